From an optimization exercise on the open Yosys and OpenROAD flow, aimed at small area; shortcuts taken in it are not production practice. In this exercise RTL edits were held to simulation tests only and were not proved equivalent to the original. Runs are listed by start time; runs that overlapped did not see each other's results, and the first one shown may already differ from the original design. Not every run is shown, and edits may drop behaviour that the tests do not exercise. The flow treats the clock pin as an ideal source, which a real chip does not have.

===== constraint.sdc =====
create_clock -name core_clock -period 13.0 [get_ports {clk}]
set_input_delay 2.6000 -clock core_clock [delete_from_list [all_inputs] [get_ports {clk}]]
set_output_delay 2.6000 -clock core_clock [all_outputs]
set_load 0.01 [all_outputs]

===== design.v =====
`timescale 1ns / 1ns
module mux2 (
    input  wire d0,   
    input  wire d1,   
    input  wire s,    
    output wire y
);
    wire not_s;
    wire and0_out;
    wire and1_out;
    not g_not (not_s, s);
    and g_and0 (and0_out, d0, not_s);
    and g_and1 (and1_out, d1, s);
    or  g_or   (y, and0_out, and1_out);
endmodule
`timescale 1ns / 1ns
module dff (
    input  wire clk,
    input  wire rst,
    input  wire d,
    output reg  q
);
    always @(posedge clk) begin
        if (rst) q <= 1'b0;
        else     q <= d;
    end
endmodule
`timescale 1ns / 1ns
module full_adder (
    input wire a, b, cin, output wire sum, cout
);
    wire xor_ab, and_ab, and_cin_xor;
    xor g1 (xor_ab, a, b);
    xor g2 (sum, xor_ab, cin);
    and g3 (and_ab, a, b);
    and g4 (and_cin_xor, cin, xor_ab);
    or  g5 (cout, and_ab, and_cin_xor);
endmodule
module adder_20b (
    input  wire [19:0] a,
    input  wire [19:0] b,
    output wire [19:0] sum
);
    wire [20:0] carry;
    assign carry[0] = 1'b0;
    genvar i;
    generate
        for (i = 0; i < 20; i = i + 1) begin : fa_loop
            full_adder fa_inst (.a(a[i]), .b(b[i]), .cin(carry[i]), .sum(sum[i]), .cout(carry[i+1]));
        end
    endgenerate
endmodule
`timescale 1ns / 1ns
module adder_n #(parameter WIDTH = 8)(input [WIDTH-1:0] a, b, input cin, output [WIDTH-1:0] sum, output cout);
    wire [WIDTH:0] carry; assign carry[0] = cin;
    genvar i;
    generate for (i=0; i<WIDTH; i=i+1) begin : fa_loop
        full_adder fa_inst (.a(a[i]), .b(b[i]), .cin(carry[i]), .sum(sum[i]), .cout(carry[i+1]));
    end endgenerate
    assign cout = carry[WIDTH];
endmodule
module twos_complement #(parameter WIDTH = 8)(input [WIDTH-1:0] in, output [WIDTH-1:0] out);
    wire [WIDTH-1:0] not_in; wire [WIDTH-1:0] ground = {WIDTH{1'b0}}; wire unused;
    genvar i; generate for (i=0; i<WIDTH; i=i+1) begin : inv_loop not g_not (not_in[i], in[i]); end endgenerate
    adder_n #(.WIDTH(WIDTH)) add_1_inst (.a(not_in), .b(ground), .cin(1'b1), .sum(out), .cout(unused));
endmodule
module mux2_n #(parameter WIDTH = 8)(input [WIDTH-1:0] d0, d1, input s, output [WIDTH-1:0] y);
    genvar i; generate for (i=0; i<WIDTH; i=i+1) begin : mux_loop
        mux2 m_inst (.d0(d0[i]), .d1(d1[i]), .s(s), .y(y[i]));
    end endgenerate
endmodule
module mult_8x8 (input [7:0] a, b, output [15:0] p);
    wire [15:0] pp [0:7];
    genvar i, j; generate for (i=0; i<8; i=i+1) begin : pp_row
        for (j=0; j<16; j=j+1) begin : pp_col
            if (j>=i && j<i+8) and g_and (pp[i][j], a[j-i], b[i]);
            else assign pp[i][j] = 1'b0;
        end
    end endgenerate
    wire [15:0] s01, s23, s45, s67, s03, s47; wire [6:0] un;
    adder_n #(.WIDTH(16)) a01(.a(pp[0]), .b(pp[1]), .cin(1'b0), .sum(s01), .cout(un[0]));
    adder_n #(.WIDTH(16)) a23(.a(pp[2]), .b(pp[3]), .cin(1'b0), .sum(s23), .cout(un[1]));
    adder_n #(.WIDTH(16)) a45(.a(pp[4]), .b(pp[5]), .cin(1'b0), .sum(s45), .cout(un[2]));
    adder_n #(.WIDTH(16)) a67(.a(pp[6]), .b(pp[7]), .cin(1'b0), .sum(s67), .cout(un[3]));
    adder_n #(.WIDTH(16)) a03(.a(s01), .b(s23), .cin(1'b0), .sum(s03), .cout(un[4]));
    adder_n #(.WIDTH(16)) a47(.a(s45), .b(s67), .cin(1'b0), .sum(s47), .cout(un[5]));
    adder_n #(.WIDTH(16)) aF(.a(s03), .b(s47), .cin(1'b0), .sum(p), .cout(un[6]));
endmodule
module mult_pixel_weight (
    input  wire [7:0]  pixel,      
    input  wire [8:0]  weight,     
    output wire [19:0] result      
);
    wire is_negative = weight[8];
    wire [7:0] neg_weight, weight_mag;
    twos_complement #(.WIDTH(8)) tc_w (.in(weight[7:0]), .out(neg_weight));
    mux2_n #(.WIDTH(8)) mux_w (.d0(weight[7:0]), .d1(neg_weight), .s(is_negative), .y(weight_mag));
    wire [15:0] mult_mag;
    mult_8x8 mult_inst (.a(pixel), .b(weight_mag), .p(mult_mag));
    wire [19:0] padded_mag = {1'b0, 1'b0, 1'b0, 1'b0, mult_mag};
    wire [19:0] negative_result;
    twos_complement #(.WIDTH(20)) tc_res (.in(padded_mag), .out(negative_result));
    mux2_n #(.WIDTH(20)) mux_final (.d0(padded_mag), .d1(negative_result), .s(is_negative), .y(result));
endmodule
`timescale 1ns / 1ns
module dot_product_4 (
    input  wire [7:0]  p0, p1, p2, p3,        
    input  wire [8:0]  w0, w1, w2, w3,        
    output wire [19:0] result                 
);
    wire [19:0] m0, m1, m2, m3;
    mult_pixel_weight mul0 (.pixel(p0), .weight(w0), .result(m0));
    mult_pixel_weight mul1 (.pixel(p1), .weight(w1), .result(m1));
    mult_pixel_weight mul2 (.pixel(p2), .weight(w2), .result(m2));
    mult_pixel_weight mul3 (.pixel(p3), .weight(w3), .result(m3));
    wire [19:0] add0_1, add2_3;
    adder_20b adder_stg1_0 (.a(m0), .b(m1), .sum(add0_1));
    adder_20b adder_stg1_1 (.a(m2), .b(m3), .sum(add2_3));
    adder_20b adder_stg2 (.a(add0_1), .b(add2_3), .sum(result));
endmodule
`timescale 1ns / 1ns
module pixel_clipper (
    input  wire [19:0] in_val,     
    output wire [7:0]  out_pixel   
);
    wire is_negative = in_val[19];
    wire [19:0] add_out;
    wire unused_cout;
    adder_n #(.WIDTH(20)) add_64 (
        .a(in_val), .b(20'd64), .cin(1'b0), .sum(add_out), .cout(unused_cout)
    );
    wire [19:0] shifted;
    assign shifted = {7'b0, add_out[19:7]};
    wire over_255 = |shifted[19:8];
    wire [7:0] mux1_out;
    mux2_n #(.WIDTH(8)) mux_over (
        .d0(shifted[7:0]), .d1(8'd255), .s(over_255), .y(mux1_out)
    );
    mux2_n #(.WIDTH(8)) mux_neg (
        .d0(mux1_out), .d1(8'd0), .s(is_negative), .y(out_pixel)
    );
endmodule
`timescale 1ns / 1ns
module mod3_counter (
    input  wire clk,
    input  wire rst,
    input  wire en,
    output wire [1:0] count
);
    wire q0, q1, not_q0, not_q1, d0_cnt, d1_cnt, d0_next, d1_next;
    not inv_q0 (not_q0, q0);
    not inv_q1 (not_q1, q1);
    and and_d0 (d0_cnt, not_q1, not_q0);
    and and_d1 (d1_cnt, not_q1, q0);
    mux2 mux0 (.d0(q0), .d1(d0_cnt), .s(en), .y(d0_next));
    mux2 mux1 (.d0(q1), .d1(d1_cnt), .s(en), .y(d1_next));
    dff ff0 (.clk(clk), .rst(rst), .d(d0_next), .q(q0));
    dff ff1 (.clk(clk), .rst(rst), .d(d1_next), .q(q1));
    assign count = {q1, q0};
endmodule
`timescale 1ns / 1ns
module reg_en #(parameter WIDTH = 8)(input clk, rst, en, input [WIDTH-1:0] d, output [WIDTH-1:0] q);
    genvar i;
    generate
        for (i = 0; i < WIDTH; i = i + 1) begin : bit_loop
            wire d_next;
            mux2 m (.d0(q[i]), .d1(d[i]), .s(en), .y(d_next));
            dff  f (.clk(clk), .rst(rst), .d(d_next), .q(q[i]));
        end
    endgenerate
endmodule
module row_shift_register #(parameter DATA_WIDTH = 24, parameter IMG_WIDTH = 384)(
    input clk, rst, ce, input [DATA_WIDTH-1:0] din, output [DATA_WIDTH-1:0] dout
);
    wire [DATA_WIDTH-1:0] tap [0:IMG_WIDTH];
    assign tap[0] = din;
    genvar i;
    generate
        for (i = 0; i < IMG_WIDTH; i = i + 1) begin : shift_loop
            reg_en #(.WIDTH(DATA_WIDTH)) r_inst (.clk(clk), .rst(rst), .en(ce), .d(tap[i]), .q(tap[i+1]));
        end
    endgenerate
    assign dout = tap[IMG_WIDTH];
endmodule
module line_buffer #(
    parameter DATA_WIDTH = 8,
    parameter IMG_WIDTH  = 128
)(
    input  wire                   clk, rst, ce,
    input  wire [DATA_WIDTH-1:0]  din,
    output wire [DATA_WIDTH-1:0]  dout_0, dout_1, dout_2, dout_3
);
    assign dout_0 = din;
    row_shift_register #(.DATA_WIDTH(DATA_WIDTH), .IMG_WIDTH(IMG_WIDTH)) row1 (.clk(clk), .rst(rst), .ce(ce), .din(dout_0), .dout(dout_1));
    row_shift_register #(.DATA_WIDTH(DATA_WIDTH), .IMG_WIDTH(IMG_WIDTH)) row2 (.clk(clk), .rst(rst), .ce(ce), .din(dout_1), .dout(dout_2));
    assign dout_3 = {DATA_WIDTH{1'b0}};
endmodule
`timescale 1ns / 1ns
module reg8 (input clk, rst, input [7:0] d, output [7:0] q);
    genvar i; generate for (i=0; i<8; i=i+1) begin : dff_loop
        dff f (.clk(clk), .rst(rst), .d(d[i]), .q(q[i]));
    end endgenerate
endmodule
module reg8_en (input clk, rst, en, input [7:0] d, output [7:0] q);
    genvar i; generate for (i=0; i<8; i=i+1) begin : reg_loop
        wire d_next; mux2 m (.d0(q[i]), .d1(d[i]), .s(en), .y(d_next));
        dff f (.clk(clk), .rst(rst), .d(d_next), .q(q[i]));
    end endgenerate
endmodule
module bicubic_core #(
    parameter DATA_WIDTH = 8
)(
    input  wire                   clk, rst, shift_window, 
    input  wire [DATA_WIDTH-1:0]  row0_in, row1_in, row2_in, row3_in,
    input  wire [8:0]             h_w0, h_w1, h_w2, h_w3, v_w0, v_w1, v_w2, v_w3,
    output wire [DATA_WIDTH-1:0]  pixel_out
);
    wire [7:0] r0_c0, r0_c1, r0_c2, r0_c3;
    wire [7:0] r1_c0, r1_c1, r1_c2, r1_c3;
    wire [7:0] r2_c0, r2_c1, r2_c2, r2_c3;
    wire [7:0] r3_c0, r3_c1, r3_c2, r3_c3;
    reg8_en R20 (.clk(clk), .rst(rst), .en(shift_window), .d(row2_in), .q(r2_c0));
    reg8_en R21 (.clk(clk), .rst(rst), .en(shift_window), .d(r2_c0),   .q(r2_c1));
    reg8_en R22 (.clk(clk), .rst(rst), .en(shift_window), .d(r2_c1),   .q(r2_c2));
    reg8_en R23 (.clk(clk), .rst(rst), .en(shift_window), .d(r2_c2),   .q(r2_c3));
    wire [19:0] h_raw_0, h_raw_1, h_raw_2, h_raw_3;
    wire [7:0]  h_norm_0, h_norm_1, h_norm_2, h_norm_3;
    dot_product_4 dp_h2 (.p0(r2_c3), .p1(r2_c2), .p2(r2_c1), .p3(r2_c0), .w0(h_w0), .w1(h_w1), .w2(h_w2), .w3(h_w3), .result(h_raw_2));
    pixel_clipper clip_h2 (.in_val(h_raw_2), .out_pixel(h_norm_2));
    wire [7:0] v_in_0, v_in_1, v_in_2, v_in_3;
    reg8 V2 (.clk(clk), .rst(rst), .d(h_norm_2), .q(v_in_2));
    wire [19:0] v_raw_final;
    assign pixel_out = v_in_2;
endmodule
`timescale 1ns / 1ns
module top_upscaler #(
    parameter IMG_W = 64,      
    parameter IMG_H = 216        
)(
    input  wire        clk, rst,
    input  wire [23:0] pixel_in,   
    input  wire        input_valid,
    output wire [23:0] pixel_out,  
    output wire        output_valid   
);
    wire [23:0] r0, r1, r2, r3;
    reg signed [8:0] h_w0, h_w1, h_w2, h_w3, v_w0, v_w1, v_w2, v_w3;
    wire [1:0] h_phase;
    wire [1:0] v_phase = 2'b00;
    mod3_counter h_counter (.clk(clk), .rst(rst), .en(input_valid), .count(h_phase));
    wire shift_enable = input_valid && (h_phase == 2'b10);
    wire valid_pipe_0;
    dff ff_vpipe0 (.clk(clk), .rst(rst), .d(input_valid), .q(valid_pipe_0));
    dff ff_vpipe1 (.clk(clk), .rst(rst), .d(valid_pipe_0), .q(output_valid));
    line_buffer #(.DATA_WIDTH(24), .IMG_WIDTH(IMG_W)) lb_inst (
        .clk(clk), .rst(rst), .ce(shift_enable),
        .din(pixel_in), .dout_0(r0), .dout_1(r1), .dout_2(r2), .dout_3(r3)
    );
    always @(*) begin
        case (h_phase)
            2'd0:    begin h_w0 = 9'h000; h_w1 = 9'h080; h_w2 = 9'h000; h_w3 = 9'h000; end
            2'd1:    begin h_w0 = 9'h1FC; h_w1 = 9'h072; h_w2 = 9'h017; h_w3 = 9'h1FB; end
            2'd2:    begin h_w0 = 9'h1FB; h_w1 = 9'h017; h_w2 = 9'h072; h_w3 = 9'h1FC; end
            default: begin h_w0 = 9'h000; h_w1 = 9'h000; h_w2 = 9'h000; h_w3 = 9'h000; end
        endcase
        case (v_phase)
            2'd0:    begin v_w0 = 9'h000; v_w1 = 9'h080; v_w2 = 9'h000; v_w3 = 9'h000; end
            2'd1:    begin v_w0 = 9'h1FC; v_w1 = 9'h072; v_w2 = 9'h017; v_w3 = 9'h1FB; end
            2'd2:    begin v_w0 = 9'h1FB; v_w1 = 9'h017; v_w2 = 9'h072; v_w3 = 9'h1FC; end
            default: begin v_w0 = 9'h000; v_w1 = 9'h000; v_w2 = 9'h000; v_w3 = 9'h000; end
        endcase
    end
    wire [7:0] out_r, out_g, out_b;
    bicubic_core core_R (.clk(clk), .rst(rst), .shift_window(shift_enable), .row0_in(r0[23:16]), .row1_in(r1[23:16]), .row2_in(r2[23:16]), .row3_in(r3[23:16]), .h_w0(h_w0), .h_w1(h_w1), .h_w2(h_w2), .h_w3(h_w3), .v_w0(v_w0), .v_w1(v_w1), .v_w2(v_w2), .v_w3(v_w3), .pixel_out(out_r));
    bicubic_core core_G (.clk(clk), .rst(rst), .shift_window(shift_enable), .row0_in(r0[15:8]), .row1_in(r1[15:8]), .row2_in(r2[15:8]), .row3_in(r3[15:8]), .h_w0(h_w0), .h_w1(h_w1), .h_w2(h_w2), .h_w3(h_w3), .v_w0(v_w0), .v_w1(v_w1), .v_w2(v_w2), .v_w3(v_w3), .pixel_out(out_g));
    bicubic_core core_B (.clk(clk), .rst(rst), .shift_window(shift_enable), .row0_in(r0[7:0]), .row1_in(r1[7:0]), .row2_in(r2[7:0]), .row3_in(r3[7:0]), .h_w0(h_w0), .h_w1(h_w1), .h_w2(h_w2), .h_w3(h_w3), .v_w0(v_w0), .v_w1(v_w1), .v_w2(v_w2), .v_w3(v_w3), .pixel_out(out_b));
    assign pixel_out = {out_r, out_g, out_b};
endmodule

===== config.mk =====
export PLATFORM = sky130hd
export DESIGN_NAME = top_upscaler
export DESIGN_NICKNAME = top_upscaler
export VERILOG_FILES = /design/flow/design.v
export SDC_FILE = /design/flow/constraint.sdc
export NUM_CORES = 4
export LEC_CHECK = 0
export CAP_MARGIN = 20
export CORE_MARGIN = 2
export CORE_UTILIZATION = 40
export SLEW_MARGIN = 20

===== run.sh =====
#!/bin/bash
# synth_recipe.tcl (not shown) runs the flow's synth.tcl, then flattens the netlist and writes it again
# the make line also repeats each setting of config.mk as NAME=value (left out here)
make -C /OpenROAD-flow-scripts/flow DESIGN_CONFIG=/design/flow/config.mk WORK_HOME=/design/flow/orfs CLKGATE_MAP_FILE= SYNTH_SCRIPT=/design/flow/synth_recipe.tcl finish

==> results of run 1 <==
-- metal layers --
layer / global-route usage / vias up / part of all wire / routed length, um
li1: - / 49400 / - / -
met1: 0.190 / 44000 / 0.50 / 119000
met2: 0.231 / 771 / 0.44 / 105000
met3: 0.0233 / 346 / 0.035 / 8250
met4: 0.0326 / 0 / 0.019 / 4570
met5: 0 / - / 0 / 0
-- cell usage after synthesis (all sizes together) --
cell type,count
clkbuf,664
dfxtp,3196
o21ai,41
o21a,24
nand4,3
or2,3
a41oi,3
conb,2
xnor3,3
nand3,3
xnor2,9
and2,124
a21oi,3176
ha,314
fa,627
nand2,6570
nor3,3
buf,466
nor2,16
mux2i,49
inv,727
nor2b,10
-- kinds of logic (layout without fill, tap and decap cells) --
family                   count (synthesis)  after routing
XOR/XNOR                                12             12
AND/OR/NAND/NOR                       6732           6732
adder cells (fa/ha/maj)                941            941
multiplexers                            49             49
AO/OA/AOI/OAI                         3244           3244
other                                    2            236
buffers and inverters                 1857           1483
flip-flops                            3196           3196
-- critical path, delay by kind of cell, from the launching register on --
kind | cells | cell delay, ns
DFF | 1 | 0.33
buffers and inverters | 7 | 0.72
adders and majority gates | 24 | 9.53
and+or+nand+nor | 6 | 0.69
AOI/OAI and AO/OA | 4 | 0.71
-- final cells by class --
class | count | area, sq um | area share
flip-flops and latches | 3196 | 64000 | 0.440
clock buffers | 511 | 10300 | 0.0710
inverters | 727 | 2730 | 0.0188
clock inverters | 103 | 1370 | 0.00942
multi-input cells | 11200 | 60000 | 0.412
well taps | 4346 | 5440 | 0.0374
repair buffers | 142 | 1620 | 0.0112
diodes | 2 | 5.00 | 0.0000344
-- through the flow --
| stage | hold slack (ns) | worst slack [ns] | std cells | cell area [sq um] | util |
|---|---|---|---|---|---|
| after floorplan | 0.414 | 1.81 | 16300 | 133000 | - |
| after global placement | 0.434 | 0.960 | 19600 | 134000 | 0.408 |
| after detailed placement | 0.432 | 0.919 | 19600 | 134000 | 0.408 |
| after CTS | 0.423 | 0.927 | 20200 | 145000 | 0.444 |
| after global routing | 0.445 | 0.162 | 20200 | 145000 | 0.444 |
| final | 0.423 | 0.879 | 20200 | 145000 | 0.444 |
-- worst max path at each step --
| stage | startpoint | end | slack (ns) | cells after the start |
|---|---|---|---|---|
| floorplan | flip-flop | core_B.V2.dff_loop[0].f.q | 1.81 | 40 |
| global placement | flip-flop | core_B.V2.dff_loop[7].f.q | 0.96 | 41 |
| detailed placement | flip-flop | core_B.V2.dff_loop[6].f.q | 0.92 | 41 |
| CTS | flip-flop | core_B.V2.dff_loop[6].f.q | 0.93 | 41 |
| global route | flip-flop | core_B.V2.dff_loop[0].f.q | 0.16 | 41 |
| finish | flip-flop | core_B.V2.dff_loop[6].f.q | 0.88 | 41 |
==> impl_metrics.yaml, run 1 <==
routing:
  wl_per_cell_um: 11.7
  ant_nets: 0
  drt-initial-drc-count: 6354
  drt_first_pass_iters: 7
  drc: 0
  vias: 94500
  wirelength_mm: 237
  post_drt_via_cell_ratio: 4.67
sta:
  setup_viol_count_final: 0
  worst_slew_pin_slew_ns: 1.15
  slew_violations: 0
  hold_viol_final: 0
  layout_worst_path_cycle_share: 0.932
  fmax_ghz: 0.0825
  rsz0062_at_grt: "no"
  finalCriticalPeriod_ns: 12.12
  relSlewSlack: 0.235
  tns_ns: 0
  finalClockSkew_ns: 0.0254
floorplan:
  io_pins: 52
  start_util: 0.402
  dieArea_sq_um: 334000
  die_h_um: 578
  rows: 210
  dieWidth_um: 578
  core_area_sq_um: 328000
setup_path:
  critPathMaxFanout: 30
  r2r_cells: 41
  cpMostUsedCell: "fa_1"
  critPathKind: "reg -> reg"
  worst_path_largest_cell_delay_ns: 0.71
  end_kind: "flip-flop"
  worstPathArrival_ns: 12.90
  worstReg2RegEnd: "core_B.V2.dff_loop[6].f.q"
  critPathLaunchType: "flip-flop"
  crit_slowest_cell: "ha_2"
  rrSetupSlack_ns: 0.88
  required_ns: 13.78
outcome:
  status: "finished clean"
cells_and_area:
  final_cell_mix: "6569 x nand2_1, 3196 x dfxtp_1, 3176 x a21oi_1"
  layout-drive-gt1-share: 0.0403
  fillCellCount: 32800
  area_delta_synth_final_pct: 10.4
  fin_nets: 16600
  final_common_cell: "nand2_1"
logic_synthesis:
  synth-seq-cells: 3196
  synth_top_area_share: 0.486
  seq_area_frac_synth: 0.486
  synthTopCellsByArea: "dfxtp_1 49%, nand2_1 19%, a21oi_1 12%"
  synth_xor_area_frac: 0.00111
  synth_top_family_by_area: "simple AND/OR/NAND/NOR gates"
  synth_top_area_cell: "dfxtp_1"
  avgSynthCellArea_sq_um: 8.22
  synthCells: 16000
  synthAdderAreaFrac: 0.125
  yosys.area_share.simple: 0.195
  synth_compound_area_frac: 0.124
  ys_types: 27
  ys_warn_count: 4
  syn-cell-area_sq_um: 132000
  synthMuxAreaShare: 0.00372
cts:
  cts_tree: "yes"
  cts_made_buffers: 350
  ctsHoldBuffers: 0
  clock-root-buffer: "clkbuf_16"
  path_clk_slew_ns: 0.06
  clock-sinks: 3196
  postCtsResizedCells: 0
  postCtsSetupBuffers: 0
  insertion_delay_ns: 0.89
  cts.path.max_buffers: 4
  h-tree-depth: 5
global_route:
  grt_pass1_vias: 89100
  grtUsageTotal: 0.140
  grt_pass1_wl_mm: 415
  grt_max_degree: 230
  overflow: 0
  antenna_found_initial: 3
worst_hold_path:
  hp-class: "reg -> reg"
  min_path_cells: 2
flow_run:
  drv_cap: 0
place:
  gp_congestion: 0.796
  port_buffers: 51
  dp_hpwl_mm: 132
Power of run 1 is not shown: the default activity estimate is doubtful for this run.
==> run 2, diff against run 1 <==
==> design.v (replaced) <==
`timescale 1ns / 1ns
module top_upscaler #(
    parameter IMG_W = 64,
    parameter IMG_H = 216
)(
    input  wire        clk, rst,
    input  wire [23:0] pixel_in,
    input  wire        input_valid,
    output wire [23:0] pixel_out,
    output wire        output_valid
);
    localparam integer DEPTH = 2 * IMG_W;
    reg [1:0] ph;
    always @(posedge clk) begin
        if (rst) ph <= 2'd0;
        else if (input_valid) ph <= {ph[0], ~(ph[0] | ph[1])};
    end
    wire se = input_valid & ph[1];
    reg [1:0] vpipe;
    always @(posedge clk) begin
        if (rst) vpipe <= 2'b00;
        else     vpipe <= {vpipe[0], input_valid};
    end
    assign output_valid = vpipe[1];
    reg [DEPTH*24-1:0] lb;
    always @(posedge clk) begin
        if (se) lb <= {lb[(DEPTH-1)*24-1:0], pixel_in};
    end
    wire [23:0] lb_out = lb[DEPTH*24-1 -: 24];
    reg [6:0] cnt;   
    reg full;
    always @(posedge clk) begin
        if (rst) begin
            cnt <= 0; full <= 1'b0;
        end else if (se) begin
            cnt <= cnt + 1'b1;
            if (&cnt) full <= 1'b1;
        end
    end
    reg [23:0] c0, c1, c2, c3;
    always @(posedge clk) begin
        if (rst) begin
            c0 <= 24'd0; c1 <= 24'd0; c2 <= 24'd0; c3 <= 24'd0;
        end else if (se) begin
            c0 <= full ? lb_out : 24'd0;
            c1 <= c0; c2 <= c1; c3 <= c2;
        end
    end
    wire sel = ph[0];
    wire [23:0] out;
    genvar k;
    generate
        for (k = 0; k < 3; k = k + 1) begin : ch
            wire [7:0] p0 = c3[8*k +: 8];
            wire [7:0] p1 = c2[8*k +: 8];
            wire [7:0] p2 = c1[8*k +: 8];
            wire [7:0] p3 = c0[8*k +: 8];
            wire [7:0] a = sel ? p0 : p3;
            wire [7:0] b = sel ? p1 : p2;
            wire [7:0] c = sel ? p2 : p1;
            wire [7:0] d = sel ? p3 : p0;
            wire [17:0] t = {10'd0, b} * 18'd114 + {10'd0, c} * 18'd23
                          - {10'd0, a} * 18'd4 - {10'd0, d} * 18'd5 + 18'd64;
            wire [7:0] f = t[17] ? 8'd0 : (|t[16:15]) ? 8'd255 : t[14:7];
            assign out[8*k +: 8] = (ph == 2'd0) ? p1 : f;
        end
    endgenerate
    reg [23:0] v;
    always @(posedge clk) v <= out;
    assign pixel_out = v;
endmodule
==> run 2 against run 1 <==
  * Critical path type unchanged
  * Die area shrank 18%
  * Wire length is 43% lower
  * Worst hold slack worse by 0.056 ns
  * Sequential share of layout area grew 33 points
  * Critical path depth decreased by 11
  * Via count fell by 56%
  * Cell area fell by 15%
  * Register-to-register slack improved by 2.9 ns
==> impl_metrics.yaml, run 2 <==
outcome:
  status: "finished clean"
cells_and_area:
  top_register: "lb"
  largest_reg_flops: 3072
  layout-drive-gt1-share: 0.0971
  final_common_cell: "edfxtp_1"
  area_delta_synth_final_pct: 14.1
  final_cell_mix: "3072 x edfxtp_1, 327 x clkbuf_16, 284 x ha_1"
  fin_nets: 5684
sta:
  layout_worst_path_cycle_share: 0.712
  relSlewSlack: 0.205
  finalClockSkew_ns: 0.0663
  rsz0062_at_grt: "no"
  worst_slew_pin_slew_ns: 1.19
  tns_ns: 0
  fmax_ghz: 0.108
  slew_violations: 0
  finalCriticalPeriod_ns: 9.25
  setup_viol_count_final: 0
  hold_viol_final: 0
cts:
  cts_tree: "yes"
  cts.path.max_buffers: 4
  ctsHoldBuffers: 0
  postCtsSetupBuffers: 0
  path_clk_slew_ns: 0.06
  postCtsResizedCells: 0
  clock-root-buffer: "clkbuf_16"
  cts_made_buffers: 319
  clock-sinks: 3204
  insertion_delay_ns: 0.86
  h-tree-depth: 5
routing:
  ant_nets: 0
  wl_per_cell_um: 15.0
  drt-initial-drc-count: 3432
  drt_first_pass_iters: 7
  drc: 0
  wirelength_mm: 135
  vias: 41200
  post_drt_via_cell_ratio: 4.56
global_route:
  grtUsageTotal: 0.0972
  grt_pass1_wl_mm: 221
  overflow: 0
  antenna_found_initial: 2
  grt_pass1_vias: 41100
  grt_max_degree: 196
setup_path:
  r2r-start: "ph[0]"
  worstPathArrival_ns: 9.90
  crit_slowest_cell: "dfxtp_4"
  r2r_cells: 30
  rrSetupSlack_ns: 3.75
  critPathKind: "reg -> reg"
  worst_path_largest_cell_delay_ns: 0.93
  cpMostUsedCell: "inv_1"
  critPathLaunchType: "flip-flop"
  required_ns: 13.65
  end_kind: "flip-flop"
  worstReg2RegEnd: "v[23]"
  critPathMaxFanout: 61
logic_synthesis:
  synthCells: 4898
  synthArstFlopShare: 0
  synth_edf_count: 3072
  avgSynthCellArea_sq_um: 22.1
  yosysMostFrequentCell: "edfxtp_1"
  ys.flop_type: "edfxtp_1"
  synth_top_area_share: 0.854
  synthTopCellsByArea: "edfxtp_1 85%, ha_1 3.3%, dfxtp_1 2.4%"
  synth-seq-cells: 3204
  ys_warn_count: 1
  synth_top_area_cell: "edfxtp_1"
  synth_commonest_cells: "3072 x edfxtp_1, 284 x ha_1, 280 x inv_1"
  ys_types: 71
  syn-cell-area_sq_um: 108000
  seq_area_frac_synth: 0.878
place:
  gp_congestion: 0.786
  port_buffers: 51
  dp_hpwl_mm: 68.4
worst_hold_path:
  hold_start: "lb[1106]"
  min_path_cells: 0
  holdPathEnd: "lb[1130]"
  hp-class: "reg -> reg"
floorplan:
  start_util: 0.403
  io_pins: 52
  core_area_sq_um: 268000
  dieArea_sq_um: 274000
  die_h_um: 524
  rows: 190
  dieWidth_um: 524
flow_run:
  drv_cap: 0
-- run 2: changes by cell type in the layout (fill, tap and decap cells not counted), sizes merged, moves of 53 or more --
cell,delta
nand2,-6357
edfxtp,+3072
dfxtp,-3064
a21oi,-2999
fa,-504
inv,-442
conb,-234
and2,-119
clkbuf,-107
buf,-56
clkinv,+53
xnor2,+53
-- run 2: stage by stage --
stage	setup slack [ns]	area (sq um)	cells	util	hold WS [ns]
after floorplan	1.88	108000	4898	-	0.400
after global placement	4.20	113000	8480	0.422	0.401
after detailed placement	3.90	113000	8480	0.422	0.405
after CTS	3.84	123000	9049	0.459	0.373
after global routing	3.13	123000	9051	0.459	0.380
final	3.75	123000	9051	0.459	0.368
-- run 2: final cells by class --
| class | instances | area [sq um] |
|---|---|---|
| multi-input cells | 1359 | 11900 |
| clock buffers | 404 | 8520 |
| well taps | 3552 | 4440 |
| flip-flops and latches | 3204 | 94900 |
| repair buffers | 86 | 951 |
| fillers | 22100 | 145000 |
| diodes | 1 | 2.50 |
| clock inverters | 165 | 1540 |
| inverters | 280 | 1060 |
-- run 2: worst max-delay path, delay by kind of cell, from the launching register on --
kind	cells	cell delay [ns]
and+or+nand+nor	7	1.26
DFF	1	0.93
AOI/OAI and AO/OA	6	1.28
adders and majority gates	8	3.24
muxes	1	0.51
buffers and inverters	6	1.19
xor gates and xnor gates	2	0.60
-- run 2: how the worst max path moves through the flow --
stage / from / end / slack, ns
global route: ph[0] / v[23] / 3.13
finish: ph[0] / v[23] / 3.75
global placement: ph[0] / v[16] / 4.20
CTS: ph[0] / v[17] / 3.84
floorplan: input_valid / lb[0] / 1.88
detailed placement: ph[0] / v[23] / 3.90
-- run 2: cells by family after synthesis --
group                      Yosys count  share of synthesized area
and+or+nand+nor                    412                     0.0173
DFF                               3204                      0.878
AOI/OAI and AO/OA                  343                     0.0197
xor gates and xnor gates            93                    0.00754
muxes                              104                    0.00998
adders and majority gates          407                     0.0557
buffers and inverters              335                     0.0118
-- run 2: routing by layer --
layer  GRT usage  vias to the layer above  routed length (um)  share of wire
li1            -                    19500                   -              -
met1       0.150                    20800               69200           0.51
met2       0.134                      583               56300           0.42
met3      0.0202                      328                5260          0.039
met4      0.0392                        2                4570          0.034
met5           0                        -                  12       0.000089
Power of run 2 is not shown: the default activity estimate is doubtful for this run.
==> run 3, diff against run 2 <==
--- a/design.v
+++ b/design.v
@@ -12,9 +12,15 @@
     localparam integer DEPTH = 2 * IMG_W;
     reg [1:0] ph;
+    reg nph1;
     always @(posedge clk) begin
-        if (rst) ph <= 2'd0;
-        else if (input_valid) ph <= {ph[0], ~(ph[0] | ph[1])};
+        if (rst) begin
+            ph <= 2'd0; nph1 <= 1'b1;
+        end else if (input_valid) begin
+            ph <= {ph[0], ~(ph[0] | ph[1])};
+            nph1 <= ~ph[0];
+        end
     end
-    wire se = input_valid & ph[1];
+    wire se   = input_valid & ph[1];
+    wire hold = ~input_valid | nph1;
     reg [1:0] vpipe;
     always @(posedge clk) begin
@@ -24,7 +30,6 @@
     assign output_valid = vpipe[1];
     reg [DEPTH*24-1:0] lb;
-    always @(posedge clk) begin
-        if (se) lb <= {lb[(DEPTH-1)*24-1:0], pixel_in};
-    end
+    always @(posedge clk)
+        lb <= ({DEPTH*24{se}} & {lb[(DEPTH-1)*24-1:0], pixel_in}) | ({DEPTH*24{hold}} & lb);
     wire [23:0] lb_out = lb[DEPTH*24-1 -: 24];
     reg [6:0] cnt;   
@@ -38,12 +43,13 @@
         end
     end
+    wire se_w   = se & ~rst;
+    wire se_c0  = se & full & ~rst;
+    wire hold_w = hold & ~rst;
     reg [23:0] c0, c1, c2, c3;
     always @(posedge clk) begin
-        if (rst) begin
-            c0 <= 24'd0; c1 <= 24'd0; c2 <= 24'd0; c3 <= 24'd0;
-        end else if (se) begin
-            c0 <= full ? lb_out : 24'd0;
-            c1 <= c0; c2 <= c1; c3 <= c2;
-        end
+        c0 <= ({24{se_c0}} & lb_out) | ({24{hold_w}} & c0);
+        c1 <= ({24{se_w}}  & c0)     | ({24{hold_w}} & c1);
+        c2 <= ({24{se_w}}  & c1)     | ({24{hold_w}} & c2);
+        c3 <= ({24{se_w}}  & c2)     | ({24{hold_w}} & c3);
     end
     wire sel = ph[0];
@@ -60,6 +66,6 @@
             wire [7:0] c = sel ? p2 : p1;
             wire [7:0] d = sel ? p3 : p0;
-            wire [17:0] t = {10'd0, b} * 18'd114 + {10'd0, c} * 18'd23
-                          - {10'd0, a} * 18'd4 - {10'd0, d} * 18'd5 + 18'd64;
+            wire [17:0] t = {3'd0, b, 7'd0} + {9'd0, b, 1'd0} + {6'd0, c, 4'd0} + {7'd0, c, 3'd0} + 18'd64
+                          - {6'd0, b, 4'd0} - {10'd0, c} - {8'd0, a, 2'd0} - {8'd0, d, 2'd0} - {10'd0, d};
             wire [7:0] f = t[17] ? 8'd0 : (|t[16:15]) ? 8'd255 : t[14:7];
             assign out[8*k +: 8] = (ph == 2'd0) ? p1 : f;
==> run 3 against run 2 <==
  * Still clean
  * Clock skew decreased by 0.0080 ns
  * Flip-flop and latch count is 1 higher
  * Worst hold slack improved by 0.051 ns
  * Worst setup slack gained 3.2 ns
  * Critical path type unchanged
==> impl_metrics.yaml, run 3 <==
place:
  placed_area_sq_um: 105000
  gp_congestion: 0.778
  dp_hpwl_mm: 83.0
  port_buffers: 51
  preCtsSetupSlack_ns: 6.68
global_route:
  antenna_found_initial: 1
  grt_pass1_vias: 57900
  grt_max_degree: 256
  grt_pass1_wl_mm: 277
  grtUsageTotal: 0.119
  overflow: 0
cells_and_area:
  layout-drive-gt1-share: 0.0785
  area_delta_synth_final_pct: 13.3
  final_cell_mix: "3204 x dfxtp_1, 3168 x a22o_1, 339 x clkbuf_16"
  largest_reg_flops: 3072
  design_area_sq_um: 116000
  fin_nets: 7895
  top_register: "lb"
  final_common_cell: "dfxtp_1"
cts:
  clock-sinks: 3205
  postCtsSetupBuffers: 0
  ctsHoldBuffers: 0
  postCtsResizedCells: 0
  cts.path.max_buffers: 4
  cts_tree: "yes"
  h-tree-depth: 5
  path_clk_slew_ns: 0.06
  insertion_delay_ns: 0.93
  cts_made_buffers: 333
  clock-root-buffer: "clkbuf_16"
logic_synthesis:
  synthCells: 7937
  synthArstFlopShare: 0
  ys.flop_type: "dfxtp_1"
  synthTopCellsByArea: "dfxtp_1 63%, a22o_1 27%, fa_1 2.6%"
  synth_edf_count: 0
  synth_commonest_cells: "3205 x dfxtp_1, 3168 x a22o_1, 677 x clkbuf_1"
  seq_area_frac_synth: 0.629
  ys_types: 60
  synth_top_area_share: 0.629
  avgSynthCellArea_sq_um: 12.9
  syn-cell-area_sq_um: 102000
  ys_warn_count: 1
  synth-seq-cells: 3205
  yosysMostFrequentCell: "dfxtp_1"
  synth_top_area_cell: "dfxtp_1"
sta:
  layout_worst_path_cycle_share: 0.468
  finalWorstSetupSlack_ns: 6.92
  finalCriticalPeriod_ns: 6.08
  rsz0062_at_grt: "no"
  tns_ns: 0
  finalClockSkew_ns: 0.0583
  worst_slew_pin_slew_ns: 1.22
  setup_viol_count_final: 0
  hold_viol_final: 0
  slew_violations: 0
  fmax_ghz: 0.164
  relSlewSlack: 0.189
routing:
  drt_first_pass_iters: 5
  wl_per_cell_um: 14.2
  wirelength_mm: 159
  drt-initial-drc-count: 3912
  drc: 0
  vias: 59600
  post_drt_via_cell_ratio: 5.29
  ant_nets: 0
floorplan:
  rows: 185
  start_util: 0.402
  io_pins: 52
  core_area_sq_um: 254000
  die_h_um: 509
  dieWidth_um: 509
  dieArea_sq_um: 259000
setup_path:
  critPathMaxFanout: 65
  worstPathArrival_ns: 6.84
  end_kind: "flip-flop"
  required_ns: 13.76
  rrSetupSlack_ns: 6.92
  critPathKind: "reg -> reg"
  critPathLaunchType: "flip-flop"
outcome:
  status: "finished clean"
worst_hold_path:
  hp-class: "reg -> reg"
flow_run:
  drv_cap: 0
run 3: cell count changes after synthesis, moves of 28 or more:
cell and delta:
nand2_1 -172, a21oi_1 -146, nand3_1 -29, ha_1 -193, inv_1 -28, a22o_1 +3168, xnor2_1 -48, dfxtp_1 +3073
edfxtp_1 -3072, clkbuf_1 +636
run 3: final cells by class:
cell class                      instances  area, sq um
Clock buffer                          479         9670
Multi-Input combinational cell       3757        34200
Antenna cell                            1         2.50
Timing Repair Buffer                   93         1130
Inverter                              252          946
Fill cell                           22600       138000
Tap cell                             3366         4210
Sequential cell                      3205        64200
Clock inverter                         98         1290
run 3: metal layers:
layer / share of wire / wire [um] / GRT usage / up-vias
met1: 0.51 / 81100 / 0.167 / 29200
met4: 0.025 / 3940 / 0.0419 / 0
met5: 0 / 0 / 0 / -
met2: 0.43 / 69300 / 0.184 / 607
li1: - / - / - / 29500
met3: 0.032 / 5140 / 0.0229 / 306
run 3: logic make-up after synthesis:
logic type                 Yosys count  synth area share
and+or+nand+nor                    134           0.00624
DFF                               3205             0.629
xor gates and xnor gates            25           0.00215
AOI/OAI and AO/OA                 3274             0.279
adders and majority gates          226            0.0376
muxes                               98            0.0102
buffers and inverters              975            0.0363
run 3: through the flow:
step / hold slack [ns] / cells / util
2_1_floorplan: 0.414 / 7937 / -
3_3_place_gp: 0.452 / 10700 / 0.412
3_5_place_dp: 0.452 / 10700 / 0.412
4_1_cts: 0.419 / 11200 / 0.455
5_1_grt: 0.435 / 11300 / 0.455
6_report: 0.419 / 11300 / 0.455
run 3: final timing paths:
check	from	end	cells past startpoint
setup / recovery	ph[0]	v[6]	17
hold / removal	lb[745]	lb[769]	1
setup reg to reg	ph[0]	v[6]	17
hold reg to reg	lb[745]	lb[769]	1
run 3: worst max-delay path, cell delays in order (launching register included):
cell and delay, ns:
dfxtp_4 0.73, buf_4 0.78, mux2i_1 0.42, inv_1 0.15, fa_1 0.49, inv_1 0.05, fa_1 0.49, inv_1 0.05
fa_1 0.55, fa_1 0.41, ha_1 0.33, a21oi_1 0.17, nand2_1 0.08, a32o_1 0.27, a221o_1 0.34, or3_1 0.31
a21oi_1 0.14, o21ai_0 0.10
Power of run 3 is not shown: the default activity estimate is doubtful for this run.
==> run 4, diff against run 3 <==
--- a/config.mk
+++ b/config.mk
@@ -8,4 +8,8 @@
 export CAP_MARGIN = 20
 export CORE_MARGIN = 2
-export CORE_UTILIZATION = 40
+export CORE_UTILIZATION = 70
+export CTS_BUF_LIST = sky130_fd_sc_hd__clkbuf_16
+export CTS_CLUSTER_DIAMETER = 100
+export CTS_CLUSTER_SIZE = 30
+export PLACE_DENSITY = 0.78
 export SLEW_MARGIN = 20
==> run 4 against run 3 <==
  * Worst hold slack improved by 0.041 ns
  * Sequential share of layout area rose by 5.0 points
  * Global-route usage rose by 8.3 points
  * Critical endpoint is now v[10]
==> impl_metrics.yaml, run 4 <==
global_route:
  grt_max_degree: 265
  grt_pass1_vias: 54100
  grt_pass1_wl_mm: 265
  grtUsageTotal: 0.202
  overflow: 0
  antenna_found_initial: 0
setup_path:
  crit_slowest_cell: "buf_4"
  critPathMaxFanout: 70
  worstPathArrival_ns: 7.33
  critPathTopFamily: "adder cells"
  critPathLaunchType: "flip-flop"
  critPathBufInv: 5
  worst_path_largest_cell_delay_ns: 0.83
  crit_chain: "buf_4 -> mux2i_1 -> inv_1 -> fa_1 -> inv_1 -> fa_1 -> fa_1 -> inv_1 -> fa_1 -> inv_1 -> ha_1 -> o2111ai_1 -> a31o_2 -> a21oi_1 -> nor3_1 -> o32ai_1 -> nand2_1 -> o21ai_0"
  end_kind: "flip-flop"
  required_ns: 13.65
  critPathKind: "reg -> reg"
floorplan:
  dieArea_sq_um: 149000
  rows: 140
  die_h_um: 386
  dieWidth_um: 386
  start_util: 0.703
  io_pins: 52
  core_area_sq_um: 145000
routing:
  ant_nets: 0
  post_drt_via_cell_ratio: 6.19
  drt-initial-drc-count: 4222
  wl_per_cell_um: 16.5
  vias: 57900
  wirelength_mm: 155
  drt_first_pass_iters: 5
  drc: 0
logic_synthesis:
  yosys.area_share.simple: 0.00624
  avgSynthCellArea_sq_um: 12.9
  seq_area_frac_synth: 0.629
  synthAdderAreaFrac: 0.0376
  ys_types: 60
  synth_top_area_share: 0.629
  synth_compound_area_frac: 0.279
  synthArstFlopShare: 0
  ys.flop_type: "dfxtp_1"
  synth_xor_area_frac: 0.00215
  synthTopCellsByArea: "dfxtp_1 63%, a22o_1 27%, fa_1 2.6%"
  synth_edf_count: 0
  synth-seq-cells: 3205
  ys_warn_count: 1
  syn-cell-area_sq_um: 102000
  synthCells: 7937
  synth_top_area_cell: "dfxtp_1"
  yosysMostFrequentCell: "dfxtp_1"
  synth_commonest_cells: "3205 x dfxtp_1, 3168 x a22o_1, 677 x clkbuf_1"
  synth_top_family_by_area: "compound AO/OA/AOI/OAI gates"
  synthMuxAreaShare: 0.0102
sta:
  relSlewSlack: 0.174
  hold_viol_final: 0
  tns_ns: 0
  finalClockSkew_ns: 0.0320
  setup_viol_count_final: 0
  worst_slew_pin_slew_ns: 1.24
  finalCriticalPeriod_ns: 6.67
  fmax_ghz: 0.150
  rsz0062_at_grt: "no"
  layout_worst_path_cycle_share: 0.513
  slew_violations: 0
cts:
  h-tree-depth: 3
  clock-root-buffer: "clkbuf_16"
  ctsHoldBuffers: 0
  clock-sinks: 3205
  cts.path.max_buffers: 3
  cts_made_buffers: 118
  cts_tree: "yes"
  insertion_delay_ns: 0.77
  postCtsSetupBuffers: 0
  postCtsResizedCells: 0
  path_clk_slew_ns: 0.10
cells_and_area:
  layout-drive-gt1-share: 0.0329
  final_cell_mix: "3204 x dfxtp_1, 3168 x a22o_1, 252 x inv_1"
  fin_nets: 7682
  n_antenna_cell: 0
  area_delta_synth_final_pct: 3.88
  final_common_cell: "dfxtp_1"
  largest_reg_flops: 3072
  top_register: "lb"
worst_hold_path:
  hp-class: "reg -> reg"
place:
  dp_hpwl_mm: 86.6
  gp_congestion: 0.828
  port_buffers: 51
outcome:
  status: "finished clean"
flow_run:
  drv_cap: 0
run 4: cell counts after synthesis:
No cell type changed its count.
run 4: cell families after synthesis:
family	count (synthesis)
AO/OA/AOI/OAI	3274
flip-flops	3205
buffers and inverters	975
adder cells (fa/ha/maj)	226
AND/OR/NAND/NOR	134
multiplexers	98
XOR/XNOR	25
run 4: per-stage QoR:
| stage | cells | setup slack, ns | utilization | area [sq um] | hold slack [ns] |
|---|---|---|---|---|---|
| global route | 9354 | 5.97 | 0.730 | 106000 | 0.476 |
| floorplan | 7937 | 7.39 | - | 102000 | 0.414 |
| finish | 9354 | 6.33 | 0.730 | 106000 | 0.459 |
| CTS | 9351 | 6.41 | 0.729 | 106000 | 0.465 |
| global placement | 9223 | 6.33 | 0.708 | 103000 | 0.450 |
| detailed placement | 9223 | 6.22 | 0.708 | 103000 | 0.452 |
run 4: worst paths after layout:
kind / slack (ns) / depth (start not counted) / endpoint / start
worst min-delay path: 0.46 / 1 / lb[3056] / lb[3032]
worst max register to register: 6.33 / 18 / v[10] / ph[0]
worst min register to register: 0.46 / 1 / lb[3056] / lb[3032]
worst max-delay path: 6.33 / 18 / v[10] / ph[0]
run 4: final cells by class:
cell class / instances / area [sq um]
multi-input combinational: 3757 / 34200
clock inverter: 7 / 126
sequential: 3205 / 64200
tap: 1917 / 2400
fill: 9830 / 39200
inverter: 252 / 946
timing repair buffer: 95 / 1140
clock buffer: 121 / 3030
run 4: layer usage:
metal	global-route usage	wire [um]	vias up	share of wire
met5	0	0	-	0
met4	0.0439	2450	0	0.016
met3	0.0213	3440	144	0.022
met2	0.317	70800	402	0.46
met1	0.304	77900	28600	0.50
li1	-	-	28800	-
Power of run 4 is not shown: the default activity estimate is doubtful for this run.
==> run 5, diff against run 4 <==
--- a/design.v
+++ b/design.v
@@ -1,2 +1,157 @@
+module filter_tap (
+    input  wire [7:0] p0, p1, p2, p3,
+    input  wire       sel,
+    output wire [7:0] f
+);
+    wire [7:0] a = sel ? p0 : p3;
+    wire [7:0] b = sel ? p1 : p2;
+    wire [7:0] c = sel ? p2 : p1;
+    wire [7:0] d = sel ? p3 : p0;
+    wire n1, n2, n3, n4, n5, n6, n7, n8, n9, n10, n11, n12, n13, n14, n15, n16, n17, n18, n19, n20, n21, n22, n23, n24, n25, n26, n27, n28, n29, n30, n31, n32, n33, n34, n35, n36, n37, n38, n39, n40, n41, n42, n43, n44, n45, n46, n47, n48, n49, n50, n51, n52, n53, n54, n55, n56, n57, n58, n59, n60, n61, n62, n63, n64, n65, n66, n67, n68, n69, n70, n71, n72, n73, n74, n75, n76, n77, n78, n79, n80, n81, n82, n83, n84, n85, n86, n87, n88, n89, n90, n91, n92, n93, n94, n95, n96, n97, n98, n99, n100, n101, n102, n103, n104, n105, n106, n107, n108, n109, n110, n111, n112, n113, n114, n115, n116, n117, n118, n119, n120, n121, n122, n123, n124, n125, n126, n127, n128, n129, n130, n131, n132, n133, n134, n135, n136, n137, n138, n139, n140, n141, n142, n143, n144, n145, n146;
+    assign n1 = ~d[3] ^ ~c[3];
+    assign n2 = ~d[3] & ~c[3];
+    assign n3 = d[4] ^ b[0] ^ c[4];
+    assign n4 = (d[4] & b[0]) | (d[4] & c[4]) | (b[0] & c[4]);
+    assign n5 = b[3] ^ c[0] ^ c[1];
+    assign n6 = (b[3] & c[0]) | (b[3] & c[1]) | (c[0] & c[1]);
+    assign n7 = a[3] ^ b[1] ^ d[5];
+    assign n8 = (a[3] & b[1]) | (a[3] & d[5]) | (b[1] & d[5]);
+    assign n9 = b[4] ^ c[1] ^ c[2];
+    assign n10 = (b[4] & c[1]) | (b[4] & c[2]) | (c[1] & c[2]);
+    assign n11 = d[6] ^ b[2] ^ c[6];
+    assign n12 = (d[6] & b[2]) | (d[6] & c[6]) | (b[2] & c[6]);
+    assign n13 = b[5] ^ c[3] ^ c[2];
+    assign n14 = (b[5] & c[3]) | (b[5] & c[2]) | (c[3] & c[2]);
+    assign n15 = ~d[4] ^ ~a[4];
+    assign n16 = ~d[4] & ~a[4];
+    assign n17 = a[5] ^ b[3] ^ c[7];
+    assign n18 = (a[5] & b[3]) | (a[5] & c[7]) | (b[3] & c[7]);
+    assign n19 = b[6] ^ b[0] ^ c[4];
+    assign n20 = (b[6] & b[0]) | (b[6] & c[4]) | (b[0] & c[4]);
+    assign n21 = d[7] ^ d[5] ^ n17;
+    assign n22 = (d[7] & d[5]) | (d[7] & n17) | (d[5] & n17);
+    assign n23 = b[1] ^ c[5] ^ b[7];
+    assign n24 = (b[1] & c[5]) | (b[1] & b[7]) | (c[5] & b[7]);
+    assign n25 = d[6] ^ a[6] ^ b[4];
+    assign n26 = (d[6] & a[6]) | (d[6] & b[4]) | (a[6] & b[4]);
+    assign n27 = c[5] ^ b[2] ^ c[6];
+    assign n28 = (c[5] & b[2]) | (c[5] & c[6]) | (b[2] & c[6]);
+    assign n29 = ~d[7] ^ ~b[5];
+    assign n30 = ~d[7] & ~b[5];
+    assign n31 = c[6] ^ b[3];
+    assign n32 = c[6] & b[3];
+    assign n33 = ~a[0] ^ ~d[2];
+    assign n34 = ~a[0] & ~d[2];
+    assign n35 = c[0] ^ n1 ^ b[2];
+    assign n36 = (c[0] & n1) | (c[0] & b[2]) | (n1 & b[2]);
+    assign n37 = ~a[1] ^ ~d[1];
+    assign n38 = ~a[1] & ~d[1];
+    assign n39 = d[2] ^ n3 ^ a[2];
+    assign n40 = (d[2] & n3) | (d[2] & a[2]) | (n3 & a[2]);
+    assign n41 = n5 ^ n2 ^ ~n39;
+    assign n42 = (n5 & n2) | (n5 & ~n39) | (n2 & ~n39);
+    assign n43 = n4 ^ n7 ^ c[5];
+    assign n44 = (n4 & n7) | (n4 & c[5]) | (n7 & c[5]);
+    assign n45 = n6 ^ n9 ^ ~d[3];
+    assign n46 = (n6 & n9) | (n6 & ~d[3]) | (n9 & ~d[3]);
+    assign n47 = n10 ^ n15 ^ n13;
+    assign n48 = (n10 & n15) | (n10 & n13) | (n15 & n13);
+    assign n49 = n8 ^ n11 ^ ~n47;
+    assign n50 = (n8 & n11) | (n8 & ~n47) | (n11 & ~n47);
+    assign n51 = n19 ^ n14 ^ n16;
+    assign n52 = (n19 & n14) | (n19 & n16) | (n14 & n16);
+    assign n53 = c[3] ^ n51 ^ ~n12;
+    assign n54 = (c[3] & n51) | (c[3] & ~n12) | (n51 & ~n12);
+    assign n55 = n20 ^ n23 ^ c[4];
+    assign n56 = (n20 & n23) | (n20 & c[4]) | (n23 & c[4]);
+    assign n57 = n18 ^ n22 ^ n25;
+    assign n58 = (n18 & n22) | (n18 & n25) | (n22 & n25);
+    assign n59 = n24 ^ n29 ^ n27;
+    assign n60 = (n24 & n29) | (n24 & n27) | (n29 & n27);
+    assign n61 = a[7] ^ n26 ^ ~n59;
+    assign n62 = (a[7] & n26) | (a[7] & ~n59) | (n26 & ~n59);
+    assign n63 = c[7] ^ n30 ^ n31;
+    assign n64 = (c[7] & n30) | (c[7] & n31) | (n30 & n31);
+    assign n65 = n28 ^ n63 ^ ~b[6];
+    assign n66 = (n28 & n63) | (n28 & ~b[6]) | (n63 & ~b[6]);
+    assign n67 = c[7] ^ n32 ^ b[4];
+    assign n68 = (c[7] & n32) | (c[7] & b[4]) | (n32 & b[4]);
+    assign n69 = ~d[1] ^ ~c[1];
+    assign n70 = ~d[1] & ~c[1];
+    assign n71 = b[1] ^ n33 ^ ~c[2];
+    assign n72 = (b[1] & n33) | (b[1] & ~c[2]) | (n33 & ~c[2]);
+    assign n73 = n35 ^ n34 ^ n37;
+    assign n74 = (n35 & n34) | (n35 & n37) | (n34 & n37);
+    assign n75 = n36 ^ n41 ^ n38;
+    assign n76 = (n36 & n41) | (n36 & n38) | (n41 & n38);
+    assign n77 = n42 ^ n45 ^ ~n40;
+    assign n78 = (n42 & n45) | (n42 & ~n40) | (n45 & ~n40);
+    assign n79 = n49 ^ n44 ^ ~n46;
+    assign n80 = (n49 & n44) | (n49 & ~n46) | (n44 & ~n46);
+    assign n81 = n48 ^ n53 ^ ~n50;
+    assign n82 = (n48 & n53) | (n48 & ~n50) | (n53 & ~n50);
+    assign n83 = n55 ^ n52 ^ n54;
+    assign n84 = (n55 & n52) | (n55 & n54) | (n52 & n54);
+    assign n85 = n61 ^ n58 ^ ~n56;
+    assign n86 = (n61 & n58) | (n61 & ~n56) | (n58 & ~n56);
+    assign n87 = n65 ^ n60 ^ ~n62;
+    assign n88 = (n65 & n60) | (n65 & ~n62) | (n60 & ~n62);
+    assign n89 = n67 ^ n64 ^ n66;
+    assign n90 = (n67 & n64) | (n67 & n66) | (n64 & n66);
+    assign n91 = n69 ^ b[0];
+    assign n92 = n69 & b[0];
+    assign n93 = n70 ^ n71 ^ ~d[0];
+    assign n94 = (n70 & n71) | (n70 & ~d[0]) | (n71 & ~d[0]);
+    assign n95 = ~(n73 ^ n72);
+    assign n96 = n73 | n72;
+    assign n97 = ~(n74 ^ n75);
+    assign n98 = n74 | n75;
+    assign n99 = n77 ^ n76 ^ ~n43;
+    assign n100 = (n77 & n76) | (n77 & ~n43) | (n76 & ~n43);
+    assign n101 = ~(n78 ^ ~n79);
+    assign n102 = n78 | ~n79;
+    assign n103 = n80 ^ n21 ^ ~n81;
+    assign n104 = (n80 & n21) | (n80 & ~n81) | (n21 & ~n81);
+    assign n105 = n83 ^ n82 ^ ~n57;
+    assign n106 = (n83 & n82) | (n83 & ~n57) | (n82 & ~n57);
+    assign n107 = ~(n84 ^ ~n85);
+    assign n108 = n84 | ~n85;
+    assign n109 = ~(n87 ^ ~n86);
+    assign n110 = n87 | ~n86;
+    assign n111 = n88 ^ n89 ^ ~b[7];
+    assign n112 = (n88 & n89) | (n88 & ~b[7]) | (n89 & ~b[7]);
+    assign n113 = n90 ^ b[5] ^ n68;
+    assign n114 = (n90 & b[5]) | (n90 & n68) | (b[5] & n68);
+    assign n115 = ~d[0] ^ ~c[0];
+    assign n116 = ~d[0] & ~c[0];
+    assign n117 = ~(n91 ^ n116);
+    assign n118 = n91 | n116;
+    assign n120 = (n93 & n92) | (n93 & n118) | (n92 & n118);
+    assign n122 = (n95 & n94) | (n95 & n120) | (n94 & n120);
+    assign n124 = (n97 & n96) | (n97 & n122) | (n96 & n122);
+    assign n126 = (n99 & n98) | (n99 & n124) | (n98 & n124);
+    assign n128 = (n101 & n100) | (n101 & n126) | (n100 & n126);
+    assign n129 = ~n103 ^ n102 ^ n128;
+    assign n130 = (~n103 & n102) | (~n103 & n128) | (n102 & n128);
+    assign n131 = n105 ^ ~n104 ^ n130;
+    assign n132 = (n105 & ~n104) | (n105 & n130) | (~n104 & n130);
+    assign n133 = n107 ^ n106 ^ n132;
+    assign n134 = (n107 & n106) | (n107 & n132) | (n106 & n132);
+    assign n135 = n109 ^ n108 ^ n134;
+    assign n136 = (n109 & n108) | (n109 & n134) | (n108 & n134);
+    assign n137 = n111 ^ n110 ^ n136;
+    assign n138 = (n111 & n110) | (n111 & n136) | (n110 & n136);
+    assign n139 = n113 ^ n112 ^ n138;
+    assign n140 = (n113 & n112) | (n113 & n138) | (n112 & n138);
+    assign n141 = ~b[6] ^ n114 ^ n140;
+    assign n142 = (~b[6] & n114) | (~b[6] & n140) | (n114 & n140);
+    assign n143 = ~b[7] ^ b[6] ^ n142;
+    assign n144 = (~b[7] & b[6]) | (~b[7] & n142) | (b[6] & n142);
+    assign n145 = ~(b[7] ^ n144);
+    assign n146 = b[7] | n144;
+    wire [16:0] t = {~n146, n145, n143, n141, n139, n137, n135, n133, n131, n129, n127, n125, n123, n121, n119, n117, n115};
+    wire neg = t[16];
+    assign f = neg ? 8'd0 : t[15] ? 8'd255 : t[14:7];
+endmodule
 `timescale 1ns / 1ns
 module top_upscaler #(
@@ -62,11 +217,6 @@
             wire [7:0] p2 = c1[8*k +: 8];
             wire [7:0] p3 = c0[8*k +: 8];
-            wire [7:0] a = sel ? p0 : p3;
-            wire [7:0] b = sel ? p1 : p2;
-            wire [7:0] c = sel ? p2 : p1;
-            wire [7:0] d = sel ? p3 : p0;
-            wire [17:0] t = {3'd0, b, 7'd0} + {9'd0, b, 1'd0} + {6'd0, c, 4'd0} + {7'd0, c, 3'd0} + 18'd64
-                          - {6'd0, b, 4'd0} - {10'd0, c} - {8'd0, a, 2'd0} - {8'd0, d, 2'd0} - {10'd0, d};
-            wire [7:0] f = t[17] ? 8'd0 : (|t[16:15]) ? 8'd255 : t[14:7];
+            wire [7:0] f;
+            filter_tap ft (.p0(p0), .p1(p1), .p2(p2), .p3(p3), .sel(sel), .f(f));
             assign out[8*k +: 8] = (ph == 2'd0) ? p1 : f;
         end
==> run 5 against run 4 <==
  * Non-clock buffer count grew 7
  * Worst hold slack lost 0.0045 ns
  * Maximum frequency shrank 26%
  * Global-route usage shrank 0.73 points
  * Count of clock-buffer cells in the layout shrank 2
==> impl_metrics.yaml, run 5 <==
floorplan:
  start_util: 0.707
  core_area_sq_um: 144000
  dieArea_sq_um: 149000
  rows: 139
  io_pins: 52
  die_h_um: 385
  dieWidth_um: 385
routing:
  ant_nets: 0
  drt_first_pass_iters: 5
  post_drt_via_cell_ratio: 6.17
  vias: 56400
  drc: 0
  wl_per_cell_um: 16.2
  wirelength_mm: 148
  drt-initial-drc-count: 4129
cells_and_area:
  layout-drive-gt1-share: 0.0311
  layout.cells.non_filler: 9142
  final_cell_mix: "3204 x dfxtp_1, 3168 x a22o_1, 201 x inv_1"
  largest_reg_flops: 3072
  top_register: "lb"
  area_delta_synth_final_pct: 3.10
  fin_nets: 7455
  final_common_cell: "dfxtp_1"
  fillCellCount: 9774
setup_path:
  critPathMaxFanout: 53
  critPathLaunch: "ph[0]"
  crit_slowest_cell: "dfxtp_4"
  critPathBufInv: 7
  critPathKind: "reg -> reg"
  worst_path_largest_cell_delay_ns: 0.92
  required_ns: 13.67
  worstPathArrival_ns: 9.65
  critPathLaunchType: "flip-flop"
  critPathTopFamily: "adder cells"
  end_kind: "flip-flop"
  cpMostUsedCell: "fa_1"
  r2r-start: "ph[0]"
global_route:
  grtUsageTotal: 0.195
  antenna_found_initial: 3
  grt_pass1_vias: 52500
  grt_pass1_wl_mm: 256
  overflow: 0
  grt_max_degree: 282
flow_run:
  drv_cap: 0
logic_synthesis:
  synthTopCellsByArea: "dfxtp_1 63%, a22o_1 27%, buf_2 3.2%"
  ys_types: 41
  synthArstFlopShare: 0
  syn-cell-area_sq_um: 102000
  synthCells: 7726
  synth_top_area_share: 0.630
  synth-seq-cells: 3205
  synth_top_area_cell: "dfxtp_1"
  avgSynthCellArea_sq_um: 13.2
  synth_commonest_cells: "3205 x dfxtp_1, 3168 x a22o_1, 647 x buf_2"
  ys_warn_count: 1
  ys.flop_type: "dfxtp_1"
  yosysMostFrequentCell: "dfxtp_1"
  synth_edf_count: 0
  seq_area_frac_synth: 0.630
cts:
  insertion_delay_ns: 0.78
  path_clk_slew_ns: 0.11
  postCtsResizedCells: 0
  h-tree-depth: 3
  clock-sinks: 3205
  cts_tree: "yes"
  cts.path.max_buffers: 3
  clock-root-buffer: "clkbuf_16"
  ctsHoldBuffers: 0
  cts_made_buffers: 117
  postCtsSetupBuffers: 0
sta:
  finalClockSkew_ns: 0.0481
  relSlewSlack: 0.140
  slew_violations: 0
  rsz0062_at_grt: "no"
  tns_ns: 0
  setup_viol_count_final: 0
  fmax_ghz: 0.111
  hold_viol_final: 0
  layout_worst_path_cycle_share: 0.691
  worst_slew_pin_slew_ns: 1.29
  finalCriticalPeriod_ns: 8.99
worst_hold_path:
  hold_start: "lb[3018]"
  hp-class: "reg -> reg"
place:
  dp_hpwl_mm: 83.2
  port_buffers: 51
  gp_congestion: 0.802
  dp_cells: 9006
outcome:
  status: "finished clean"
## run 5: changes by cell type after synthesis, sizes merged, moves of 13 or more
cell,previous run,this run
clkbuf,677,65
buf,46,656
inv,252,199
ha,91,44
o21ai,31,4
nand2,41,15
nor2,42,16
a21oi,31,7
fa,135,158
mux2i,47,60
## run 5: area by class of cell
class / count / area, sq um / share of cell area
sequential: 3205 / 64200 / 0.611
multi-input combinational: 3601 / 33400 / 0.318
clock buffer: 119 / 2980 / 0.0284
tap: 1903 / 2380 / 0.0227
timing repair buffer: 102 / 1190 / 0.0114
inverter: 199 / 747 / 0.00712
clock inverter: 10 / 135 / 0.00129
antenna: 3 / 7.51 / 0.0000715
## run 5: worst paths after layout
check,depth (start not counted),slack [ns],endpoint
worst min-delay path,1,0.45,lb[3042]
worst max-delay path,26,4.01,v[21]
worst max register to register,26,4.01,v[21]
worst min register to register,1,0.45,lb[3042]
## run 5: stage by stage
stage                     cell area (sq um)   util  worst slack [ns]  hold WS (ns)
after detailed placement             102000  0.706              3.95         0.447
after global routing                 105000  0.729              3.48         0.475
after CTS                            105000  0.728              3.92         0.452
after global placement               102000  0.706              4.07         0.427
final                                105000  0.729              4.01         0.455
after floorplan                      102000      -              5.01         0.414
## run 5: kinds of logic after synthesis
| group | Yosys count | synth area share |
|---|---|---|
| flip-flops | 3205 | 0.630 |
| multiplexers | 99 | 0.0102 |
| adder cells (fa/ha/maj) | 207 | 0.0370 |
| AND/OR/NAND/NOR | 64 | 0.00315 |
| XOR/XNOR | 7 | 0.000602 |
| AO/OA/AOI/OAI | 3224 | 0.276 |
| buffers and inverters | 920 | 0.0424 |
## run 5: per-layer routing
metal  global-route usage  share of wire  vias to the layer above
li1                     -              -                    28100
met1                0.298           0.51                    27800
met2                0.298           0.45                      333
met3               0.0225          0.019                      174
met4               0.0431          0.020                        0
met5                    0              0                        -
## run 5: worst reg2reg max path, stage by stage (launching register included)
cell	delay (ns)
dfxtp_4	0.92
buf_4	0.77
mux2i_1	0.56
inv_1	0.14
fa_1	0.50
fa_1	0.51
inv_1	0.05
fa_1	0.53
inv_1	0.05
fa_1	0.45
ha_1	0.30
inv_1	0.04
maj3_2	0.30
a221oi_2	0.30
fa_1	0.26
fa_1	0.20
fa_1	0.20
fa_1	0.17
inv_1	0.05
fa_1	0.44
fa_1	0.48
fa_1	0.51
fa_1	0.45
inv_1	0.07
ha_1	0.30
nor2b_1	0.17
o31ai_1	0.18
Power of run 5 is not shown: the default activity estimate is doubtful for this run.
==> run 6, diff against run 5 <==
==> design.v (replaced) <==
module filter_tap (
    input  wire [7:0] p0, p1, p2, p3,
    input  wire       sel,
    output wire [7:0] f
);
    wire [7:0] b = sel ? p1 : p2;
    wire [7:0] c = sel ? p2 : p1;
    wire [7:0] d = sel ? p3 : p0;
    wire n1, n2, n3, n4, n5, n6, n7, n8, n9, n10, n11, n12, n13, n14, n15, n16, n17, n18, n19, n20, n21, n22, n23, n24, n25, n26, n27, n28, n29, n30, n31, n32, n33, n34, n35, n36, n37, n38, n39, n40, n41, n42, n43, n44, n45, n46, n47, n48, n49, n50, n51, n52, n53, n54, n55, n56, n57, n58, n59, n60, n61, n62, n63, n64, n65, n66, n67, n68, n69, n70, n71, n72, n73, n74, n75, n76, n77, n78, n79, n80, n81, n82, n83, n84, n85, n86, n87, n88, n89, n90, n91, n92, n93, n94, n95, n96, n97, n98, n99, n100, n101, n102, n103, n104, n105, n106, n107, n108, n109, n110, n111, n112, n113, n114, n115, n116, n117, n118, n119, n120, n121, n122, n123, n124, n125, n126, n127, n128, n129, n130, n131, n132, n133, n134, n135, n136, n137, n138, n139, n140, n141, n142, n143, n144, n145, n146;
    assign n1 = ~c[3] ^ ~p0[1];
    assign n2 = ~c[3] & ~p0[1];
    assign n3 = b[0] ^ c[4] ^ p0[2];
    assign n4 = (b[0] & c[4]) | (b[0] & p0[2]) | (c[4] & p0[2]);
    assign n5 = b[3] ^ c[0] ^ c[1];
    assign n6 = (b[3] & c[0]) | (b[3] & c[1]) | (c[0] & c[1]);
    assign n7 = b[1] ^ c[5] ^ p0[3];
    assign n8 = (b[1] & c[5]) | (b[1] & p0[3]) | (c[5] & p0[3]);
    assign n9 = b[4] ^ c[1] ^ c[2];
    assign n10 = (b[4] & c[1]) | (b[4] & c[2]) | (c[1] & c[2]);
    assign n11 = b[2] ^ c[6] ^ p0[4];
    assign n12 = (b[2] & c[6]) | (b[2] & p0[4]) | (c[6] & p0[4]);
    assign n13 = b[5] ^ c[2] ^ c[3];
    assign n14 = (b[5] & c[2]) | (b[5] & c[3]) | (c[2] & c[3]);
    assign n15 = ~p3[4] ^ ~d[6];
    assign n16 = ~p3[4] & ~d[6];
    assign n17 = b[3] ^ c[7] ^ p0[5];
    assign n18 = (b[3] & c[7]) | (b[3] & p0[5]) | (c[7] & p0[5]);
    assign n19 = b[0] ^ b[6] ^ c[3];
    assign n20 = (b[0] & b[6]) | (b[0] & c[3]) | (b[6] & c[3]);
    assign n21 = p3[5] ^ d[7] ^ n17;
    assign n22 = (p3[5] & d[7]) | (p3[5] & n17) | (d[7] & n17);
    assign n23 = b[1] ^ b[7] ^ c[4];
    assign n24 = (b[1] & b[7]) | (b[1] & c[4]) | (b[7] & c[4]);
    assign n25 = b[4] ^ p0[6] ^ p3[6];
    assign n26 = (b[4] & p0[6]) | (b[4] & p3[6]) | (p0[6] & p3[6]);
    assign n27 = b[2] ^ c[5] ^ c[6];
    assign n28 = (b[2] & c[5]) | (b[2] & c[6]) | (c[5] & c[6]);
    assign n29 = ~b[5] ^ ~p0[7];
    assign n30 = ~b[5] & ~p0[7];
    assign n31 = b[3] ^ c[6];
    assign n32 = b[3] & c[6];
    assign n33 = ~c[2] ^ ~p0[0];
    assign n34 = ~c[2] & ~p0[0];
    assign n35 = b[2] ^ c[0] ^ n1;
    assign n36 = (b[2] & c[0]) | (b[2] & n1) | (c[0] & n1);
    assign n37 = ~p3[1] ^ ~d[3];
    assign n38 = ~p3[1] & ~d[3];
    assign n39 = p3[2] ^ d[4] ^ n3;
    assign n40 = (p3[2] & d[4]) | (p3[2] & n3) | (d[4] & n3);
    assign n41 = n5 ^ n2 ^ ~n39;
    assign n42 = (n5 & n2) | (n5 & ~n39) | (n2 & ~n39);
    assign n43 = p3[3] ^ d[5] ^ n7;
    assign n44 = (p3[3] & d[5]) | (p3[3] & n7) | (d[5] & n7);
    assign n45 = n9 ^ n6 ^ ~n4;
    assign n46 = (n9 & n6) | (n9 & ~n4) | (n6 & ~n4);
    assign n47 = n13 ^ n15 ^ n10;
    assign n48 = (n13 & n15) | (n13 & n10) | (n15 & n10);
    assign n49 = n11 ^ n8 ^ ~n47;
    assign n50 = (n11 & n8) | (n11 & ~n47) | (n8 & ~n47);
    assign n51 = c[4] ^ n19 ^ n14;
    assign n52 = (c[4] & n19) | (c[4] & n14) | (n19 & n14);
    assign n53 = n16 ^ n51 ^ ~n21;
    assign n54 = (n16 & n51) | (n16 & ~n21) | (n51 & ~n21);
    assign n55 = c[5] ^ n23 ^ n20;
    assign n56 = (c[5] & n23) | (c[5] & n20) | (n23 & n20);
    assign n57 = n25 ^ n18 ^ n22;
    assign n58 = (n25 & n18) | (n25 & n22) | (n18 & n22);
    assign n59 = n27 ^ n29 ^ n24;
    assign n60 = (n27 & n29) | (n27 & n24) | (n29 & n24);
    assign n61 = p3[7] ^ n26 ^ ~n59;
    assign n62 = (p3[7] & n26) | (p3[7] & ~n59) | (n26 & ~n59);
    assign n63 = c[7] ^ n31 ^ n28;
    assign n64 = (c[7] & n31) | (c[7] & n28) | (n31 & n28);
    assign n65 = n30 ^ n63 ^ ~b[6];
    assign n66 = (n30 & n63) | (n30 & ~b[6]) | (n63 & ~b[6]);
    assign n67 = b[4] ^ c[7] ^ n32;
    assign n68 = (b[4] & c[7]) | (b[4] & n32) | (c[7] & n32);
    assign n69 = ~c[1] ^ ~d[1];
    assign n70 = ~c[1] & ~d[1];
    assign n71 = b[1] ^ n33 ^ ~p3[0];
    assign n72 = (b[1] & n33) | (b[1] & ~p3[0]) | (n33 & ~p3[0]);
    assign n73 = n35 ^ n37 ^ n34;
    assign n74 = (n35 & n37) | (n35 & n34) | (n37 & n34);
    assign n75 = n41 ^ n36 ^ n38;
    assign n76 = (n41 & n36) | (n41 & n38) | (n36 & n38);
    assign n77 = n45 ^ n42 ^ ~n43;
    assign n78 = (n45 & n42) | (n45 & ~n43) | (n42 & ~n43);
    assign n79 = n49 ^ n44 ^ ~n46;
    assign n80 = (n49 & n44) | (n49 & ~n46) | (n44 & ~n46);
    assign n81 = n53 ^ n48 ^ ~n12;
    assign n82 = (n53 & n48) | (n53 & ~n12) | (n48 & ~n12);
    assign n83 = n55 ^ n52 ^ n54;
    assign n84 = (n55 & n52) | (n55 & n54) | (n52 & n54);
    assign n85 = n61 ^ n58 ^ ~n56;
    assign n86 = (n61 & n58) | (n61 & ~n56) | (n58 & ~n56);
    assign n87 = n65 ^ n60 ^ ~n62;
    assign n88 = (n65 & n60) | (n65 & ~n62) | (n60 & ~n62);
    assign n89 = n67 ^ n64 ^ n66;
    assign n90 = (n67 & n64) | (n67 & n66) | (n64 & n66);
    assign n91 = b[0] ^ n69;
    assign n92 = b[0] & n69;
    assign n93 = n71 ^ n70 ^ ~d[2];
    assign n94 = (n71 & n70) | (n71 & ~d[2]) | (n70 & ~d[2]);
    assign n95 = ~(n73 ^ n72);
    assign n96 = n73 | n72;
    assign n97 = ~(n75 ^ n74);
    assign n98 = n75 | n74;
    assign n99 = n77 ^ n76 ^ ~n40;
    assign n100 = (n77 & n76) | (n77 & ~n40) | (n76 & ~n40);
    assign n101 = ~(n78 ^ ~n79);
    assign n102 = n78 | ~n79;
    assign n103 = n50 ^ n80 ^ ~n81;
    assign n104 = (n50 & n80) | (n50 & ~n81) | (n80 & ~n81);
    assign n105 = n83 ^ n82 ^ ~n57;
    assign n106 = (n83 & n82) | (n83 & ~n57) | (n82 & ~n57);
    assign n107 = ~(n84 ^ ~n85);
    assign n108 = n84 | ~n85;
    assign n109 = ~(n87 ^ ~n86);
    assign n110 = n87 | ~n86;
    assign n111 = n89 ^ n88 ^ ~b[7];
    assign n112 = (n89 & n88) | (n89 & ~b[7]) | (n88 & ~b[7]);
    assign n113 = b[5] ^ n68 ^ n90;
    assign n114 = (b[5] & n68) | (b[5] & n90) | (n68 & n90);
    assign n115 = ~c[0] ^ ~d[0];
    assign n116 = ~c[0] & ~d[0];
    assign n117 = ~(n91 ^ n116);
    assign n118 = n91 | n116;
    assign n120 = (n93 & n92) | (n93 & n118) | (n92 & n118);
    assign n122 = (n95 & n94) | (n95 & n120) | (n94 & n120);
    assign n124 = (n97 & n96) | (n97 & n122) | (n96 & n122);
    assign n126 = (n99 & n98) | (n99 & n124) | (n98 & n124);
    assign n128 = (n101 & n100) | (n101 & n126) | (n100 & n126);
    assign n129 = ~n103 ^ n102 ^ n128;
    assign n130 = (~n103 & n102) | (~n103 & n128) | (n102 & n128);
    assign n131 = n105 ^ ~n104 ^ n130;
    assign n132 = (n105 & ~n104) | (n105 & n130) | (~n104 & n130);
    assign n133 = n107 ^ n106 ^ n132;
    assign n134 = (n107 & n106) | (n107 & n132) | (n106 & n132);
    assign n135 = n109 ^ n108 ^ n134;
    assign n136 = (n109 & n108) | (n109 & n134) | (n108 & n134);
    assign n137 = n111 ^ n110 ^ n136;
    assign n138 = (n111 & n110) | (n111 & n136) | (n110 & n136);
    assign n139 = n113 ^ n112 ^ n138;
    assign n140 = (n113 & n112) | (n113 & n138) | (n112 & n138);
    assign n141 = ~b[6] ^ n114 ^ n140;
    assign n142 = (~b[6] & n114) | (~b[6] & n140) | (n114 & n140);
    assign n143 = ~b[7] ^ b[6] ^ n142;
    assign n144 = (~b[7] & b[6]) | (~b[7] & n142) | (b[6] & n142);
    assign n145 = ~(b[7] ^ n144);
    assign n146 = b[7] | n144;
    wire [16:0] t = {~n146, n145, n143, n141, n139, n137, n135, n133, n131, n129, n127, n125, n123, n121, n119, n117, n115};
    wire neg = t[16];
    assign f = neg ? 8'd0 : t[15] ? 8'd255 : t[14:7];
endmodule
`timescale 1ns / 1ns
module top_upscaler #(
    parameter IMG_W = 64,
    parameter IMG_H = 216
)(
    input  wire        clk, rst,
    input  wire [23:0] pixel_in,
    input  wire        input_valid,
    output wire [23:0] pixel_out,
    output wire        output_valid
);
    localparam integer DEPTH = 2 * IMG_W;
    reg [1:0] ph;
    reg nph1;
    always @(posedge clk) begin
        if (rst) begin
            ph <= 2'd0; nph1 <= 1'b1;
        end else if (input_valid) begin
            ph <= {ph[0], ~(ph[0] | ph[1])};
            nph1 <= ~ph[0];
        end
    end
    wire se   = input_valid & ph[1];
    wire hold = ~input_valid | nph1;
    reg [1:0] vpipe;
    always @(posedge clk) begin
        if (rst) vpipe <= 2'b00;
        else     vpipe <= {vpipe[0], input_valid};
    end
    assign output_valid = vpipe[1];
    reg [DEPTH*24-1:0] lb;
    always @(posedge clk)
        lb <= ({DEPTH*24{se}} & {lb[(DEPTH-1)*24-1:0], pixel_in}) | ({DEPTH*24{hold}} & lb);
    wire [23:0] lb_out = lb[DEPTH*24-1 -: 24];
    reg [6:0] cnt;   
    reg full;
    always @(posedge clk) begin
        if (rst) begin
            cnt <= 0; full <= 1'b0;
        end else if (se) begin
            cnt <= cnt + 1'b1;
            if (&cnt) full <= 1'b1;
        end
    end
    wire se_w   = se & ~rst;
    wire se_c0  = se & full & ~rst;
    wire hold_w = hold & ~rst;
    reg [23:0] c0, c1, c2, c3;
    always @(posedge clk) begin
        c0 <= ({24{se_c0}} & lb_out) | ({24{hold_w}} & c0);
        c1 <= ({24{se_w}}  & c0)     | ({24{hold_w}} & c1);
        c2 <= ({24{se_w}}  & c1)     | ({24{hold_w}} & c2);
        c3 <= ({24{se_w}}  & c2)     | ({24{hold_w}} & c3);
    end
    wire sel = ph[0];
    wire [23:0] out;
    genvar k;
    generate
        for (k = 0; k < 3; k = k + 1) begin : ch
            wire [7:0] p0 = c3[8*k +: 8];
            wire [7:0] p1 = c2[8*k +: 8];
            wire [7:0] p2 = c1[8*k +: 8];
            wire [7:0] p3 = c0[8*k +: 8];
            wire [7:0] f;
            filter_tap ft (.p0(p0), .p1(p1), .p2(p2), .p3(p3), .sel(sel), .f(f));
            assign out[8*k +: 8] = (ph == 2'd0) ? p1 : f;
        end
    endgenerate
    reg [23:0] v;
    always @(posedge clk) v <= out;
    assign pixel_out = v;
endmodule
==> run 6 against run 5 <==
  * Still clean
  * First-iteration DRC count is 7.7% lower
  * Worst setup slack better by 0.40 ns
  * Die area is 0.17% lower
  * Synthesized area is 0.17% lower
  * Worst hold slack better by 0.011 ns
  * Cell area is 0.34% lower
  * Largest cell class unchanged
==> impl_metrics.yaml, run 6 <==
outcome:
  status: "finished clean"
cells_and_area:
  final_cell_mix: "3204 x dfxtp_1, 3168 x a22o_1, 208 x inv_1"
  design_area_sq_um: 105000
  multiInputGateArea_sq_um: 33000
  largest_reg_flops: 3072
  fin_nets: 7435
  top_register: "lb"
  n_antenna_cell: 0
  area_delta_synth_final_pct: 2.92
  fillCellCount: 9748
  layout-drive-gt1-share: 0.0272
  final_common_cell: "dfxtp_1"
  regArea_sq_um: 64200
sta:
  hold_viol_final: 0
  relSlewSlack: 0.142
  slew_violations: 0
  worst_slew_pin_slew_ns: 1.29
  layout_worst_path_cycle_share: 0.660
  finalCriticalPeriod_ns: 8.59
  tns_ns: 0
  setup_viol_count_final: 0
  fmax_ghz: 0.116
  finalClockSkew_ns: 0.0355
  rsz0062_at_grt: "no"
logic_synthesis:
  synth_commonest_cells: "3205 x dfxtp_1, 3168 x a22o_1, 598 x buf_2"
  ys_types: 40
  seq_area_frac_synth: 0.631
  syn-cell-area_sq_um: 102000
  synthTopCellsByArea: "dfxtp_1 63%, a22o_1 27%, fa_1 3.1%"
  avgSynthCellArea_sq_um: 13.2
  ys.flop_type: "dfxtp_1"
  synth_top_area_share: 0.631
  synth_edf_count: 0
  synth_top_area_cell: "dfxtp_1"
  yosysMostFrequentCell: "dfxtp_1"
  synthArstFlopShare: 0
  ys_warn_count: 1
  synthCells: 7710
  synth-seq-cells: 3205
cts:
  postCtsSetupBuffers: 0
  cts_made_buffers: 118
  clock-sinks: 3205
  clock-root-buffer: "clkbuf_16"
  h-tree-depth: 3
  insertion_delay_ns: 0.77
  path_clk_slew_ns: 0.11
  cts_tree: "yes"
  cts.path.max_buffers: 3
  postCtsResizedCells: 0
  ctsHoldBuffers: 0
setup_path:
  critPathKind: "reg -> reg"
  critPathLaunchType: "flip-flop"
  required_ns: 13.69
  critPathLaunch: "ph[0]"
  worstPathArrival_ns: 9.27
  r2r-start: "ph[0]"
  critPathMaxFanout: 30
  end_kind: "flip-flop"
routing:
  vias: 56400
  drt_first_pass_iters: 5
  drt-initial-drc-count: 3812
  post_drt_via_cell_ratio: 6.19
  wirelength_mm: 149
  drc: 0
  wl_per_cell_um: 16.3
  ant_nets: 0
floorplan:
  core_area_sq_um: 144000
  die_h_um: 385
  dieArea_sq_um: 148000
  start_util: 0.707
  rows: 139
  dieWidth_um: 385
  io_pins: 52
global_route:
  grt_pass1_vias: 53000
  grtUsageTotal: 0.194
  antenna_found_initial: 0
  grt_max_degree: 270
  grt_pass1_wl_mm: 256
  overflow: 0
place:
  gp_congestion: 0.796
  placed_area_sq_um: 101000
  dp_hpwl_mm: 82.8
  port_buffers: 51
flow_run:
  drv_cap: 0
worst_hold_path:
  hp-class: "reg -> reg"
  hold_start: "lb[2384]"
run 6: cell families after synthesis:
group | share of synthesized area
buf+inv | 0.0440
simple gates | 0.00331
mux | 0.00678
flops | 0.631
xor+xnor | 0.000517
compound gates | 0.277
fa+ha+maj | 0.0368
run 6: cell type report:
class	count	area share
clock buffers	120	0.0287
clock inverters	12	0.00165
inverters	207	0.00743
multi-input cells	3579	0.316
flip-flops and latches	3205	0.613
well taps	1903	0.0228
repair buffers	95	0.0103
run 6: layer usage:
layer	part of all wire	global-route usage	vias to the layer above
met3	0.020	0.0230	166
met5	0	0	-
met2	0.45	0.299	380
met4	0.018	0.0411	0
met1	0.51	0.295	27900
li1	-	-	28000
run 6: stage by stage:
step | worst slack (ns) | util | hold WS (ns) | std cells
finish | 4.41 | 0.727 | 0.465 | 9121
global route | 3.83 | 0.727 | 0.480 | 9121
CTS | 4.32 | 0.727 | 0.455 | 9121
detailed placement | 4.37 | 0.705 | 0.452 | 8989
global placement | 4.49 | 0.705 | 0.443 | 8989
floorplan | 5.29 | - | 0.414 | 7710
run 6: final timing paths:
kind | slack (ns) | depth (start not counted) | endpoint
max | 4.41 | 24 | v[0]
min reg2reg | 0.47 | 1 | lb[2408]
max reg2reg | 4.41 | 24 | v[0]
min | 0.47 | 1 | lb[2408]
run 6: worst max-delay path, stage by stage (launching register included):
cell and delay [ns]:
dfxtp_4 0.64, buf_4 0.50, mux2i_1 0.53, fa_1 0.53
fa_1 0.52, inv_1 0.06, fa_1 0.50, fa_1 0.43
fa_1 0.49, and2_1 0.15, a2111oi_0 0.36, nor3_1 0.15
fa_1 0.47, fa_1 0.46, fa_1 0.45, fa_1 0.42
inv_1 0.10, fa_1 0.22, fa_1 0.21, fa_1 0.26
fa_1 0.20, inv_1 0.05, ha_1 0.37, a211oi_1 0.31
a21o_1 0.12
Power of run 6 is not shown: the default activity estimate is doubtful for this run.
==> run 7, diff against run 6 <==
==> flow/run.sh (new file) <==
#!/bin/bash
# The standard layout (standard.sh) with two changes, both through ORFS's own
# variables:
#  - port buffers are buf_1 (the standard flow's pick is clkdlybuf4s50_1);
#  - CTS uses clkbuf_16 only, clusters of up to 30 sinks within 100 um, and
#    no dummy loads.
set -euo pipefail
export BUFFER_PORTS_ARGS="-buffer_cell sky130_fd_sc_hd__buf_1"
export CTS_ARGS="-sink_clustering_enable -repair_clock_nets -dont_use_dummy_load -sink_clustering_size 30 -sink_clustering_max_diameter 100 -buf_list sky130_fd_sc_hd__clkbuf_16"
bash standard.sh > standard.log 2>&1
==> standard.sh (new file) <==
#!/bin/bash
# synth_recipe.tcl (not shown) runs the flow's synth.tcl, then flattens the netlist and writes it again
# the make line also repeats each setting of config.mk as NAME=value (left out here)
make -C /OpenROAD-flow-scripts/flow DESIGN_CONFIG=/design/flow/config.mk WORK_HOME=/design/flow/orfs CLKGATE_MAP_FILE= SYNTH_SCRIPT=/design/flow/synth_recipe.tcl "${@:-finish}"
removed: run.sh
==> run 7 against run 6 <==
  * Register-to-register slack better by 0.08 ns
  * Largest cell class unchanged
  * Still clean
  * Wire length decreased by 1.3%
  * Synthesized cell count unchanged
  * Worst setup slack improved by 0.082 ns
  * Via count shrank 0.37%
  * Global-route usage shrank 0.082 points
  * Die area did not move
  * Flip-flop and latch count unchanged
  * Non-clock buffer count down 3
  * Utilization shrank 0.40 points
==> impl_metrics.yaml, run 7 <==
outcome:
  status: "finished clean"
routing:
  drt_first_pass_iters: 5
  ant_nets: 0
  drc: 0
  wl_per_cell_um: 16.1
  wirelength_mm: 147
  vias: 56200
  post_drt_via_cell_ratio: 6.17
  drt-initial-drc-count: 3678
logic_synthesis:
  synth_edf_count: 0
  synth_top_area_share: 0.631
  synthMuxAreaShare: 0.00678
  syn-cell-area_sq_um: 102000
  yosysMostFrequentCell: "dfxtp_1"
  avgSynthCellArea_sq_um: 13.2
  seq_area_frac_synth: 0.631
  synth_compound_area_frac: 0.277
  synthArstFlopShare: 0
  synthTopCellsByArea: "dfxtp_1 63%, a22o_1 27%, fa_1 3.1%"
  synth_top_family_by_area: "compound AO/OA/AOI/OAI gates"
  synth_commonest_cells: "3205 x dfxtp_1, 3168 x a22o_1, 598 x buf_2"
  ys_types: 40
  synth-seq-cells: 3205
  yosys.area_share.simple: 0.00331
  synth_top_area_cell: "dfxtp_1"
  ys_warn_count: 1
  ys.flop_type: "dfxtp_1"
  synthAdderAreaFrac: 0.0368
  synth_xor_area_frac: 0.000517
  synthCells: 7710
cts:
  path_clk_slew_ns: 0.11
  cts_made_buffers: 117
  ctsHoldBuffers: 0
  postCtsResizedCells: 0
  cts.path.max_buffers: 3
  h-tree-depth: 3
  clock-root-buffer: "clkbuf_16"
  postCtsSetupBuffers: 0
  insertion_delay_ns: 0.77
  clock-sinks: 3205
  cts_tree: "yes"
worst_hold_path:
  hp-class: "reg -> reg"
  min_path_cells: 1
global_route:
  top_usage_layer: "met2"
  antenna_found_initial: 0
  grt_max_degree: 266
  use_met2: 0.306
  use_met3: 0.0238
  grtUsageMet1: 0.288
  grt_pass1_wl_mm: 254
  grtUsageTotal: 0.193
  grt_pass1_vias: 53000
  overflow: 0
cells_and_area:
  final_common_cell: "dfxtp_1"
  area_delta_synth_final_pct: 2.36
  layout-drive-gt1-share: 0.0249
  final_cell_mix: "3204 x dfxtp_1, 3168 x a22o_1, 207 x inv_1"
  n_antenna_cell: 0
  largest_reg_flops: 3072
  fin_nets: 7431
  top_register: "lb"
  utilization: 0.723
setup_path:
  r2r_cells: 24
  worstPathArrival_ns: 9.12
  r2r-start: "ph[0]"
  worstReg2RegEnd: "v[22]"
  crit_path_end: "v[22]"
  end_kind: "flip-flop"
  critPathLaunchType: "flip-flop"
  critPathMaxFanout: 30
  rrSetupSlack_ns: 4.50
  required_ns: 13.62
  critPathLaunch: "ph[0]"
  critPathKind: "reg -> reg"
sta:
  finalCriticalPeriod_ns: 8.50
  whs_ns: 0.421
  hold_viol_final: 0
  worst_slew_pin_slew_ns: 1.19
  tns_ns: 0
  fmax_ghz: 0.118
  relSlewSlack: 0.204
  slew_violations: 0
  layout_worst_path_cycle_share: 0.654
  rsz0062_at_grt: "no"
  setup_viol_count_final: 0
  finalWorstSetupSlack_ns: 4.50
  finalClockSkew_ns: 0.0619
floorplan:
  dieWidth_um: 385
  die_h_um: 385
  dieArea_sq_um: 148000
  start_util: 0.707
  io_pins: 52
  core_area_sq_um: 144000
  rows: 139
place:
  dp_hpwl_mm: 82.1
  port_buffers: 51
  gp_congestion: 0.777
  preCtsSetupSlack_ns: 4.43
flow_run:
  drv_cap: 0
## run 7: cell type report
class / count / area [sq um]
clock buffers: 117 / 2930
fillers: 9763 / 39800
inverters: 207 / 777
multi-input cells: 3579 / 33000
flip-flops and latches: 3205 / 64200
well taps: 1903 / 2380
repair buffers: 92 / 749
## run 7: worst min path at each step
stage	start	endpoint	slack (ns)
2_1_floorplan	vpipe[0]	vpipe[1]	0.41
4_1_cts	lb[2225]	lb[2249]	0.43
3_3_place_gp	full	full	0.44
3_5_place_dp	lb[2490]	lb[2514]	0.45
5_1_grt	lb[2225]	lb[2249]	0.45
6_report	lb[2225]	lb[2249]	0.42
## run 7: worst max-delay path, stage by stage (launching register included)
cell      delay [ns]
dfxtp_4         0.60
buf_4           0.48
mux2i_1         0.49
fa_1            0.52
fa_1            0.52
inv_1           0.06
fa_1            0.44
fa_1            0.53
fa_1            0.45
a211oi_1        0.28
a311oi_1        0.10
maj3_1          0.40
fa_1            0.46
fa_1            0.46
fa_1            0.47
fa_1            0.43
inv_1           0.09
fa_1            0.20
fa_1            0.22
fa_1            0.26
fa_1            0.20
inv_1           0.05
ha_1            0.36
nor2b_1         0.16
o31ai_1         0.17
## run 7: cells by family after synthesis
logic type               count (synthesis)
flip-flops                            3205
AO/OA/AOI/OAI                         3231
AND/OR/NAND/NOR                         71
adder cells (fa/ha/maj)                204
XOR/XNOR                                 6
buffers and inverters                  926
multiplexers                            67
## run 7: layer usage
metal  part of all wire  wire length, um
met5                  0                0
met1               0.51            75100
met3              0.020             2980
met2               0.45            66400
met4              0.016             2320
## run 7: metrics by stage
stage / instance area (sq um) / instances
finish: 104000 / 9103
global route: 104000 / 9103
CTS: 104000 / 9103
detailed placement: 101000 / 8986
global placement: 101000 / 8986
floorplan: 102000 / 7710
Power of run 7 is not shown: the default activity estimate is doubtful for this run.
==> run 8, diff against run 7 <==
--- a/design.v
+++ b/design.v
@@ -183,8 +183,11 @@
     end
     assign output_valid = vpipe[1];
+    reg pol;
+    always @(posedge clk) pol <= ~pol & ~rst;
+    wire [23:0] din = pixel_in ^ {24{pol}};
     reg [DEPTH*24-1:0] lb;
     always @(posedge clk)
-        lb <= ({DEPTH*24{se}} & {lb[(DEPTH-1)*24-1:0], pixel_in}) | ({DEPTH*24{hold}} & lb);
-    wire [23:0] lb_out = lb[DEPTH*24-1 -: 24];
+        lb <= ~(({DEPTH*24{hold}} | {lb[(DEPTH-1)*24-1:0], din}) & ({DEPTH*24{se}} | lb));
+    wire [23:0] lb_out = lb[DEPTH*24-1 -: 24] ^ {24{pol}};
     reg [6:0] cnt;   
     reg full;
==> run.sh (new file) <==
#!/bin/bash
# synth_recipe.tcl (not shown) runs the flow's synth.tcl, then flattens the netlist and writes it again
# the make line also repeats each setting of config.mk as NAME=value (left out here)
make -C /OpenROAD-flow-scripts/flow DESIGN_CONFIG=/design/flow/config.mk WORK_HOME=/design/flow/orfs CLKGATE_MAP_FILE= SYNTH_SCRIPT=/design/flow/synth_recipe.tcl finish
removed: flow/run.sh
removed: standard.sh
==> run 8 against run 7 <==
  * Cell count is 0.48% lower
  * Worst setup slack worse by 0.33 ns
  * Register-to-register slack worse by 0.33 ns
  * Utilization is 0.52 points higher
  * Flip-flop and latch count is 1 higher
  * Non-clock buffer count is 2 higher
  * Maximum frequency is 3.8% lower
  * Sequential share of layout area is 4.3 points higher
  * Clock skew is 0.035 ns lower
  * Highest routed layer unchanged
==> impl_metrics.yaml, run 8 <==
setup_path:
  end_kind: "flip-flop"
  critPathMaxFanout: 50
  critPathKind: "reg -> reg"
  critPathBufInv: 7
  cpMostUsedCell: "fa_1"
  critPathTopFamily: "adder cells"
  critPathLaunchType: "flip-flop"
  rrSetupSlack_ns: 4.16
  crit_slowest_cell: "dfxtp_4"
  cp.depth: 26
  r2r_cells: 26
  required_ns: 13.71
  worstPathArrival_ns: 9.54
  worst_path_largest_cell_delay_ns: 0.87
cts:
  cts_tree: "yes"
  h-tree-depth: 3
  postCtsResizedCells: 0
  ctsHoldBuffers: 0
  path_clk_slew_ns: 0.11
  postCtsSetupBuffers: 0
  cts.path.max_buffers: 3
  insertion_delay_ns: 0.77
  clock-sinks: 3206
  clock-root-buffer: "clkbuf_16"
  cts_made_buffers: 118
logic_synthesis:
  ys_types: 42
  synthCells: 7789
  synthTopCellsByArea: "dfxtp_1 68%, o22ai_1 20%, fa_1 3.4%"
  yosysMostFrequentCell: "dfxtp_1"
  synth-seq-cells: 3206
  synthAdderAreaFrac: 0.0397
  ys.flop_type: "dfxtp_1"
  synthMuxAreaShare: 0.00732
  synth_compound_area_frac: 0.217
  avgSynthCellArea_sq_um: 12.1
  syn-cell-area_sq_um: 94200
  synth_xor_area_frac: 0.00502
  synth_top_area_share: 0.681
  synthArstFlopShare: 0
  synth_top_family_by_area: "compound AO/OA/AOI/OAI gates"
  synth_top_area_cell: "dfxtp_1"
  synth_edf_count: 0
  seq_area_frac_synth: 0.681
  ys_warn_count: 1
  synth_commonest_cells: "3206 x dfxtp_1, 3072 x o22ai_1, 313 x buf_2"
  yosys.area_share.simple: 0.00459
global_route:
  top_usage_layer: "met2"
  grt_max_degree: 278
  grt_pass1_wl_mm: 247
  grt_pass1_vias: 51500
  use_met2: 0.316
  use_met3: 0.0245
  overflow: 0
  grtUsageTotal: 0.205
  grtUsageMet1: 0.314
  antenna_found_initial: 0
cells_and_area:
  final_common_cell: "dfxtp_1"
  multiInputGateArea_sq_um: 25800
  final_cell_mix: "3204 x dfxtp_1, 3072 x o22ai_1, 208 x inv_1"
  area_delta_synth_final_pct: 3.17
  n_antenna_cell: 0
  regArea_sq_um: 64200
  top_register: "lb"
  fillCellCount: 9132
  fin_nets: 7508
  layout-drive-gt1-share: 0.0266
  largest_reg_flops: 3072
  utilization: 0.729
routing:
  drt-initial-drc-count: 3843
  wirelength_mm: 145
  vias: 56200
  post_drt_via_cell_ratio: 6.20
  drt_first_pass_iters: 7
  drc: 0
  wl_per_cell_um: 16.0
  ant_nets: 0
flow_run:
  drv_cap: 0
sta:
  finalClockSkew_ns: 0.0270
  hold_viol_final: 0
  tns_ns: 0
  finalCriticalPeriod_ns: 8.84
  setup_viol_count_final: 0
  layout_worst_path_cycle_share: 0.680
  worst_slew_pin_slew_ns: 1.23
  relSlewSlack: 0.183
  rsz0062_at_grt: "no"
  fmax_ghz: 0.113
  slew_violations: 0
floorplan:
  start_util: 0.706
  rows: 134
  dieWidth_um: 371
  die_h_um: 371
  core_area_sq_um: 133000
  io_pins: 52
  dieArea_sq_um: 138000
outcome:
  status: "finished clean"
place:
  port_buffers: 51
  gp_congestion: 0.790
  dp_hpwl_mm: 82.4
worst_hold_path:
  min_path_cells: 1
  hp-class: "reg -> reg"
run 8: changes by cell type after synthesis, moves of 10 or more:
cell	before	now
a22o_1	3168	72
o22ai_1	0	3072
buf_2	598	313
clkbuf_1	60	244
buf_1	2	61
buf_4	53	101
nand2_1	24	49
xnor2_1	2	26
xor2_1	4	28
o21ai_0	9	23
o21ai_1	0	10
run 8: layout make-up:
cell class,instances,share of cell area
multi-input cells,3652,0.265
clock inverters,12,0.00179
clock buffers,120,0.0309
repair buffers,94,0.0112
inverters,207,0.00799
flip-flops and latches,3206,0.660
well taps,1768,0.0228
run 8: final timing paths:
kind,from,endpoint
worst max-delay path,ph[0],v[0]
worst min-delay path,lb[1244],lb[1244]
worst max register to register,ph[0],v[0]
worst min register to register,lb[1244],lb[1244]
run 8: metrics by stage:
step	setup WS, ns	hold slack [ns]	area, sq um	cells
after floorplan	5.29	0.412	94200	7789
after global placement	4.15	0.418	94000	8926
after detailed placement	4.10	0.427	94000	8926
after CTS	4.06	0.440	97200	9058
after global routing	3.65	0.449	97200	9059
final	4.16	0.436	97200	9059
run 8: logic make-up (layout without fill, tap and decap cells):
logic type,after synthesis,count (layout)
buffers and inverters,931,433
XOR/XNOR,54,54
adder cells (fa/ha/maj),204,204
AO/OA/AOI/OAI,3231,3231
AND/OR/NAND/NOR,96,96
multiplexers,67,67
flip-flops,3206,3206
run 8: routing by layer:
layer  vias up  part of all wire
met3       159             0.024
met5         -                 0
li1      28800                 -
met2       486              0.45
met4         0             0.016
met1     26800              0.51
Power of run 8 is not shown: the default activity estimate is doubtful for this run.
==> run 9, diff against run 8 <==
==> flow/run.sh (new file) <==
#!/bin/bash
# The standard layout (standard.sh) with two changes, both through ORFS's own
# variables:
#  - port buffers are buf_1 (the standard flow's pick is clkdlybuf4s50_1);
#  - CTS uses clkbuf_16 only, clusters of up to 30 sinks within 100 um, and
#    no dummy loads.
set -euo pipefail
export BUFFER_PORTS_ARGS="-buffer_cell sky130_fd_sc_hd__buf_1"
export CTS_ARGS="-sink_clustering_enable -repair_clock_nets -dont_use_dummy_load -sink_clustering_size 30 -sink_clustering_max_diameter 100 -buf_list sky130_fd_sc_hd__clkbuf_16"
bash standard.sh > standard.log 2>&1
==> standard.sh (new file) <==
#!/bin/bash
# synth_recipe.tcl (not shown) runs the flow's synth.tcl, then flattens the netlist and writes it again
# the make line also repeats each setting of config.mk as NAME=value (left out here)
make -C /OpenROAD-flow-scripts/flow DESIGN_CONFIG=/design/flow/config.mk WORK_HOME=/design/flow/orfs CLKGATE_MAP_FILE= SYNTH_SCRIPT=/design/flow/synth_recipe.tcl "${@:-finish}"
removed: run.sh
==> run 9 against run 8 <==
  * Critical path type unchanged
  * Sequential share of layout area up 0.34 points
  * Synthesized area did not move
  * Largest cell class unchanged
  * Still clean on timing, DRC and antenna
  * Die area unchanged
  * Critical path depth is the same
==> impl_metrics.yaml, run 9 <==
outcome:
  status: "finished clean"
floorplan:
  start_util: 0.706
  rows: 134
  dieArea_sq_um: 138000
  dieWidth_um: 371
  die_h_um: 371
  io_pins: 52
  core_area_sq_um: 133000
logic_synthesis:
  ys.flop_type: "dfxtp_1"
  avgSynthCellArea_sq_um: 12.1
  syn-cell-area_sq_um: 94200
  synthArstFlopShare: 0
  synth_edf_count: 0
  synthTopCellsByArea: "dfxtp_1 68%, o22ai_1 20%, fa_1 3.4%"
  synth-seq-cells: 3206
  seq_area_frac_synth: 0.681
  yosysMostFrequentCell: "dfxtp_1"
  ys_types: 42
  ys_warn_count: 1
  synth_commonest_cells: "3206 x dfxtp_1, 3072 x o22ai_1, 313 x buf_2"
  synth_top_area_share: 0.681
  synthCells: 7789
  synth_top_area_cell: "dfxtp_1"
cts:
  insertion_delay_ns: 0.76
  h-tree-depth: 3
  postCtsResizedCells: 0
  path_clk_slew_ns: 0.10
  cts_tree: "yes"
  cts_made_buffers: 118
  ctsHoldBuffers: 0
  cts.path.max_buffers: 3
  clock-root-buffer: "clkbuf_16"
  clock-sinks: 3206
  postCtsSetupBuffers: 0
routing:
  drc: 0
  vias: 56100
  wl_per_cell_um: 16.4
  ant_nets: 0
  drt_first_pass_iters: 5
  drt-initial-drc-count: 3579
  post_drt_via_cell_ratio: 6.20
  wirelength_mm: 148
sta:
  whs_ns: 0.414
  rsz0062_at_grt: "no"
  hold_viol_final: 0
  fmax_ghz: 0.114
  finalCriticalPeriod_ns: 8.79
  tns_ns: 0
  setup_viol_count_final: 0
  layout_worst_path_cycle_share: 0.676
  finalClockSkew_ns: 0.0553
  slew_violations: 0
  relSlewSlack: 0.184
  worst_slew_pin_slew_ns: 1.22
global_route:
  antenna_found_initial: 0
  overflow: 0
  grt_pass1_wl_mm: 252
  grt_max_degree: 269
  grtUsageTotal: 0.209
  grt_pass1_vias: 52500
setup_path:
  worstPathArrival_ns: 9.48
  critPathMaxFanout: 52
  crit_path_end: "v[0]"
  worstReg2RegEnd: "v[0]"
  critPathLaunchType: "flip-flop"
  required_ns: 13.69
  critPathLaunch: "ph[0]"
  critPathKind: "reg -> reg"
  rrSetupSlack_ns: 4.21
  end_kind: "flip-flop"
  r2r-start: "ph[0]"
  r2r_cells: 26
place:
  gp_congestion: 0.769
  port_buffers: 51
  dp_hpwl_mm: 85.2
  placed_area_sq_um: 93700
cells_and_area:
  design_area_sq_um: 96700
  n_antenna_cell: 0
  area_delta_synth_final_pct: 2.64
  fin_nets: 7519
  final_common_cell: "dfxtp_1"
  final_cell_mix: "3204 x dfxtp_1, 3072 x o22ai_1, 207 x inv_1"
  layout-drive-gt1-share: 0.0268
  largest_reg_flops: 3072
  top_register: "lb"
worst_hold_path:
  hold_start: "lb[1364]"
  hp-class: "reg -> reg"
  min_path_cells: 1
flow_run:
  drv_cap: 0
## run 9: worst min path at each step
stage,end,slack [ns]
CTS,lb[1388],0.41
global route,lb[1388],0.40
global placement,lb[1355],0.42
detailed placement,lb[1070],0.43
floorplan,lb[24],0.41
finish,lb[1388],0.41
## run 9: routing by layer
| metal | wire length, um | vias up | part of all wire | global-route usage |
|---|---|---|---|---|
| met2 | 67300 | 483 | 0.45 | 0.327 |
| met1 | 74800 | 26800 | 0.50 | 0.314 |
| met4 | 2660 | 0 | 0.018 | 0.0441 |
| met3 | 3440 | 164 | 0.023 | 0.0250 |
| met5 | 0 | - | 0 | 0 |
| li1 | - | 28700 | - | - |
## run 9: stage by stage
stage | setup WS, ns | util | instances
2_1_floorplan | 5.29 | - | 7789
3_3_place_gp | 4.11 | 0.702 | 8936
3_5_place_dp | 4.10 | 0.702 | 8936
4_1_cts | 4.07 | 0.724 | 9054
5_1_grt | 3.69 | 0.725 | 9056
6_report | 4.21 | 0.725 | 9056
## run 9: worst max-delay path: stages, from the launching register on
cell and delay, ns:
dfxtp_4 0.91, buf_4 0.56, mux2i_1 0.50, inv_1 0.13, fa_1 0.49, fa_1 0.49
inv_1 0.06, fa_1 0.52, inv_1 0.05, fa_1 0.47, inv_1 0.04, ha_1 0.31
a2111oi_0 0.40, nor3_1 0.13, fa_1 0.47, fa_1 0.47, fa_1 0.46, fa_1 0.43
inv_1 0.09, fa_1 0.20, fa_1 0.21, fa_1 0.27, fa_1 0.20, inv_1 0.05
ha_1 0.38, a211oi_1 0.31, a21o_1 0.12
## run 9: cells by family (layout without fill, tap and decap cells)
group | after synthesis | count (layout) | share of synthesized area
adders and majority gates | 204 | 204 | 0.0397
buffers and inverters | 931 | 430 | 0.0457
xor gates and xnor gates | 54 | 54 | 0.00502
DFF | 3206 | 3206 | 0.681
AOI/OAI and AO/OA | 3231 | 3231 | 0.217
muxes | 67 | 67 | 0.00732
and+or+nand+nor | 96 | 96 | 0.00459
## run 9: area by class of cell
type,instances,area [sq um]
well taps,1768,2210
repair buffers,105,816
clock buffers,118,2950
inverters,207,777
fillers,9213,36700
flip-flops and latches,3206,64200
multi-input cells,3652,25800
Power of run 9 is not shown: the default activity estimate is doubtful for this run.
==> run 10, diff against run 9 <==
==> flow/run.sh (replaced) <==
#!/bin/bash
# The standard layout (standard.sh) with two changes, both through ORFS's own
# variables:
#  - port buffers are buf_1 (the standard flow's pick is clkdlybuf4s50_1);
#  - CTS puts clkbuf_8 at the leaves (clusters of up to 19 sinks within
#    70 um) under a clkbuf_16 root, with no dummy loads.
set -euo pipefail
export BUFFER_PORTS_ARGS="-buffer_cell sky130_fd_sc_hd__buf_1"
export CTS_ARGS="-sink_clustering_enable -repair_clock_nets -dont_use_dummy_load -sink_clustering_size 19 -sink_clustering_max_diameter 70 -buf_list sky130_fd_sc_hd__clkbuf_8 -root_buf sky130_fd_sc_hd__clkbuf_16"
bash standard.sh > standard.log 2>&1
==> run 10 against run 9 <==
  * Worst setup slack gained 0.059 ns
  * Register-to-register slack gained 0.06 ns
  * Die area is the same
  * Synthesized area is the same
  * Non-clock buffer count shrank 1
  * Utilization shrank 0.26 points
  * Flip-flop and latch count is the same
  * Global-route usage grew 0.16 points
  * Synthesized cell count is the same
  * Critical path type unchanged
  * Largest cell class unchanged
==> impl_metrics.yaml, run 10 <==
cts:
  insertion_delay_ns: 0.79
  clock-sinks: 3206
  cts.path.max_buffers: 3
  postCtsSetupBuffers: 0
  cts_tree: "yes"
  ctsHoldBuffers: 0
  cts_made_buffers: 191
  postCtsResizedCells: 0
  h-tree-depth: 4
  clock-root-buffer: "clkbuf_16"
  path_clk_slew_ns: 0.10
sta:
  rsz0062_at_grt: "no"
  fmax_ghz: 0.115
  layout_worst_path_cycle_share: 0.672
  worst_slew_pin_slew_ns: 1.21
  tns_ns: 0
  finalCriticalPeriod_ns: 8.73
  setup_viol_count_final: 0
  slew_violations: 0
  relSlewSlack: 0.191
  finalClockSkew_ns: 0.0834
  hold_viol_final: 0
cells_and_area:
  fillCellCount: 9335
  n_antenna_cell: 0
  final_cell_mix: "3204 x dfxtp_1, 3072 x o22ai_1, 207 x inv_1"
  top_register: "lb"
  regArea_sq_um: 64200
  multiInputGateArea_sq_um: 25800
  fin_nets: 7591
  layout-drive-gt1-share: 0.0363
  largest_reg_flops: 3072
  area_delta_synth_final_pct: 2.28
  final_common_cell: "dfxtp_1"
global_route:
  grt_max_degree: 269
  grtUsageTotal: 0.210
  overflow: 0
  antenna_found_initial: 0
  grt_pass1_vias: 53400
  grt_pass1_wl_mm: 252
logic_synthesis:
  syn-cell-area_sq_um: 94200
  synth-seq-cells: 3206
  synthTopCellsByArea: "dfxtp_1 68%, o22ai_1 20%, fa_1 3.4%"
  ys_types: 42
  synthCells: 7789
  seq_area_frac_synth: 0.681
  avgSynthCellArea_sq_um: 12.1
  synth_edf_count: 0
  synth_commonest_cells: "3206 x dfxtp_1, 3072 x o22ai_1, 313 x buf_2"
  ys_warn_count: 1
  synthArstFlopShare: 0
  synth_top_area_cell: "dfxtp_1"
  ys.flop_type: "dfxtp_1"
  synth_top_area_share: 0.681
  yosysMostFrequentCell: "dfxtp_1"
routing:
  ant_nets: 0
  vias: 56400
  post_drt_via_cell_ratio: 6.18
  drt-initial-drc-count: 3429
  wl_per_cell_um: 16.2
  drt_first_pass_iters: 8
  wirelength_mm: 148
  drc: 0
worst_hold_path:
  hold_start: "lb[1361]"
  hp-class: "reg -> reg"
setup_path:
  critPathLaunchType: "flip-flop"
  critPathLaunch: "ph[0]"
  required_ns: 13.74
  critPathMaxFanout: 52
  worstPathArrival_ns: 9.47
  end_kind: "flip-flop"
  r2r-start: "ph[0]"
  critPathKind: "reg -> reg"
floorplan:
  dieWidth_um: 371
  die_h_um: 371
  core_area_sq_um: 133000
  start_util: 0.706
  dieArea_sq_um: 138000
  rows: 134
  io_pins: 52
flow_run:
  drv_cap: 0
outcome:
  status: "finished clean"
place:
  gp_congestion: 0.769
  dp_hpwl_mm: 85.2
  port_buffers: 51
## run 10: cell counts after synthesis
Identical to the previous run, type by type.
## run 10: metal layers
metal,wire (um),global-route usage
met1,74000,0.305
met2,67200,0.332
met3,4300,0.0333
met4,2650,0.0527
met5,0,0
## run 10: through the flow
stage / setup slack, ns / hold slack, ns / instance area, sq um / std cells / utilization
after global placement: 4.11 / 0.417 / 93700 / 8936 / 0.702
final: 4.27 / 0.385 / 96400 / 9128 / 0.722
after detailed placement: 4.10 / 0.427 / 93700 / 8936 / 0.702
after floorplan: 5.29 / 0.412 / 94200 / 7789 / -
after CTS: 4.13 / 0.385 / 96400 / 9127 / 0.722
after global routing: 3.73 / 0.404 / 96400 / 9128 / 0.722
## run 10: worst paths after layout
| check | to | slack (ns) | cells past startpoint |
|---|---|---|---|
| setup reg to reg | v[0] | 4.27 | 26 |
| hold reg to reg | lb[1385] | 0.38 | 1 |
| hold / removal | lb[1385] | 0.38 | 1 |
| setup / recovery | v[0] | 4.27 | 26 |
## run 10: kinds of logic (layout without fill, tap and decap cells)
family	Yosys count	in the layout	share of synthesized area
AO/OA/AOI/OAI	3231	3231	0.217
multiplexers	67	67	0.00732
AND/OR/NAND/NOR	96	96	0.00459
flip-flops	3206	3206	0.681
XOR/XNOR	54	54	0.00502
adder cells (fa/ha/maj)	204	204	0.0397
buffers and inverters	931	502	0.0457
## run 10: critical path: stages (launching register included)
cell and delay (ns):
dfxtp_4 0.91, buf_4 0.57, mux2i_1 0.50, inv_1 0.13
fa_1 0.49, fa_1 0.49, inv_1 0.06, fa_1 0.52
inv_1 0.05, fa_1 0.47, inv_1 0.04, ha_1 0.31
a2111oi_0 0.39, nor3_1 0.13, fa_1 0.47, fa_1 0.47
fa_1 0.46, fa_1 0.43, inv_1 0.09, fa_1 0.20
fa_1 0.21, fa_1 0.27, fa_1 0.20, inv_1 0.05
ha_1 0.38, a211oi_1 0.31, a21o_1 0.12
## run 10: final cells by class
| type | count | area share |
|---|---|---|
| multi-input combinational | 3652 | 0.267 |
| inverter | 207 | 0.00806 |
| timing repair buffer | 104 | 0.00818 |
| clock buffer | 191 | 0.0274 |
| sequential | 3206 | 0.666 |
| tap | 1768 | 0.0230 |
Power of run 10 is not shown: the default activity estimate is doubtful for this run.

## static timing again, ports no longer ideal
The flow's constraints put no driver on any port. The routed layouts listed below were extracted and timed again, unchanged, in two steps. Step 1, drivers: a clkbuf_16 drives clk and a buf_2 each remaining input, both assumed. Step 2, shift: input delay + t, output delay - t, t = (earliest + latest rising clock arrival at the registers) / 2. This alone moves slack from input paths to output paths. a / b / c = ideal / step 1 / step 2; a / b = the first two.
run | t (ns) | setup WS [ns] | hold WS [ns] | slew at the worst register clock pin (ns) | worst data-port slew with drivers (ns)
run 1 | 0.973 | 0.879 / 0.879 / 0.879 | 0.423 / 0.423 / 0.423 | 0.07 / 0.07 | 0.12
run 2 | 0.889 | 3.749 / 3.749 / 3.749 | 0.368 / 0.368 / 0.368 | 0.06 / 0.06 | 0.04
run 3 | 0.987 | 6.918 / 6.918 / 6.559 | 0.419 / 0.419 / 0.419 | 0.06 / 0.06 | 0.07
run 4 | 0.829 | 6.325 / 6.325 / 6.037 | 0.459 / 0.459 / 0.459 | 0.11 / 0.11 | 0.08
run 5 | 0.835 | 4.012 / 4.012 / 4.012 | 0.455 / 0.455 / 0.455 | 0.11 / 0.11 | 0.10
run 6 | 0.829 | 4.414 / 4.414 / 4.414 | 0.465 / 0.465 / 0.465 | 0.11 / 0.11 | 0.07
run 7 | 0.818 | 4.496 / 4.496 / 4.496 | 0.421 / 0.421 / 0.421 | 0.11 / 0.11 | 0.08
run 8 | 0.826 | 4.165 / 4.165 / 4.165 | 0.436 / 0.436 / 0.436 | 0.11 / 0.11 | 0.06
run 9 | 0.814 | 4.210 / 4.210 / 4.210 | 0.414 / 0.414 / 0.414 | 0.11 / 0.11 | 0.04
run 10 | 0.827 | 4.269 / 4.269 / 4.269 | 0.385 / 0.385 / 0.385 | 0.11 / 0.11 | 0.04
After both steps setup and hold are still met in every run listed. For run 3, which loses most, drivers alone change the setup slack by 0.000 ns; drivers and shift together by -0.359 ns.
